Context: an optimization exercise on an open-source flow, tuned for a short achievable clock period and few clock cycles. The choices shown serve that exercise and are no tape-out recipe.
Only simulation tests tie the RTL to the original design; equivalence was not proved.
Order is by start time. A run may have started before the one above it ended, and the first run may already hold edits.
Some runs may be left out. An edit can pass the tests and still lose a function that they never use.
No driver is modelled on the clock port, so clocking that relies on it looks cheaper here than on a real chip.

==> run.sh <==
#!/bin/bash
# synth_recipe.tcl (not shown) runs the flow's synth.tcl, then flattens the netlist and writes it again
# the make line also repeats each setting of config.mk as NAME=value (left out here)
make -C /OpenROAD-flow-scripts/flow DESIGN_CONFIG=/design/flow/config.mk WORK_HOME=/design/flow/orfs CLKGATE_MAP_FILE= SYNTH_SCRIPT=/design/flow/synth_recipe.tcl finish
==> config.mk <==
export PLATFORM = sky130hd
export DESIGN_NAME = mnpk01
export DESIGN_NICKNAME = mnpk01
export VERILOG_FILES = /design/flow/design.v
export SDC_FILE = /design/flow/constraint.sdc
export NUM_CORES = 4
export LEC_CHECK = 0
export CAP_MARGIN = 20
export CORE_MARGIN = 2
export CORE_UTILIZATION = 40
export SLEW_MARGIN = 20
==> constraint.sdc <==
create_clock -name core_clock -period 9.0 [get_ports {clk}]
set_input_delay 1.8000 -clock core_clock [delete_from_list [all_inputs] [get_ports {clk}]]
set_output_delay 1.8000 -clock core_clock [all_outputs]
set_load 0.01 [all_outputs]
==> design.v <==
module register_file(
    input clk,
    input rst_n,
    input [3:0] addr,
    input high_b,
    input [7:0] d_in,
    input write_en,
    output [7:0] q_out
);
reg [15:0] regfile [15:0];
integer i;
assign q_out = high_b ? regfile[addr][15:8] : regfile[addr][7:0];
always @(posedge clk or negedge rst_n) begin
    if (!rst_n) begin
        for (i = 0; i < 16; i = i + 1)
            regfile[i] <= 16'h0000;
    end else if (write_en) begin
        if (high_b)
            regfile[addr][15:8] <= d_in;
        else
            regfile[addr][7:0] <= d_in;
    end
end
endmodule
module programcounter (
    input clk,
    input rst,
    input pc_inc,
    input pc_load,
    input [15:0] d_in,
    output reg [15:0] pc
);
    always @(posedge clk or posedge rst) begin
        if (rst) begin
            pc <= 16'h0;
        end else begin
        if(pc_inc) begin
            pc <= pc + 16'h1;
        end
        else if(pc_load)begin
            pc <= d_in;
        end
    end
    end
endmodule
module resourcehandler(
    input [7:0] d_in,
    input [7:0] reg_data,
    input reg_passthrough,
    input clk,
    input rst,
    input [3:0] reg_addr_write,
    input [3:0] reg_addr_read,
    output reg [7:0] reg_in
);
always @(posedge clk or posedge rst) begin
    if (rst) begin
        reg_in <= 8'h00;
    end else if (reg_passthrough) begin
        reg_in <= d_in;
    end
end
endmodule
module alu (
    input [7:0] a,
    input [7:0] b,
    input [3:0] op,
    output reg [7:0] out,
    output reg z_flag,
    output reg c_flag,
    output reg n_flag
);
    reg [8:0] tmp_result;
    always @(*) begin
        tmp_result = 9'b0;
        out = a;
        c_flag = 1'b0;
        z_flag = 1'b0;
        n_flag = 1'b0;
        case (op)
        4'b0000: begin   
             tmp_result = a+b;
             out = tmp_result[7:0];
             c_flag =tmp_result[8];
             case(out)
             0: begin
                z_flag=1;
             end
             endcase
        end
        4'b0001: begin   
            out = a-b;
            c_flag = (a<b);
            case(out)
            0: begin
                z_flag = 1;
            end
            endcase
        end
        4'b0010: begin   
            tmp_result = a+1;
            out = tmp_result[7:0];
            c_flag = tmp_result[8];
        end
        4'b0011: begin  
            out = a-1;
            c_flag = (a<1);
            case(out)
            0: begin
                z_flag = 1;
            end
            endcase
        end
        4'b0100: begin  
            out= a&b;
        end
        4'b0101: begin  
            out= a|b;
        end
        4'b0110: begin  
            out = a^b;
        end
        4'b0111: begin  
            out = ~a;
        end
        4'b1000: begin  
            c_flag = a[7];
            out = a<<1;
        end
        4'b1001: begin  
            c_flag = a[0];
            out = a>>1;
        end
        4'b1010: begin  
            out = {a[6:0], a[7]};
            c_flag = a[7];
        end
        4'b1011:begin 
            out = a;
            z_flag = (a==b);
            c_flag = (a>b);
            n_flag = (a<b);
        end
        4'b1100: begin  
            out= a;
        end
        4'b1101: begin  
            out = 0;
        end
        4'b1110: begin  
        end
        endcase
    end
endmodule
module controlunit (
    input             clk,
    input             rst,
    input      [7:0]  rom_data,
    output reg        pc_inc,
    output reg        pc_load,
    output     [15:0] pc_d,
    output reg [3:0]  rf_addr,
    output reg        rf_high,
    output reg        rf_we,
    output reg [7:0]  rf_din,
    input      [7:0]  rf_q,
    output reg        tmp_load,
    input      [7:0]  tmp,
    output     [3:0]  alu_op,
    input      [7:0]  alu_out,
    input             alu_z,
    input             alu_c,
    input             alu_n,
    output     [15:0] ram_addr,
    output     [7:0]  ram_wdata,
    output reg        ram_we,
    input      [7:0]  ram_rdata,
    output            halted
);
    localparam S_FETCH  = 3'd0,
               S_DECODE = 3'd1,
               S_B1     = 3'd2,
               S_B2     = 3'd3,
               S_B3     = 3'd4,
               S_EXEC   = 3'd5,
               S_EXEC2  = 3'd6,
               S_HALT   = 3'd7;
    reg [2:0] state;
    reg [7:0] ir, b1, b2, b3;
    reg       fz, fc, fn;
    wire is_mvi   = (ir == 8'h01);
    wire is_mov   = (ir == 8'h02);
    wire is_mvib  = (ir == 8'h03);
    wire is_load  = (ir == 8'h04);
    wire is_store = (ir == 8'h05);
    wire is_jmp   = (ir >= 8'h06) && (ir <= 8'h0B);
    wire is_alu   = (ir[7:4] == 4'h1) && (ir[3:0] <= 4'hD);
    wire four_byte = is_mvib | is_load | is_store;
    wire rom_multi = ((rom_data >= 8'h01) && (rom_data <= 8'h0B)) ||
                     ((rom_data[7:4] == 4'h1) && (rom_data[3:0] <= 4'hD));
    reg take;
    always @(*) begin
        case (ir[3:0])
            4'h6:    take = 1'b1;
            4'h7:    take = fz;
            4'h8:    take = ~fz;
            4'h9:    take = fc;
            4'hA:    take = ~fc;
            4'hB:    take = fn;
            default: take = 1'b0;
        endcase
    end
    assign alu_op    = ir[3:0];
    assign pc_d      = {b2, b1};
    assign ram_addr  = is_store ? {b2, b1} : {b3, b2};
    assign ram_wdata = rf_q;
    assign halted    = (state == S_HALT);
    always @(*) begin
        pc_inc   = 1'b0;
        pc_load  = 1'b0;
        rf_addr  = b1[3:0];
        rf_high  = b1[4];
        rf_we    = 1'b0;
        rf_din   = b2;
        tmp_load = 1'b0;
        ram_we   = 1'b0;
        case (state)
            S_FETCH, S_B1, S_B2, S_B3: pc_inc = 1'b1;
            S_EXEC: begin
                if (is_mvi) begin
                    rf_we = 1'b1;
                end else if (is_mvib) begin
                    rf_we   = 1'b1;
                    rf_high = 1'b0;
                end else if (is_mov | is_alu) begin
                    rf_addr  = b2[3:0];
                    rf_high  = b2[4];
                    tmp_load = 1'b1;
                end else if (is_load) begin
                    rf_we  = 1'b1;
                    rf_din = ram_rdata;
                end else if (is_store) begin
                    rf_addr = b3[3:0];
                    rf_high = b3[4];
                    ram_we  = 1'b1;
                end else if (is_jmp) begin
                    pc_load = take;
                end
            end
            S_EXEC2: begin
                if (is_mvib) begin
                    rf_we   = 1'b1;
                    rf_high = 1'b1;
                    rf_din  = b3;
                end else if (is_mov) begin
                    rf_we  = 1'b1;
                    rf_din = tmp;
                end else if (is_alu) begin
                    rf_we  = 1'b1;
                    rf_din = alu_out;
                end
            end
            default: ;
        endcase
    end
    always @(posedge clk or posedge rst) begin
        if (rst) begin
            state <= S_FETCH;
            ir <= 8'h00;
            b1 <= 8'h00;
            b2 <= 8'h00;
            b3 <= 8'h00;
            fz <= 1'b0;
            fc <= 1'b0;
            fn <= 1'b0;
        end else begin
            case (state)
                S_FETCH: ir <= rom_data;
                S_B1:    b1 <= rom_data;
                S_B2:    b2 <= rom_data;
                S_B3:    b3 <= rom_data;
                default: ;
            endcase
            case (state)
                S_FETCH: begin
                    if (rom_data == 8'hFF)
                        state <= S_HALT;
                    else if (rom_multi)
                        state <= S_DECODE;
                    else
                        state <= S_FETCH;
                end
                S_DECODE: state <= S_B1;
                S_B1:     state <= S_B2;
                S_B2:     state <= four_byte ? S_B3 : S_EXEC;
                S_B3:     state <= S_EXEC;
                S_EXEC:   state <= (is_mvib | is_mov | is_alu) ? S_EXEC2 : S_FETCH;
                S_EXEC2: begin
                    if (is_alu) begin
                        fz <= alu_z;
                        fc <= alu_c;
                        fn <= alu_n;
                    end
                    state <= S_FETCH;
                end
                default:  state <= S_HALT;
            endcase
        end
    end
endmodule
module mnpk01 (
    input         clk,
    input         rst,
    output [15:0] rom_addr,
    input  [7:0]  rom_data,
    output [15:0] ram_addr,
    output [7:0]  ram_wdata,
    output        ram_we,
    input  [7:0]  ram_rdata,
    output        halted
);
    wire        pc_inc, pc_load;
    wire [15:0] pc_d, pc;
    wire [3:0]  rf_addr;
    wire        rf_high, rf_we;
    wire [7:0]  rf_din, rf_q;
    wire        tmp_load;
    wire [7:0]  tmp;
    wire [3:0]  alu_op;
    wire [7:0]  alu_out;
    wire        alu_z, alu_c, alu_n;
    assign rom_addr = pc;
    programcounter u_pc (
        .clk(clk), .rst(rst), .pc_inc(pc_inc), .pc_load(pc_load),
        .d_in(pc_d), .pc(pc)
    );
    register_file u_rf (
        .clk(clk), .rst_n(~rst), .addr(rf_addr), .high_b(rf_high),
        .d_in(rf_din), .write_en(rf_we), .q_out(rf_q)
    );
    resourcehandler u_rh (
        .d_in(rf_q), .reg_data(8'h00), .reg_passthrough(tmp_load),
        .clk(clk), .rst(rst), .reg_addr_write(4'h0), .reg_addr_read(4'h0),
        .reg_in(tmp)
    );
    alu u_alu (
        .a(rf_q), .b(tmp), .op(alu_op), .out(alu_out),
        .z_flag(alu_z), .c_flag(alu_c), .n_flag(alu_n)
    );
    controlunit u_cu (
        .clk(clk), .rst(rst), .rom_data(rom_data),
        .pc_inc(pc_inc), .pc_load(pc_load), .pc_d(pc_d),
        .rf_addr(rf_addr), .rf_high(rf_high), .rf_we(rf_we), .rf_din(rf_din),
        .rf_q(rf_q), .tmp_load(tmp_load), .tmp(tmp),
        .alu_op(alu_op), .alu_out(alu_out),
        .alu_z(alu_z), .alu_c(alu_c), .alu_n(alu_n),
        .ram_addr(ram_addr), .ram_wdata(ram_wdata), .ram_we(ram_we),
        .ram_rdata(ram_rdata), .halted(halted)
    );
endmodule
==> flow_metrics.tcl, run 1 <==
set metrics [dict create \
    hold_buffers 0 \
    crit_path_end_kind "flip-flop" \
    rsz0062_at_grt "false" \
    synth_edf_count 0 \
    finalSetupViolCount 0 \
    dp_hpwl_um 47500 \
    place_congestion 0.987 \
    clockRootBuffer "clkbuf_16" \
    drt_first_pass_iters 6 \
    num_vias 16600 \
    synth_cell_type_count 87 \
    wl_um 68500 \
    grt_overflow 0 \
    die_w_um 217 \
    layout_commonest_cell "dfrtp_1" \
    fillerInstances 4229 \
    stdcell_area_um2 20800 \
    cts_num_sinks 318 \
    grt_pass1_wl_um 104000 \
    drive_above_1_share_pct 16.1 \
    finalHoldViolations 0 \
    place_area_um2 19500 \
    fp.coreArea_um2 44400 \
    hp-class "flip-flop to flip-flop" \
    drcViolationCount 0 \
    postRouteAntennaNets 0 \
    drt_iter0_drc 2093 \
    syn_inst 1942 \
    finalWorstSetupSlack_ns 1.21 \
    crit_type "flip-flop to flip-flop" \
    synth_async_sr_flop_share_pct 100 \
    startpoint_type "flip-flop" \
    worstMarginPinSlew_ns 1.12 \
    syn_nets 1990 \
    dp_slack_ns 1.50 \
    synth.yosys.seq_area_share_pct 44.0 \
    crit_required_ns 9.41 \
    cts_resized 0 \
    synthTopCellsByArea "dfrtp_1 44%, mux2_2 9.2%, nor2_1 5.2%" \
    r2r_setup_slack_ns 1.21 \
    status "timing/DRC/antenna clean" \
    grt_max_degree 183 \
    cts-htree-levels 2 \
    hold-worst-slack_ns 0.472 \
    post_drt_wl_per_cell_um 26.3 \
    relSlewSlack_pct 25.4 \
    critPathMaxStageDelay_ns 0.66 \
    max_freq_mhz 128 \
    num_io_pins 60 \
    synthFlopType "dfrtp_1" \
    period_needed_ns 7.79 \
    clk_latency_ns 0.57 \
    layout_common_cells "318 x dfrtp_1, 251 x nor2_1, 192 x nand2_1" \
    num_rows 77 \
    fin_nets 2035 \
    cts_setup_buffers 0 \
    regMostFlops "u_rf.regfile" \
    synth_seq_cells 318 \
    finalCritPeriodShare_pct 86.5 \
    crit_fanout 32 \
    reg.largest.list "u_rf.regfile x256, u_pc.pc x16" \
    synth_warnings 6 \
    grt_pass1_vias 16100 \
    areaGrowthSynthToFinish_pct 15.1 \
    start_util_pct 40.8 \
    grtUsageTotal_pct 29.0 \
    numCtsBuffers 37 \
    drv_cap 0 \
    synthesis.area_um2 18100 \
    antenna_found_initial 1 \
    cts_max_path_buffers 3 \
    tritoncts "done" \
    avgSynthCellArea_um2 9.32 \
    yosysTopAreaCell "dfrtp_1" \
    arrival_ns 8.19 \
    diodes 0 \
    skew_ns 0.0308 \
    worstPathCellList "buf_4, nor4bb_1, a2111o_1, a21oi_1, nor2_4, buf_12, mux2i_1, nor3_1, or4_1, o221ai_1, nand2_1, buf_4, ha_1, o21bai_1, a21oi_1, o21bai_1, a21oi_1, xnor2_1, a221oi_1, o221ai_1, a211oi_4, buf_4, o31ai_1" \
    tns_ns 0 \
    die_h_um 217 \
    dieArea_um2 47000 \
    io_buffers 59 \
    slowest_stage "nor2_4" \
    synth_top_area_share_pct 44.0 \
    vias_per_cell 6.38 \
    clkTransAtPathRegs_ns 0.06 \
    report.final.slew_viol_count 0 \
    largest_reg_flops 256 \
]
-- per-stage QoR --
| stage | instances | utilization [%] |
|---|---|---|
| finish | 2606 | 46.9 |
| global route | 2606 | 46.9 |
| CTS | 2605 | 46.8 |
| detailed placement | 2539 | 44.0 |
| global placement | 2539 | 44.0 |
| floorplan | 1942 | - |
-- cells in the mapped netlist (15+ instances only) --
master	instances
a221o_1	15
mux2i_1	26
clkbuf_1	59
o21ai_0	107
ha_1	28
nand4_1	20
a31oi_1	49
mux2_2	148
a21oi_1	140
o31ai_1	47
and3_1	15
nor3_1	24
nand3_1	65
buf_2	50
a221oi_1	20
inv_1	46
nor2_1	253
nand2_1	192
o22ai_1	15
dfrtp_1	318
a22oi_1	26
-- per-layer routing --
metal	vias to the layer above	track usage (%)	wire length (um)
met5	-	0	13
met4	2	16.3	4450
met3	260	5.47	6040
met2	942	44.9	30500
met1	8149	38.3	27500
li1	7275	-	-
-- worst max-delay path, delay by kind of cell, from the launching register on --
family	cells	cell delay (ns)
AO/OA/AOI/OAI	11	3.08
AND/OR/NAND/NOR	5	1.90
flip-flops	1	0.46
buffers and inverters	4	1.19
adder cells (fa/ha/maj)	1	0.39
XOR/XNOR	1	0.13
multiplexers	1	0.44
-- cells by family (layout without fill, tap and decap cells) --
| kind of cell | after synthesis | after routing | share of synthesized area (%) |
|---|---|---|---|
| adder cells (fa/ha/maj) | 30 | 30 | 2.16 |
| XOR/XNOR | 17 | 17 | 0.823 |
| AND/OR/NAND/NOR | 639 | 639 | 15.7 |
| flip-flops | 318 | 318 | 44.0 |
| multiplexers | 174 | 174 | 10.6 |
| AO/OA/AOI/OAI | 590 | 590 | 22.4 |
| buffers and inverters | 174 | 246 | 4.27 |
-- cell type report --
type	instances	area [um2]	area share, %
Multi-Input combinational cell	1450	9480	45.5
Sequential cell	318	7960	38.2
Timing Repair Buffer	134	1220	5.88
Clock buffer	51	1050	5.04
Tap cell	592	741	3.56
Clock inverter	15	201	0.967
Inverter	46	176	0.847
-- final timing paths --
check | from | endpoint | depth (start not counted)
max | u_cu.ir[3] | u_rf.regfile[11][7] | 23
min | u_rf.regfile[4][15] | u_rf.regfile[4][15] | 2
max reg2reg | u_cu.ir[3] | u_rf.regfile[11][7] | 23
min reg2reg | u_rf.regfile[4][15] | u_rf.regfile[4][15] | 2
max in group asynchronous | rst | u_rh.reg_in[7] | 4
min in group asynchronous | rst | u_rf.regfile[7][10] | 3
Testbench counts, summed over its fixed seeds: cycles 83,636.
Power of run 1 is not shown: the default activity estimate is doubtful for this run.
==> run 2: changes to the inputs <==
==> design.v (replaced) <==
module mnpk01 (
    input         clk,
    input         rst,
    output [15:0] rom_addr,
    input  [7:0]  rom_data,
    output [15:0] ram_addr,
    output [7:0]  ram_wdata,
    output        ram_we,
    input  [7:0]  ram_rdata,
    output        halted
);
    localparam OP = 2'd0, B1 = 2'd1, B2 = 2'd2, B3 = 2'd3;
    reg [15:0] pc;
    reg [1:0]  st;
    reg        hlt;
    reg        fz, fc, fn;
    reg [3:0]  jop;
    reg        d_mvi, d_mov, d_mvib, d_load, d_store, d_jmp, d_alu;
    reg [7:0]  b1, b2, q;
    reg [31:0] sela, selb;           
    wire op_multi = ((rom_data >= 8'h01) && (rom_data <= 8'h0B)) ||
                    ((rom_data[7:4] == 4'h1) && (rom_data[3:0] <= 4'hD));
    wire op_halt  = (rom_data == 8'hFF);
    reg jcond;
    always @(*) begin
        case (jop)
            4'h6:    jcond = 1'b1;
            4'h7:    jcond = fz;
            4'h8:    jcond = ~fz;
            4'h9:    jcond = fc;
            4'hA:    jcond = ~fc;
            4'hB:    jcond = fn;
            default: jcond = 1'b0;
        endcase
    end
    wire [31:0] rom_sel = 32'd1 << rom_data[4:0];
    reg        x_valid;
    reg        w_valid, w_alu, w_both;
    reg [31:0] w_we;
    reg [7:0]  w_a, w_b, w_hi;
    reg        w_cin;
    reg        w_sum, w_and, w_or, w_xor, w_not, w_shl, w_shr, w_rol, w_pass;
    reg        w_zf, w_c_co, w_c_nco, w_cmp, w_c7, w_c0;
    reg [31:0] r_we;
    reg [7:0]  r_lo, r_hi;
    reg [15:0] ram_addr_r;
    reg [7:0]  ram_wdata_r;
    reg        ram_we_r;
    reg        halted_r;
    wire flags_busy = w_valid & w_alu;    
    wire skip  = (st == B1) & d_jmp & ~flags_busy & ~jcond;
    wire take  = (st == B2) & d_jmp & jcond;
    wire last3 = (st == B2) & (d_mvi | d_mov | d_alu);
    wire last4 = (st == B3);
    wire disp  = ~hlt & (last3 | last4);
    always @(posedge clk or posedge rst) begin
        if (rst) begin
            pc  <= 16'h0000;
            st  <= OP;
            hlt <= 1'b0;
        end else begin
            if (take)
                pc <= {rom_data, b1};
            else if (skip)
                pc <= pc + 16'd2;
            else
                pc <= pc + 16'd1;
            case (st)
                OP: begin
                    if (op_halt)
                        hlt <= 1'b1;
                    st <= op_multi ? B1 : OP;
                end
                B1:      st <= skip ? OP : B2;
                B2:      st <= (d_mvib | d_load | d_store) ? B3 : OP;
                default: st <= OP;
            endcase
        end
    end
    always @(posedge clk) begin
        q    <= rom_data;
        selb <= rom_sel;
        if (st == OP) begin
            jop     <= rom_data[3:0];
            d_mvi   <= (rom_data == 8'h01);
            d_mov   <= (rom_data == 8'h02);
            d_mvib  <= (rom_data == 8'h03);
            d_load  <= (rom_data == 8'h04);
            d_store <= (rom_data == 8'h05);
            d_jmp   <= (rom_data >= 8'h06) && (rom_data <= 8'h0B);
            d_alu   <= (rom_data[7:4] == 4'h1) && (rom_data[3:0] <= 4'hD);
        end
        if (st == B1) begin
            b1   <= rom_data;
            sela <= rom_sel;
        end
        if (st == B2)
            b2 <= rom_data;
    end
    reg [7:0]  rf [0:31];             
    reg [31:0] rv;                    
    reg [7:0] qa, qb;
    integer i;
    always @(*) begin
        qa = 8'h00;
        qb = 8'h00;
        for (i = 0; i < 32; i = i + 1) begin
            qa = qa | ({8{sela[i] & rv[i]}} & rf[i]);
            qb = qb | ({8{selb[i] & rv[i]}} & rf[i]);
        end
    end
    always @(posedge clk) begin
        for (i = 0; i < 32; i = i + 1)
            if (r_we[i])
                rf[i] <= (i < 16) ? r_lo : r_hi;
    end
    wire [3:0] aop = jop;
    wire x_wr = x_valid & (d_mvi | d_mov | d_mvib | d_load | d_alu);
    wire [31:0] x_we = d_mvib ? {sela[15:0] | sela[31:16], sela[15:0] | sela[31:16]} : sela;
    wire [8:0] sum = {1'b0, w_a} + {1'b0, w_b} + {8'd0, w_cin};
    wire       zero = (sum[7:0] == 8'h00);
    wire [7:0] res = ({8{w_sum}}  & sum[7:0])
                   | ({8{w_and}}  & (w_a & w_b))
                   | ({8{w_or}}   & (w_a | w_b))
                   | ({8{w_xor}}  & (w_a ^ w_b))
                   | ({8{w_not}}  & ~w_a)
                   | ({8{w_shl}}  & {w_a[6:0], 1'b0})
                   | ({8{w_shr}}  & {1'b0, w_a[7:1]})
                   | ({8{w_rol}}  & {w_a[6:0], w_a[7]})
                   | ({8{w_pass}} & w_a);
    always @(posedge clk or posedge rst) begin
        if (rst) begin
            x_valid  <= 1'b0;
            w_valid  <= 1'b0;
            w_alu    <= 1'b0;
            w_we     <= 32'h0;
            r_we     <= 32'h0;
            rv       <= 32'h0;
            ram_we_r <= 1'b0;
            fz <= 1'b0; fc <= 1'b0; fn <= 1'b0;
            halted_r <= 1'b0;
        end else begin
            x_valid  <= disp;
            w_valid  <= x_wr;
            w_alu    <= x_valid & d_alu;
            w_we     <= x_wr ? x_we : 32'h0;
            ram_we_r <= x_valid & d_store;
            r_we     <= w_we;
            if (w_valid & w_alu) begin
                fz <= w_zf & zero;
                fc <= (w_c_co & sum[8]) | (w_c_nco & ~sum[8]) |
                      (w_cmp & sum[8] & ~zero) | (w_c7 & w_a[7]) | (w_c0 & w_a[0]);
                fn <= w_cmp & ~sum[8];
            end
            rv <= rv | r_we;
            if (hlt | ((st == OP) & op_halt & ~(x_valid & d_store)))
                halted_r <= 1'b1;
        end
    end
    always @(posedge clk) begin
        if (last4 & d_load)
            ram_addr_r <= {rom_data, b2};
        if (x_valid & d_store) begin
            ram_addr_r  <= {b2, b1};
            ram_wdata_r <= qb;
        end
        w_both <= d_mvib;
        w_hi   <= q;
        if (d_alu)
            w_a <= qa;
        else if (d_mvi)
            w_a <= q;
        else if (d_mvib)
            w_a <= b2;
        else if (d_load)
            w_a <= ram_rdata;
        else
            w_a <= qb;
        case (aop)
            4'h1, 4'hB: w_b <= ~qb;      
            4'h2:       w_b <= 8'h00;    
            4'h3:       w_b <= 8'hFF;    
            default:    w_b <= qb;
        endcase
        w_cin   <= (aop == 4'h1) | (aop == 4'h2) | (aop == 4'hB);
        w_sum   <= d_alu & (aop <= 4'h3);
        w_and   <= d_alu & (aop == 4'h4);
        w_or    <= d_alu & (aop == 4'h5);
        w_xor   <= d_alu & (aop == 4'h6);
        w_not   <= d_alu & (aop == 4'h7);
        w_shl   <= d_alu & (aop == 4'h8);
        w_shr   <= d_alu & (aop == 4'h9);
        w_rol   <= d_alu & (aop == 4'hA);
        w_pass  <= ~d_alu | (aop == 4'hB) | (aop == 4'hC);
        w_zf    <= (aop == 4'h0) | (aop == 4'h1) | (aop == 4'h3) | (aop == 4'hB);
        w_c_co  <= (aop == 4'h0) | (aop == 4'h2);
        w_c_nco <= (aop == 4'h1) | (aop == 4'h3);
        w_cmp   <= (aop == 4'hB);
        w_c7    <= (aop == 4'h8) | (aop == 4'hA);
        w_c0    <= (aop == 4'h9);
        r_lo <= res;
        r_hi <= w_both ? w_hi : res;
    end
    assign rom_addr  = pc;
    assign ram_addr  = ram_addr_r;
    assign ram_wdata = ram_wdata_r;
    assign ram_we    = ram_we_r;
    assign halted    = halted_r;
endmodule
==> flow/run.sh (new file) <==
#!/bin/bash
# The standard layout (standard.sh: standard synthesis, ORFS
# floorplan to finish), with the timing repair aiming well past the clock
# period: repair_timing's setup margin makes it keep improving the paths
# after the 9 ns constraint is met.
set -euo pipefail
bash standard.sh SETUP_SLACK_MARGIN=6.4 finish > standard.log 2>&1
==> standard.sh (new file) <==
#!/bin/bash
# synth_recipe.tcl (not shown) runs the flow's synth.tcl, then flattens the netlist and writes it again
# the make line also repeats each setting of config.mk as NAME=value (left out here)
make -C /OpenROAD-flow-scripts/flow DESIGN_CONFIG=/design/flow/config.mk WORK_HOME=/design/flow/orfs CLKGATE_MAP_FILE= SYNTH_SCRIPT=/design/flow/synth_recipe.tcl "${@:-finish}"
--- a/config.mk
+++ b/config.mk
@@ -5,7 +5,9 @@
 export SDC_FILE = /design/flow/constraint.sdc
 export NUM_CORES = 4
 export LEC_CHECK = 0
+export ABC_CLOCK_PERIOD_IN_PS = 2500
 export CAP_MARGIN = 20
 export CORE_MARGIN = 2
 export CORE_UTILIZATION = 40
 export SLEW_MARGIN = 20
+export TNS_END_PERCENT = 100
removed: run.sh
==> run 2 against run 1 <==
First-iteration DRC count up 16%. Still clean. Global-route usage is 3.2 points higher. Clock-buffer cell count up 28. Die area up 22%. Hold slack lost 0.13 ns. Highest routed layer unchanged. Flip-flop and latch count up 241. Worst setup slack better by 4.7 ns. Clock skew is 0.010 ns higher.
==> flow_metrics.tcl, run 2 <==
set metrics [dict create \
    vias_per_cell 6.59 \
    hold_buffers 0 \
    finalSetupViolCount 0 \
    relSlewSlack_pct 26.8 \
    yosysMostFrequentCell "edfxtp_1" \
    fillerInstances 4840 \
    crit_required_ns 7.20 \
    drt_first_pass_iters 9 \
    dp_hpwl_um 62600 \
    layout_common_cells "339 x edfxtp_1, 105 x dfrtp_1, 100 x nor2_1" \
    hp-class "flip-flop to flip-flop" \
    layout_commonest_cell "edfxtp_1" \
    die_w_um 240 \
    worstMarginPinSlew_ns 1.10 \
    finalHoldViolations 0 \
    finalCritPeriodShare_pct 33.8 \
    drive_above_1_share_pct 19.1 \
    crit_path_end_kind "primary output" \
    wl_um 92700 \
    grt_overflow 0 \
    arrival_ns 1.25 \
    synthTopCellsByArea "edfxtp_1 46%, dfrtp_1 14%, dfxtp_1 8.7%" \
    place_congestion 1.00 \
    synth.yosys.seq_area_share_pct 68.4 \
    synth_warnings 2 \
    rsz0062_at_grt "true" \
    post_drt_wl_per_cell_um 36.9 \
    drv_cap 0 \
    seqCellArea_um2 15200 \
    fin_nets 1753 \
    crit_fanout 3 \
    num_io_pins 60 \
    grt_max_degree 68 \
    clockRootBuffer "clkbuf_16" \
    fp.coreArea_um2 55000 \
    status "timing/DRC/antenna clean" \
    clk_latency_ns 0.65 \
    cts_max_path_buffers 3 \
    synth_async_sr_flop_share_pct 22.0 \
    startpoint_type "flip-flop" \
    period_needed_ns 3.05 \
    path_delay_family "flip-flops" \
    synthesis.area_um2 22200 \
    multi_input_area_um2 6650 \
    avgSynthCellArea_um2 13.4 \
    syn_nets 1701 \
    synth_seq_cells 559 \
    cts-htree-levels 2 \
    max_freq_mhz 328 \
    grt_pass1_vias 16000 \
    crit_type "flip-flop to primary output" \
    synth_edf_count 339 \
    skew_ns 0.0411 \
    num_vias 16600 \
    numCtsBuffers 57 \
    tritoncts "done" \
    postRouteAntennaNets 0 \
    syn_inst 1663 \
    synth_top_area_share_pct 45.8 \
    regMostFlops "rf" \
    synthFlopType "edfxtp_1" \
    yosysTopAreaCell "edfxtp_1" \
    cts_num_sinks 559 \
    grtUsageTotal_pct 32.2 \
    antenna_found_initial 2 \
    largest_reg_flops 256 \
    worstPathCellList "buf_2" \
    drcViolationCount 0 \
    dieArea_um2 57400 \
    synth_cell_type_count 68 \
    die_h_um 240 \
    synth_common_cells "339 x edfxtp_1, 123 x dfrtp_1, 106 x nor2_1" \
    clkTransAtPathRegs_ns 0.07 \
    io_buffers 59 \
    drt_iter0_drc 2422 \
    cp.buffers_inverters 1 \
    slowest_stage "dfrtp_1" \
    tns_ns 0 \
    num_rows 86 \
    grt_pass1_wl_um 127000 \
    report.final.slew_viol_count 0 \
    critPathMaxStageDelay_ns 0.42 \
    areaGrowthSynthToFinish_pct 15.8 \
    start_util_pct 40.4 \
]
-- run 2: cell count changes after synthesis, moves of 67 or more --
cell	change
edfxtp_1	+339
dfrtp_1	-195
nor2_1	-147
nand2_1	-136
mux2_2	-121
dfxtp_1	+97
o21ai_0	-80
a21oi_1	-74
a32oi_1	+67
-- run 2: stage by stage --
| stage | hold WS [ns] | utilization [%] | std cells | area [um2] | setup WS [ns] |
|---|---|---|---|---|---|
| after floorplan | 0.331 | - | 1663 | 22300 | 5.69 |
| after global placement | 0.331 | 42.7 | 2371 | 23500 | 5.18 |
| after detailed placement | 0.335 | 42.7 | 2371 | 23500 | 5.12 |
| after CTS | 0.341 | 46.4 | 2498 | 25500 | 5.91 |
| after global routing | 0.349 | 46.8 | 2512 | 25700 | 5.93 |
| final | 0.338 | 46.8 | 2513 | 25700 | 5.95 |
-- run 2: routing by layer --
layer,GRT usage [%],vias up,wire length [um]
met5,0,-,12
met2,46.5,1230,39100
met4,19.9,2,6910
li1,-,6551,-
met1,43.1,8421,35800
met3,8.66,364,10900
-- run 2: worst paths after layout --
path	start	endpoint	depth (start not counted)	slack, ns
setup / recovery	pc[13]	rom_addr[13]	1	5.95
hold / removal	w_we[20]	r_we[20]	0	0.34
setup reg to reg	rv[7]	w_a[0]	6	6.39
hold reg to reg	w_we[20]	r_we[20]	0	0.34
max in group asynchronous	rst	rv[4]	4	6.56
min in group asynchronous	rst	pc[10]	3	1.65
-- run 2: cells by family (layout without fill, tap and decap cells) --
logic type | count (synthesis) | count (layout) | synth area share [%]
AOI/OAI and AO/OA | 403 | 403 | 13.6
DFF | 559 | 559 | 68.4
xor gates and xnor gates | 15 | 15 | 0.591
adders and majority gates | 20 | 20 | 1.19
muxes | 45 | 45 | 2.18
and+or+nand+nor | 469 | 471 | 11.3
other | 0 | 2 | 0
buffers and inverters | 152 | 250 | 2.71
-- run 2: layout make-up --
| class | count | area share [%] |
|---|---|---|
| antenna | 2 | 0.0195 |
| clock buffer | 79 | 6.23 |
| clock inverter | 28 | 1.28 |
| inverter | 33 | 0.496 |
| multi-input combinational | 954 | 25.9 |
| sequential | 559 | 59.2 |
| tap | 748 | 3.64 |
| timing repair buffer | 110 | 3.28 |
-- run 2: what timing repair did --
| action | in CTS | in global routing |
|---|---|---|
| gates resized for setup | 239 | 43 |
| setup endpoints to repair | 211 | 139 |
| cloned | 1 | 1 |
| setup buffers | 19 | 11 |
| pin swaps | 2 | 4 |
Testbench counts for the RTL of run 2, summed over its fixed seeds: cycles 47,411.
Power of run 2 is not shown: the default activity estimate is doubtful for this run.
==> run 3: changes to the inputs <==
--- a/design.v
+++ b/design.v
@@ -21,19 +21,6 @@
     wire op_multi = ((rom_data >= 8'h01) && (rom_data <= 8'h0B)) ||
                     ((rom_data[7:4] == 4'h1) && (rom_data[3:0] <= 4'hD));
     wire op_halt  = (rom_data == 8'hFF);
-    reg jcond;
-    always @(*) begin
-        case (jop)
-            4'h6:    jcond = 1'b1;
-            4'h7:    jcond = fz;
-            4'h8:    jcond = ~fz;
-            4'h9:    jcond = fc;
-            4'hA:    jcond = ~fc;
-            4'hB:    jcond = fn;
-            default: jcond = 1'b0;
-        endcase
-    end
-    wire [31:0] rom_sel = 32'd1 << rom_data[4:0];
     reg        x_valid;
     reg        w_valid, w_alu, w_both;
     reg [31:0] w_we;
@@ -47,9 +34,35 @@
     reg [7:0]  ram_wdata_r;
     reg        ram_we_r;
     reg        halted_r;
-    wire flags_busy = w_valid & w_alu;    
-    wire skip  = (st == B1) & d_jmp & ~flags_busy & ~jcond;
-    wire take  = (st == B2) & d_jmp & jcond;
+    wire [8:0] sum = {1'b0, w_a} + {1'b0, w_b} + {8'd0, w_cin};
+    wire       w_fl   = w_valid & w_alu;
+    wire       zero_f = ((w_a ^ w_b) == {w_a[6:0] | w_b[6:0], w_cin});
+    wire       nz = w_fl ? (w_zf & zero_f) : fz;
+    wire       nc = w_fl ? ((w_c_co & sum[8]) | (w_c_nco & ~sum[8]) |
+                            (w_cmp & sum[8] & ~zero_f) | (w_c7 & w_a[7]) | (w_c0 & w_a[0]))
+                         : fc;
+    wire       nn = w_fl ? (w_cmp & ~sum[8]) : fn;
+    function jc;
+        input [3:0] o;
+        input z, c, n;
+        case (o)
+            4'h6:    jc = 1'b1;
+            4'h7:    jc = z;
+            4'h8:    jc = ~z;
+            4'h9:    jc = c;
+            4'hA:    jc = ~c;
+            4'hB:    jc = n;
+            default: jc = 1'b0;
+        endcase
+    endfunction
+    wire jcondf = jc(jop, nz, nc, nn);           
+    wire op_cj  = (rom_data[7:4] == 4'h0) && (rom_data[3:0] >= 4'h7) && (rom_data[3:0] <= 4'hB);
+    wire op_nt  = op_cj & ~jc(rom_data[3:0], fz, fc, fn) & ~(x_valid & d_alu) & ~w_fl;
+    wire [31:0] rom_sel = 32'd1 << rom_data[4:0];
+    wire skip0 = (st == OP) & op_nt;
+    wire skip  = (st == B1) & d_jmp & ~jcondf;
+    reg  take_r;                       
+    wire take  = take_r;
     wire last3 = (st == B2) & (d_mvi | d_mov | d_alu);
     wire last4 = (st == B3);
     wire disp  = ~hlt & (last3 | last4);
@@ -57,10 +70,14 @@
         if (rst) begin
             pc  <= 16'h0000;
             st  <= OP;
+            take_r <= 1'b0;
             hlt <= 1'b0;
         end else begin
+            take_r <= (st == B1) & d_jmp & jcondf;
             if (take)
                 pc <= {rom_data, b1};
+            else if (skip0)
+                pc <= pc + 16'd3;
             else if (skip)
                 pc <= pc + 16'd2;
             else
@@ -69,7 +86,7 @@
                 OP: begin
                     if (op_halt)
                         hlt <= 1'b1;
-                    st <= op_multi ? B1 : OP;
+                    st <= (op_multi & ~op_nt) ? B1 : OP;
                 end
                 B1:      st <= skip ? OP : B2;
                 B2:      st <= (d_mvib | d_load | d_store) ? B3 : OP;
@@ -117,8 +134,6 @@
     wire [3:0] aop = jop;
     wire x_wr = x_valid & (d_mvi | d_mov | d_mvib | d_load | d_alu);
     wire [31:0] x_we = d_mvib ? {sela[15:0] | sela[31:16], sela[15:0] | sela[31:16]} : sela;
-    wire [8:0] sum = {1'b0, w_a} + {1'b0, w_b} + {8'd0, w_cin};
-    wire       zero = (sum[7:0] == 8'h00);
     wire [7:0] res = ({8{w_sum}}  & sum[7:0])
                    | ({8{w_and}}  & (w_a & w_b))
                    | ({8{w_or}}   & (w_a | w_b))
@@ -147,23 +162,17 @@
             ram_we_r <= x_valid & d_store;
             r_we     <= w_we;
             if (w_valid & w_alu) begin
-                fz <= w_zf & zero;
-                fc <= (w_c_co & sum[8]) | (w_c_nco & ~sum[8]) |
-                      (w_cmp & sum[8] & ~zero) | (w_c7 & w_a[7]) | (w_c0 & w_a[0]);
-                fn <= w_cmp & ~sum[8];
+                fz <= w_zf & zero_f;
+                fc <= nc;
+                fn <= nn;
             end
             rv <= rv | r_we;
-            if (hlt | ((st == OP) & op_halt & ~(x_valid & d_store)))
-                halted_r <= 1'b1;
+            halted_r <= hlt | ((st == OP) & op_halt & ~(x_valid & d_store));
         end
     end
     always @(posedge clk) begin
-        if (last4 & d_load)
-            ram_addr_r <= {rom_data, b2};
-        if (x_valid & d_store) begin
-            ram_addr_r  <= {b2, b1};
-            ram_wdata_r <= qb;
-        end
+        ram_addr_r  <= (last4 & d_load) ? {rom_data, b2} : {b2, b1};
+        ram_wdata_r <= qb;
         w_both <= d_mvib;
         w_hi   <= q;
         if (d_alu)
==> run 3 against run 2 <==
Still clean. Flip-flop and latch count grew 1. Maximum frequency shrank 12%. First-iteration DRC count grew 14%. Clock skew grew 0.0079 ns. Non-clock buffer count grew 63. Worst setup slack lost 0.41 ns. Register-to-register slack lost 0.67 ns. Sequential share of layout area shrank 3.9 points. Global-route usage grew 4.2 points. Core utilization grew 2.5 points. Critical path type is now primary input to flip-flop. Critical endpoint is now pc[7]. Highest routed layer is now met4.
==> flow_metrics.tcl, run 3 <==
set metrics [dict create \
    r2r_setup_slack_ns 5.72 \
    relSlewSlack_pct 26.5 \
    synth_edf_count 315 \
    startpoint_type "primary input" \
    layout_common_cells "315 x edfxtp_1, 266 x nand3_1, 97 x dfrtp_1, 97 x dfxtp_1, 93 x buf_4" \
    grt_overflow 0 \
    drv_cap 0 \
    num_rows 86 \
    clockRootBuffer "clkbuf_16" \
    synth_warnings 2 \
    seqCellArea_um2 15100 \
    post_drt_wl_per_cell_um 39.1 \
    multi_input_area_um2 7500 \
    place_congestion 0.993 \
    syn_inst 1815 \
    synth_top_area_share_pct 42.2 \
    synth.yosys.seq_area_share_pct 66.8 \
    arrival_ns 4.04 \
    synthFlopType "edfxtp_1" \
    clk_latency_ns 0.67 \
    tritoncts "done" \
    yosysMostFrequentCell "edfxtp_1" \
    start_util_pct 40.5 \
    fillerInstances 4902 \
    fin_nets 1953 \
    avgSynthCellArea_um2 12.4 \
    status "timing/DRC/antenna clean" \
    cts-htree-levels 2 \
    cts_num_sinks 560 \
    num_io_pins 60 \
    crit_fanout 12 \
    grt_pass1_wl_um 142000 \
    largest_reg_flops 256 \
    period_needed_ns 3.46 \
    die_w_um 241 \
    io_buffers 59 \
    synth_common_cells "315 x edfxtp_1, 271 x nand3_1, 127 x clkbuf_1" \
    areaGrowthSynthToFinish_pct 21.5 \
    cts_max_path_buffers 3 \
    crit_required_ns 9.58 \
    hp-class "flip-flop to flip-flop" \
    regMostFlops "rf" \
    dp_hpwl_um 72500 \
    synthTopCellsByArea "edfxtp_1 42%, dfrtp_1 14%, dfxtp_1 11%" \
    postRouteAntennaNets 0 \
    synth_seq_cells 560 \
    place_area_um2 23900 \
    tns_ns 0 \
    layout_commonest_cell "edfxtp_1" \
    wl_um 106000 \
    finalCritPeriodShare_pct 38.4 \
    synth_async_sr_flop_share_pct 22.1 \
    drt_iter0_drc 2761 \
    finalWorstSetupSlack_ns 5.54 \
    finalHoldViolations 0 \
    grt_pass1_vias 17000 \
    stdcell_area_um2 27300 \
    drive_above_1_share_pct 25.4 \
    synthesis.area_um2 22400 \
    die_h_um 241 \
    skew_ns 0.0491 \
    crit_path_end_kind "flip-flop" \
    grt_max_degree 74 \
    worstMarginPinSlew_ns 1.10 \
    hold_buffers 0 \
    antenna_found_initial 3 \
    num_vias 17800 \
    clkTransAtPathRegs_ns 0.06 \
    yosysTopAreaCell "edfxtp_1" \
    vias_per_cell 6.57 \
    numCtsBuffers 60 \
    finalSetupViolCount 0 \
    max_freq_mhz 289 \
    drcViolationCount 0 \
    grtUsageTotal_pct 36.4 \
    rsz0062_at_grt "true" \
    dp_slack_ns 3.22 \
    fp.coreArea_um2 55300 \
    dieArea_um2 58000 \
    hold-worst-slack_ns 0.338 \
    crit_type "primary input to flip-flop" \
    drt_first_pass_iters 8 \
    syn_nets 1855 \
    report.final.slew_viol_count 0 \
    synth_cell_type_count 70 \
]
-- run 3: final cells by class --
cell class	count	share of cell area [%]
sequential	560	55.3
multi-input combinational	1077	27.5
clock buffer	85	6.28
timing repair buffer	173	5.80
tap	748	3.43
clock inverter	29	1.13
inverter	41	0.578
antenna	1	0.00918
-- run 3: layer usage --
metal | routed length (um) | GRT usage, % | vias up
met5 | 0 | 0 | -
met4 | 7090 | 21.1 | 0
met3 | 11100 | 8.80 | 337
met2 | 45700 | 52.8 | 1286
met1 | 42200 | 50.0 | 9104
li1 | - | - | 7091
-- run 3: path summary, 6_finish.rpt --
kind | from | endpoint | cells past startpoint
setup / recovery | rom_data[2] | pc[7] | 9
max in group asynchronous | rst | rv[9] | 4
hold reg to reg | w_we[10] | r_we[10] | 0
setup reg to reg | w_a[0] | pc[3] | 12
hold / removal | w_we[10] | r_we[10] | 0
min in group asynchronous | rst | r_we[2] | 3
-- run 3: worst max-delay path, stage by stage --
cell and delay (ns):
buf_16 0.11, nand2b_4 0.13, o22ai_2 0.07, a2111o_1 0.48, nor4_4 0.27, a21oi_2 0.14, or3b_4 0.43, or4_1 0.41
a31oi_1 0.19
-- run 3: kinds of logic (layout without fill, tap and decap cells) --
| family | Yosys count | after routing | synth area share (%) |
|---|---|---|---|
| AO/OA/AOI/OAI | 302 | 302 | 9.82 |
| multiplexers | 46 | 46 | 2.24 |
| buffers and inverters | 179 | 328 | 3.09 |
| AND/OR/NAND/NOR | 694 | 695 | 16.3 |
| other | 0 | 1 | 0 |
| XOR/XNOR | 12 | 12 | 0.469 |
| flip-flops | 560 | 560 | 66.8 |
| adder cells (fa/ha/maj) | 22 | 22 | 1.29 |
-- run 3: per-stage QoR --
stage	utilization [%]	std cells
floorplan	-	1815
global placement	43.2	2529
detailed placement	43.2	2529
CTS	48.2	2678
global route	49.3	2713
finish	49.3	2714
-- run 3: repair_timing --
item / CTS / global route
pin swaps: 35 / 37
gates resized for setup: 382 / 87
setup endpoints to repair: 222 / 86
setup buffers: 34 / 33
gates cloned: 1 / 2
Testbench counts for the RTL of run 3, summed over its fixed seeds: cycles 46,571.
Power of run 3 is not shown: the default activity estimate is doubtful for this run.
==> run 4: changes to the inputs <==
--- a/design.v
+++ b/design.v
@@ -17,18 +17,19 @@
     reg [3:0]  jop;
     reg        d_mvi, d_mov, d_mvib, d_load, d_store, d_jmp, d_alu;
     reg [7:0]  b1, b2, q;
-    reg [31:0] sela, selb;           
     wire op_multi = ((rom_data >= 8'h01) && (rom_data <= 8'h0B)) ||
                     ((rom_data[7:4] == 4'h1) && (rom_data[3:0] <= 4'hD));
     wire op_halt  = (rom_data == 8'hFF);
     reg        x_valid;
     reg        w_valid, w_alu, w_both;
-    reg [31:0] w_we;
+    reg        w_wlo, w_whi;
+    reg [3:0]  w_reg;
     reg [7:0]  w_a, w_b, w_hi;
     reg        w_cin;
     reg        w_sum, w_and, w_or, w_xor, w_not, w_shl, w_shr, w_rol, w_pass;
     reg        w_zf, w_c_co, w_c_nco, w_cmp, w_c7, w_c0;
-    reg [31:0] r_we;
+    reg        r_wlo, r_whi;
+    reg [3:0]  r_reg;
     reg [7:0]  r_lo, r_hi;
     reg [15:0] ram_addr_r;
     reg [7:0]  ram_wdata_r;
@@ -37,58 +38,39 @@
     wire [8:0] sum = {1'b0, w_a} + {1'b0, w_b} + {8'd0, w_cin};
     wire       w_fl   = w_valid & w_alu;
     wire       zero_f = ((w_a ^ w_b) == {w_a[6:0] | w_b[6:0], w_cin});
-    wire       nz = w_fl ? (w_zf & zero_f) : fz;
-    wire       nc = w_fl ? ((w_c_co & sum[8]) | (w_c_nco & ~sum[8]) |
-                            (w_cmp & sum[8] & ~zero_f) | (w_c7 & w_a[7]) | (w_c0 & w_a[0]))
-                         : fc;
-    wire       nn = w_fl ? (w_cmp & ~sum[8]) : fn;
-    function jc;
-        input [3:0] o;
-        input z, c, n;
-        case (o)
-            4'h6:    jc = 1'b1;
-            4'h7:    jc = z;
-            4'h8:    jc = ~z;
-            4'h9:    jc = c;
-            4'hA:    jc = ~c;
-            4'hB:    jc = n;
-            default: jc = 1'b0;
-        endcase
-    endfunction
-    wire jcondf = jc(jop, nz, nc, nn);           
-    wire op_cj  = (rom_data[7:4] == 4'h0) && (rom_data[3:0] >= 4'h7) && (rom_data[3:0] <= 4'hB);
-    wire op_nt  = op_cj & ~jc(rom_data[3:0], fz, fc, fn) & ~(x_valid & d_alu) & ~w_fl;
-    wire [31:0] rom_sel = 32'd1 << rom_data[4:0];
-    wire skip0 = (st == OP) & op_nt;
-    wire skip  = (st == B1) & d_jmp & ~jcondf;
-    reg  take_r;                       
-    wire take  = take_r;
+    wire       nz = w_zf & zero_f;
+    wire       nc = (w_c_co & sum[8]) | (w_c_nco & ~sum[8]) |
+                    (w_cmp & sum[8] & ~zero_f) | (w_c7 & w_a[7]) | (w_c0 & w_a[0]);
+    wire       nn = w_cmp & ~sum[8];
+    reg  [4:0] ntm;                    
+    reg  [5:0] jt;                     
+    wire op_nt = (st == OP) && (rom_data[7:4] == 4'h0) &&
+                 (((rom_data[3:0] == 4'h7) & ntm[0]) | ((rom_data[3:0] == 4'h8) & ntm[1]) |
+                  ((rom_data[3:0] == 4'h9) & ntm[2]) | ((rom_data[3:0] == 4'hA) & ntm[3]) |
+                  ((rom_data[3:0] == 4'hB) & ntm[4]));
+    wire take  = jt[0] | (jt[1] & fz) | (jt[2] & ~fz) | (jt[3] & fc) | (jt[4] & ~fc) | (jt[5] & fn);
     wire last3 = (st == B2) & (d_mvi | d_mov | d_alu);
     wire last4 = (st == B3);
     wire disp  = ~hlt & (last3 | last4);
+    wire [15:0] pc_a = take ? {rom_data, b1} : pc + 16'd1;
     always @(posedge clk or posedge rst) begin
         if (rst) begin
             pc  <= 16'h0000;
             st  <= OP;
-            take_r <= 1'b0;
+            ntm <= 5'h00;
+            jt  <= 6'h00;
             hlt <= 1'b0;
         end else begin
-            take_r <= (st == B1) & d_jmp & jcondf;
-            if (take)
-                pc <= {rom_data, b1};
-            else if (skip0)
-                pc <= pc + 16'd3;
-            else if (skip)
-                pc <= pc + 16'd2;
-            else
-                pc <= pc + 16'd1;
+            pc  <= op_nt ? pc + 16'd3 : pc_a;
+            ntm <= {5{~(disp & d_alu) & ~(x_valid & d_alu) & ~w_fl}} & {~fn, fc, ~fc, fz, ~fz};
+            jt  <= {6{(st == B1) & d_jmp}} & (6'd1 << (jop - 4'd6));
             case (st)
                 OP: begin
                     if (op_halt)
                         hlt <= 1'b1;
                     st <= (op_multi & ~op_nt) ? B1 : OP;
                 end
-                B1:      st <= skip ? OP : B2;
+                B1:      st <= B2;
                 B2:      st <= (d_mvib | d_load | d_store) ? B3 : OP;
                 default: st <= OP;
             endcase
@@ -96,7 +78,6 @@
     end
     always @(posedge clk) begin
         q    <= rom_data;
-        selb <= rom_sel;
         if (st == OP) begin
             jop     <= rom_data[3:0];
             d_mvi   <= (rom_data == 8'h01);
@@ -109,23 +90,16 @@
         end
         if (st == B1) begin
             b1   <= rom_data;
-            sela <= rom_sel;
         end
         if (st == B2)
             b2 <= rom_data;
     end
     reg [7:0]  rf [0:31];             
     reg [31:0] rv;                    
-    reg [7:0] qa, qb;
+    wire [7:0] qa = rv[b1[4:0]] ? rf[b1[4:0]] : 8'h00;
+    wire [7:0] qb = rv[q[4:0]]  ? rf[q[4:0]]  : 8'h00;
+    wire [31:0] r_we = {{16{r_whi}} & (16'd1 << r_reg), {16{r_wlo}} & (16'd1 << r_reg)};
     integer i;
-    always @(*) begin
-        qa = 8'h00;
-        qb = 8'h00;
-        for (i = 0; i < 32; i = i + 1) begin
-            qa = qa | ({8{sela[i] & rv[i]}} & rf[i]);
-            qb = qb | ({8{selb[i] & rv[i]}} & rf[i]);
-        end
-    end
     always @(posedge clk) begin
         for (i = 0; i < 32; i = i + 1)
             if (r_we[i])
@@ -133,7 +107,6 @@
     end
     wire [3:0] aop = jop;
     wire x_wr = x_valid & (d_mvi | d_mov | d_mvib | d_load | d_alu);
-    wire [31:0] x_we = d_mvib ? {sela[15:0] | sela[31:16], sela[15:0] | sela[31:16]} : sela;
     wire [7:0] res = ({8{w_sum}}  & sum[7:0])
                    | ({8{w_and}}  & (w_a & w_b))
                    | ({8{w_or}}   & (w_a | w_b))
@@ -148,8 +121,10 @@
             x_valid  <= 1'b0;
             w_valid  <= 1'b0;
             w_alu    <= 1'b0;
-            w_we     <= 32'h0;
-            r_we     <= 32'h0;
+            w_wlo    <= 1'b0;
+            w_whi    <= 1'b0;
+            r_wlo    <= 1'b0;
+            r_whi    <= 1'b0;
             rv       <= 32'h0;
             ram_we_r <= 1'b0;
             fz <= 1'b0; fc <= 1'b0; fn <= 1'b0;
@@ -158,11 +133,13 @@
             x_valid  <= disp;
             w_valid  <= x_wr;
             w_alu    <= x_valid & d_alu;
-            w_we     <= x_wr ? x_we : 32'h0;
+            w_wlo    <= x_wr & (d_mvib | ~b1[4]);
+            w_whi    <= x_wr & (d_mvib | b1[4]);
             ram_we_r <= x_valid & d_store;
-            r_we     <= w_we;
-            if (w_valid & w_alu) begin
-                fz <= w_zf & zero_f;
+            r_wlo    <= w_wlo;
+            r_whi    <= w_whi;
+            if (w_fl) begin
+                fz <= nz;
                 fc <= nc;
                 fn <= nn;
             end
@@ -174,6 +151,8 @@
         ram_addr_r  <= (last4 & d_load) ? {rom_data, b2} : {b2, b1};
         ram_wdata_r <= qb;
         w_both <= d_mvib;
+        w_reg  <= b1[3:0];
+        r_reg  <= w_reg;
         w_hi   <= q;
         if (d_alu)
             w_a <= qa;
==> flow/run.sh (replaced) <==
#!/bin/bash
set -euo pipefail
here=$(pwd)
bash standard.sh SETUP_SLACK_MARGIN=6.4 PRE_CTS_TCL="$here/flow/pre_cts.tcl" finish > standard.log 2>&1
==> flow/pre_cts.tcl (new file) <==
proc my_remove_clock_root {} {
  set block [ord::get_db_block]
  set clk_net [$block findNet clk]
  set roots {}
  foreach it [$clk_net getITerms] {
    lappend roots [$it getInst]
  }
  if { [llength $roots] != 1 } {
    puts "remove_clock_root: clk drives [llength $roots] cells, left as is"
    return
  }
  set root [lindex $roots 0]
  set out_net ""
  foreach it [$root getITerms] {
    if { [$it isOutputSignal] } { set out_net [$it getNet] }
  }
  if { $out_net == "" } { return }
  set loads {}
  foreach it [$out_net getITerms] {
    if { [$it getInst] != $root } { lappend loads $it }
  }
  if { [llength $loads] > 4 || [llength [$out_net getBTerms]] > 0 } {
    puts "remove_clock_root: root drives [llength $loads] pins, left as is"; foreach l $loads { puts "  [[$l getInst] getName] [[[$l getInst] getMaster] getName] [$l getIoType]" }
    return
  }
  puts "remove_clock_root: removing [$root getName], clk now drives [llength $loads] buffers"
  foreach it [$root getITerms] {
    if { [$it getNet] != "NULL" } { $it disconnect }
  }
  foreach it $loads {
    $it disconnect
    $it connect $clk_net
  }
  odb::dbInst_destroy $root
  odb::dbNet_destroy $out_net
}

rename clock_tree_synthesis my_clock_tree_synthesis
proc clock_tree_synthesis { args } {
  my_clock_tree_synthesis {*}$args
  my_remove_clock_root
}
==> run 4 against run 3 <==
Synthesized cell count decreased by 5.8%. Non-clock buffer count rose by 133. Global-route usage grew 1.4 points. Design area grew 0.26%. Worst setup slack gained 0.066 ns. Maximum frequency increased by 1.9%. Routed wire length decreased by 2.8%. Via count grew 4.2%. Sequential share of layout area fell by 10 points. Critical endpoint is now pc[13]. Highest routed layer is now met5.
==> flow_metrics.tcl, run 4 <==
set metrics [dict create \
    clk_latency_ns 0.41 \
    synthesis.area_um2 20600 \
    synth_cell_type_count 95 \
    skew_ns 0.0284 \
    avgSynthCellArea_um2 12.1 \
    critPathMaxStageDelay_ns 0.48 \
    fin_util_pct 53.5 \
    areaGrowthSynthToFinish_pct 32.6 \
    die_h_um 231 \
    post_drt_wl_per_cell_um 38.2 \
    dp_hpwl_um 64600 \
    crit_required_ns 9.33 \
    cts_num_sinks 454 \
    largest_reg_flops 256 \
    numCtsBuffers 50 \
    regMostFlops "rf" \
    crit_path_frequent_cell "or3_4" \
    dp_slack_ns 4.49 \
    synthTopCellsByArea "edfxtp_1 41%, dfxtp_1 9.4%, dfrtp_1 9.0%" \
    yosysTopAreaCell "edfxtp_1" \
    layout_common_cells "283 x edfxtp_1, 167 x buf_4, 76 x nand3_1, 76 x nor2_1, 76 x dfxtp_1" \
    tritoncts "done" \
    synth_top_area_share_pct 41.2 \
    hold_buffers 0 \
    fin_nets 2018 \
    synthFlopType "edfxtp_1" \
    drv_cap 0 \
    num_io_pins 60 \
    status "timing/DRC/antenna clean" \
    grt_overflow 0 \
    drcViolationCount 0 \
    startpoint_type "primary input" \
    synth.yosys.seq_area_share_pct 59.6 \
    finalSetupViolCount 0 \
    clkTransAtPathRegs_ns 0.06 \
    yosysMostFrequentCell "edfxtp_1" \
    finalHoldViolations 0 \
    drt_iter0_drc 3048 \
    crit_type "primary input to flip-flop" \
    start_util_pct 40.3 \
    syn_inst 1709 \
    num_vias 18600 \
    slowest_stage "or4_4" \
    use_met1_pct 51.3 \
    worstMarginPinSlew_ns 1.27 \
    crit_fanout 5 \
    grtUsageMet2_pct 53.8 \
    max_freq_mhz 295 \
    grt_pass1_wl_um 139000 \
    antenna_found_initial 5 \
    fp.coreArea_um2 51100 \
    arrival_ns 3.73 \
    dieArea_um2 53400 \
    worstPathCellList "buf_8, or3_4, or2_4, or4_4, or3_4, o21ai_2, nand4b_1, a21oi_1" \
    postRouteAntennaNets 0 \
    place_congestion 1.07 \
    synth_async_sr_flop_share_pct 16.3 \
    die_w_um 231 \
    reg.largest.list "rf x256, rv x32" \
    synth_common_cells "283 x edfxtp_1, 131 x nor2_1, 97 x dfxtp_1" \
    grt_max_degree 75 \
    grt-busiest-layer "met2" \
    wl_um 103000 \
    vias_per_cell 6.88 \
    num_rows 83 \
    layout_commonest_cell "edfxtp_1" \
    grtUsageTotal_pct 37.8 \
    grt_pass1_vias 17500 \
    synth_warnings 2 \
    rsz0062_at_grt "true" \
    drt_first_pass_iters 7 \
    drive_above_1_share_pct 35.9 \
    report.final.slew_viol_count 0 \
    period_needed_ns 3.39 \
    finalWorstSetupSlack_ns 5.61 \
    path_delay_family "simple AND/OR/NAND/NOR gates" \
    tns_ns 0 \
    cp.buffers_inverters 1 \
    hp-class "flip-flop to flip-flop" \
    synth_seq_cells 454 \
    syn_nets 1748 \
    met3_usage_pct 10.4 \
    crit_path_end_kind "flip-flop" \
    diodes 0 \
    relSlewSlack_pct 15.4 \
    finalCritPeriodShare_pct 37.7 \
    synth_edf_count 283 \
    io_buffers 59 \
]
-- run 4: changes by cell type after synthesis, sizes merged, moves of 20 or more --
cell | before | now
nor2 | 101 | 132
and2 | 42 | 12
nand3 | 271 | 80
dfxtp | 121 | 97
edfxtp | 315 | 283
buf | 9 | 35
o21ai | 27 | 50
clkbuf | 129 | 53
a32oi | 1 | 21
nand4 | 88 | 41
dfrtp | 124 | 74
and3 | 8 | 45
-- run 4: worst paths after layout --
check                       startpoint        to  depth (start not counted)  slack [ns]
max in group asynchronous          rst    pc[14]                          3        6.58
min in group asynchronous          rst    rv[12]                          3        1.94
min reg2reg                   w_reg[1]  r_reg[1]                          0        0.33
max reg2reg                      b1[1]    w_a[2]                          9        6.26
max                        rom_data[7]    pc[13]                          8        5.61
min                           w_reg[1]  r_reg[1]                          0        0.33
-- run 4: layer usage --
layer	vias up	wire [um]
met1	9339	39600
li1	7259	-
met2	1553	43000
met5	-	22
met3	420	12900
met4	4	7620
-- run 4: repair_timing --
action	in CTS	in global routing
resized for setup	476	155
setup buffers	99	64
pin swaps	47	53
endpoints found under the setup margin	174	102
cloned	13	3
-- run 4: final cells by class --
type | count | area [um2]
multi-input combinational | 1115 | 8930
timing repair buffer | 306 | 3240
inverter | 53 | 203
clock buffer | 66 | 1390
sequential | 454 | 12300
clock inverter | 27 | 368
fill | 4423 | 23800
tap | 680 | 851
-- run 4: per-stage QoR --
step           std cells  hold slack (ns)  instance area, um2
5_1_grt             2701            0.334               27300
3_5_place_dp        2428            0.312               22300
2_1_floorplan       1709            0.310               20600
4_1_cts             2633            0.326               26000
6_report            2701            0.327               27300
3_3_place_gp        2427            0.311               22300
-- run 4: cell families after synthesis --
kind of cell | synth area share (%)
xor+xnor | 0.977
compound gates | 14.9
flops | 59.6
mux | 5.15
buf+inv | 3.01
fa+ha+maj | 1.35
simple gates | 15.0
Testbench counts for the RTL of run 4, summed over its fixed seeds: cycles 47,035.
Power of run 4 is not shown: the default activity estimate is doubtful for this run.
==> run 5: changes to the inputs <==
--- a/design.v
+++ b/design.v
@@ -42,54 +42,71 @@
     wire       nc = (w_c_co & sum[8]) | (w_c_nco & ~sum[8]) |
                     (w_cmp & sum[8] & ~zero_f) | (w_c7 & w_a[7]) | (w_c0 & w_a[0]);
     wire       nn = w_cmp & ~sum[8];
-    reg  [4:0] ntm;                    
+    wire       fz_n = w_fl ? nz : fz;
+    wire       fc_n = w_fl ? nc : fc;
+    wire       fn_n = w_fl ? nn : fn;
+    reg        jnt;                    
     reg  [5:0] jt;                     
-    wire op_nt = (st == OP) && (rom_data[7:4] == 4'h0) &&
-                 (((rom_data[3:0] == 4'h7) & ntm[0]) | ((rom_data[3:0] == 4'h8) & ntm[1]) |
-                  ((rom_data[3:0] == 4'h9) & ntm[2]) | ((rom_data[3:0] == 4'hA) & ntm[3]) |
-                  ((rom_data[3:0] == 4'hB) & ntm[4]));
+    wire op_cj = (rom_data[7:4] == 4'h0) && (rom_data[3:0] >= 4'h7) && (rom_data[3:0] <= 4'hB);
+    reg  op_c;
+    always @(*) begin
+        case (rom_data[3:0])
+            4'h7:    op_c = fz_n;
+            4'h8:    op_c = ~fz_n;
+            4'h9:    op_c = fc_n;
+            4'hA:    op_c = ~fc_n;
+            default: op_c = fn_n;
+        endcase
+    end
+    wire skip  = (st == B1) & jnt;
     wire take  = jt[0] | (jt[1] & fz) | (jt[2] & ~fz) | (jt[3] & fc) | (jt[4] & ~fc) | (jt[5] & fn);
     wire last3 = (st == B2) & (d_mvi | d_mov | d_alu);
     wire last4 = (st == B3);
     wire disp  = ~hlt & (last3 | last4);
     wire [15:0] pc_a = take ? {rom_data, b1} : pc + 16'd1;
+    reg dq_mvi, dq_mov, dq_mvib, dq_load, dq_store, dq_jmp, dq_alu;
     always @(posedge clk or posedge rst) begin
         if (rst) begin
             pc  <= 16'h0000;
             st  <= OP;
-            ntm <= 5'h00;
+            jnt <= 1'b0;
             jt  <= 6'h00;
             hlt <= 1'b0;
         end else begin
-            pc  <= op_nt ? pc + 16'd3 : pc_a;
-            ntm <= {5{~(disp & d_alu) & ~(x_valid & d_alu) & ~w_fl}} & {~fn, fc, ~fc, fz, ~fz};
-            jt  <= {6{(st == B1) & d_jmp}} & (6'd1 << (jop - 4'd6));
+            pc  <= skip ? pc + 16'd2 : pc_a;
+            jnt <= (st == OP) & op_cj & ~op_c & ~(x_valid & d_alu);
+            jt  <= {6{(st == B1) & dq_jmp & ~jnt}} & (6'd1 << (q[3:0] - 4'd6));
             case (st)
                 OP: begin
                     if (op_halt)
                         hlt <= 1'b1;
-                    st <= (op_multi & ~op_nt) ? B1 : OP;
+                    st <= op_multi ? B1 : OP;
                 end
-                B1:      st <= B2;
+                B1:      st <= skip ? OP : B2;
                 B2:      st <= (d_mvib | d_load | d_store) ? B3 : OP;
                 default: st <= OP;
             endcase
         end
     end
     always @(posedge clk) begin
-        q    <= rom_data;
-        if (st == OP) begin
-            jop     <= rom_data[3:0];
-            d_mvi   <= (rom_data == 8'h01);
-            d_mov   <= (rom_data == 8'h02);
-            d_mvib  <= (rom_data == 8'h03);
-            d_load  <= (rom_data == 8'h04);
-            d_store <= (rom_data == 8'h05);
-            d_jmp   <= (rom_data >= 8'h06) && (rom_data <= 8'h0B);
-            d_alu   <= (rom_data[7:4] == 4'h1) && (rom_data[3:0] <= 4'hD);
-        end
+        q        <= rom_data;
+        dq_mvi   <= (rom_data == 8'h01);
+        dq_mov   <= (rom_data == 8'h02);
+        dq_mvib  <= (rom_data == 8'h03);
+        dq_load  <= (rom_data == 8'h04);
+        dq_store <= (rom_data == 8'h05);
+        dq_jmp   <= (rom_data >= 8'h06) && (rom_data <= 8'h0B);
+        dq_alu   <= (rom_data[7:4] == 4'h1) && (rom_data[3:0] <= 4'hD);
         if (st == B1) begin
-            b1   <= rom_data;
+            b1      <= rom_data;
+            jop     <= q[3:0];
+            d_mvi   <= dq_mvi;
+            d_mov   <= dq_mov;
+            d_mvib  <= dq_mvib;
+            d_load  <= dq_load;
+            d_store <= dq_store;
+            d_jmp   <= dq_jmp;
+            d_alu   <= dq_alu;
         end
         if (st == B2)
             b2 <= rom_data;
==> run 5 against run 4 <==
Final cell count hardly changed. Die area is 0.42% lower. Via count is 1.3% lower. Critical path type is now flip-flop to flip-flop. Largest cell class unchanged.
==> flow_metrics.tcl, run 5 <==
set metrics [dict create \
    syn_inst 1765 \
    finalHoldViolations 0 \
    finalSetupViolCount 0 \
    yosysMostFrequentCell "edfxtp_1" \
    synth_warnings 2 \
    path_delay_family "simple AND/OR/NAND/NOR gates" \
    io_buffers 59 \
    grtUsageTotal_pct 36.4 \
    yosysTopAreaCell "edfxtp_1" \
    place_area_um2 22100 \
    num_vias 18300 \
    hp-start "w_reg[2]" \
    crit_start "q[1]" \
    crit_fanout 20 \
    hp-class "flip-flop to flip-flop" \
    synth_seq_cells 456 \
    synth_edf_count 282 \
    grt_overflow 0 \
    critPathMaxStageDelay_ns 0.55 \
    start_util_pct 40.3 \
    areaGrowthSynthToFinish_pct 28.7 \
    hold_buffers 0 \
    status "timing/DRC/antenna clean" \
    dp_slack_ns 5.02 \
    r2r-start "q[1]" \
    antenna_found_initial 3 \
    synth.yosys.seq_area_share_pct 59.9 \
    grt_pass1_vias 17200 \
    num_io_pins 60 \
    drive_above_1_share_pct 30.5 \
    stdcell_area_um2 26400 \
    cp.buffers_inverters 2 \
    clk_latency_ns 0.41 \
    report.final.slew_viol_count 0 \
    layout_common_cells "282 x edfxtp_1, 140 x nand3_1, 126 x a22oi_1, 126 x buf_4, 97 x nor2_1" \
    die_h_um 231 \
    max_freq_mhz 355 \
    synth_cell_type_count 81 \
    rsz0062_at_grt "true" \
    num_rows 83 \
    cts_num_sinks 456 \
    worstMarginPinSlew_ns 1.28 \
    drt_iter0_drc 3188 \
    post_drt_wl_per_cell_um 37.2 \
    wl_um 100000 \
    avgSynthCellArea_um2 11.6 \
    clkTransAtPathRegs_ns 0.06 \
    fp.coreArea_um2 51000 \
    arrival_ns 3.12 \
    slowest_stage "or4b_1" \
    dieArea_um2 53100 \
    tns_ns 0 \
    period_needed_ns 2.82 \
    crit_path_end_kind "flip-flop" \
    reg.largest.list "rf x256, rv x32" \
    syn_nets 1804 \
    place_congestion 1.06 \
    crit_required_ns 9.30 \
    synthFlopType "edfxtp_1" \
    layout_commonest_cell "edfxtp_1" \
    synth_async_sr_flop_share_pct 15.4 \
    diodes 0 \
    regMostFlops "rf" \
    numCtsBuffers 50 \
    startpoint_type "flip-flop" \
    synth_common_cells "282 x edfxtp_1, 155 x nor2_1, 154 x nand3_1" \
    dp_hpwl_um 61700 \
    crit_path_frequent_cell "nand4_1" \
    crit_type "flip-flop to flip-flop" \
    synth_top_area_share_pct 41.3 \
    largest_reg_flops 256 \
    drcViolationCount 0 \
    fin_nets 2018 \
    finalWorstSetupSlack_ns 6.18 \
    grt_max_degree 71 \
    vias_per_cell 6.79 \
    drt_first_pass_iters 6 \
    drv_cap 0 \
    tritoncts "done" \
    grt_pass1_wl_um 135000 \
    skew_ns 0.0145 \
    finalCritPeriodShare_pct 31.3 \
    relSlewSlack_pct 14.5 \
    synthTopCellsByArea "edfxtp_1 41%, dfxtp_1 10%, dfrtp_1 8.5%" \
    die_w_um 231 \
    synthesis.area_um2 20500 \
    worstPathCellList "buf_12, nor2b_4, buf_16, nand4_1, and4_1, nand4_1, o32ai_4, or4b_1, a221oi_1" \
    postRouteAntennaNets 0 \
]
run 5: changes by cell type after synthesis, moves of 12 or more:
cell	delta
a22o_1	-29
and3_1	-20
inv_1	-13
nand3_1	+74
a21oi_1	-18
a22oi_1	+62
nor2_1	+24
nand4_1	+13
a221oi_1	-33
mux2i_1	-12
nand2_1	+34
run 5: metal layers:
metal	share of wire, %	global-route usage [%]	up-vias
met1	39	50.9	9178
met3	12	8.00	383
met4	6.9	19.7	4
met5	0.052	0	-
li1	-	-	7246
met2	42	52.8	1514
run 5: area by class of cell:
| cell class | count | area [um2] |
|---|---|---|
| inverters | 39 | 158 |
| clock buffers | 66 | 1350 |
| clock inverters | 26 | 269 |
| multi-input cells | 1176 | 8650 |
| fillers | 4382 | 24600 |
| well taps | 680 | 851 |
| repair buffers | 257 | 2770 |
| flip-flops and latches | 456 | 12400 |
run 5: timing repair:
action | 4_1_cts | 5_1_grt
endpoints found under the setup margin | 161 | 65
hold endpoints to repair | 0 | 0
gates resized for setup | 415 | 128
buffers inserted | 86 | 46
pin swaps | 34 | 61
cloned | 12 | 7
run 5: path summary, 6_finish.rpt:
path	depth (start not counted)	slack, ns	endpoint
hold / removal	0	0.32	r_reg[2]
max in group asynchronous	3	6.57	pc[13]
setup reg to reg	9	6.18	w_b[7]
min in group asynchronous	3	1.95	rv[6]
hold reg to reg	0	0.32	r_reg[2]
setup / recovery	9	6.18	w_b[7]
run 5: kinds of logic after synthesis:
group	count (synthesis)	share of synthesized area [%]
AO/OA/AOI/OAI	372	13.1
XOR/XNOR	21	0.896
AND/OR/NAND/NOR	692	17.4
multiplexers	68	4.35
adder cells (fa/ha/maj)	21	1.35
flip-flops	456	59.9
buffers and inverters	135	2.94
run 5: per-stage QoR:
stage / cells / hold slack, ns / utilization (%)
floorplan: 1765 / 0.310 / -
global placement: 2455 / 0.313 / 43.2
detailed placement: 2457 / 0.312 / 43.3
CTS: 2647 / 0.325 / 49.7
global route: 2700 / 0.331 / 51.8
finish: 2700 / 0.325 / 51.8
Testbench counts for the RTL of run 5, summed over its fixed seeds: cycles 47,411.
Power of run 5 is not shown: the default activity estimate is doubtful for this run.
==> run 6: changes to the inputs <==
--- a/design.v
+++ b/design.v
@@ -25,7 +25,7 @@
     reg        w_wlo, w_whi;
     reg [3:0]  w_reg;
     reg [7:0]  w_a, w_b, w_hi;
-    reg        w_cin;
+    reg        w_cin, w_bz, w_binv;
     reg        w_sum, w_and, w_or, w_xor, w_not, w_shl, w_shr, w_rol, w_pass;
     reg        w_zf, w_c_co, w_c_nco, w_cmp, w_c7, w_c0;
     reg        r_wlo, r_whi;
@@ -35,9 +35,10 @@
     reg [7:0]  ram_wdata_r;
     reg        ram_we_r;
     reg        halted_r;
-    wire [8:0] sum = {1'b0, w_a} + {1'b0, w_b} + {8'd0, w_cin};
+    wire [7:0] bb  = (w_b & {8{~w_bz}}) ^ {8{w_binv}};
+    wire [8:0] sum = {1'b0, w_a} + {1'b0, bb} + {8'd0, w_cin};
     wire       w_fl   = w_valid & w_alu;
-    wire       zero_f = ((w_a ^ w_b) == {w_a[6:0] | w_b[6:0], w_cin});
+    wire       zero_f = ((w_a ^ bb) == {w_a[6:0] | bb[6:0], w_cin});
     wire       nz = w_zf & zero_f;
     wire       nc = (w_c_co & sum[8]) | (w_c_nco & ~sum[8]) |
                     (w_cmp & sum[8] & ~zero_f) | (w_c7 & w_a[7]) | (w_c0 & w_a[0]);
@@ -90,6 +91,7 @@
     end
     always @(posedge clk) begin
         q        <= rom_data;
+        selb     <= 32'd1 << rom_data[4:0];
         dq_mvi   <= (rom_data == 8'h01);
         dq_mov   <= (rom_data == 8'h02);
         dq_mvib  <= (rom_data == 8'h03);
@@ -99,6 +101,7 @@
         dq_alu   <= (rom_data[7:4] == 4'h1) && (rom_data[3:0] <= 4'hD);
         if (st == B1) begin
             b1      <= rom_data;
+            sela    <= 32'd1 << rom_data[4:0];
             jop     <= q[3:0];
             d_mvi   <= dq_mvi;
             d_mov   <= dq_mov;
@@ -113,8 +116,19 @@
     end
     reg [7:0]  rf [0:31];             
     reg [31:0] rv;                    
-    wire [7:0] qa = rv[b1[4:0]] ? rf[b1[4:0]] : 8'h00;
-    wire [7:0] qb = rv[q[4:0]]  ? rf[q[4:0]]  : 8'h00;
+    reg [31:0] sela, selb;
+    wire [31:0] va = sela & rv;
+    wire [31:0] vb = selb & rv;
+    reg [7:0] qa, qb;
+    integer k;
+    always @(*) begin
+        qa = 8'h00;
+        qb = 8'h00;
+        for (k = 0; k < 32; k = k + 1) begin
+            qa = qa | ({8{va[k]}} & rf[k]);
+            qb = qb | ({8{vb[k]}} & rf[k]);
+        end
+    end
     wire [31:0] r_we = {{16{r_whi}} & (16'd1 << r_reg), {16{r_wlo}} & (16'd1 << r_reg)};
     integer i;
     always @(posedge clk) begin
@@ -181,12 +195,9 @@
             w_a <= ram_rdata;
         else
             w_a <= qb;
-        case (aop)
-            4'h1, 4'hB: w_b <= ~qb;      
-            4'h2:       w_b <= 8'h00;    
-            4'h3:       w_b <= 8'hFF;    
-            default:    w_b <= qb;
-        endcase
+        w_b     <= qb;
+        w_bz    <= (aop == 4'h2) | (aop == 4'h3);
+        w_binv  <= (aop == 4'h1) | (aop == 4'h3) | (aop == 4'hB);
         w_cin   <= (aop == 4'h1) | (aop == 4'h2) | (aop == 4'hB);
         w_sum   <= d_alu & (aop <= 4'h3);
         w_and   <= d_alu & (aop == 4'h4);
==> flow/run.sh (replaced) <==
#!/bin/bash
set -euo pipefail
here=$(pwd)
bash standard.sh SETUP_SLACK_MARGIN=6.6 PRE_CTS_TCL="$here/flow/pre_cts.tcl" finish > standard.log 2>&1
==> run 6 against run 5 <==
Final cell count is 10% lower. Critical path depth decreased by 4. Hold slack improved by 0.0077 ns. Sequential share of layout area increased by 8.1 points. Still clean. Flip-flop and latch count grew 58. Global-route usage down 5.1 points. Worst setup slack lost 0.061 ns. Core utilization is 2.7 points lower. First-iteration DRC count shrank 8.8%. Die area rose by 1.5%. Synthesized cell count shrank 8.8%.
==> flow_metrics.tcl, run 6 <==
set metrics [dict create \
    status "timing/DRC/antenna clean" \
    antenna_found_initial 4 \
    grt_overflow 0 \
    tritoncts "done" \
    synth_seq_cells 514 \
    hold_buffers 0 \
    yosysMostFrequentCell "edfxtp_1" \
    synth_edf_count 314 \
    dp_hpwl_um 55000 \
    fp.coreArea_um2 51400 \
    dieArea_um2 53900 \
    synthTopCellsByArea "edfxtp_1 45%, dfxtp_1 12%, dfrtp_1 8.4%" \
    num_rows 83 \
    grt_pass1_vias 15500 \
    syn_nets 1663 \
    drt_first_pass_iters 8 \
    start_util_pct 40.5 \
    die_w_um 232 \
    num_io_pins 60 \
    relSlewSlack_pct 14.4 \
    topRoutingLayerUsed "met5" \
    synth_async_sr_flop_share_pct 13.6 \
    synth_cell_type_count 64 \
    synth_warnings 2 \
    wl_met3_um 11500 \
    hp-class "flip-flop to flip-flop" \
    synth.yosys.seq_area_share_pct 66.2 \
    regMostFlops "rf" \
    crit_fanout 14 \
    drcViolationCount 0 \
    wl_met2_um 36300 \
    grt_pass1_wl_um 118000 \
    finalCritPeriodShare_pct 32.0 \
    arrival_ns 3.19 \
    clkTransAtPathRegs_ns 0.06 \
    clk_latency_ns 0.42 \
    startpoint_type "primary input" \
    yosysTopAreaCell "edfxtp_1" \
    numCtsBuffers 53 \
    largest_reg_flops 256 \
    io_buffers 59 \
    rsz0062_at_grt "true" \
    layout_commonest_cell "edfxtp_1" \
    drive_above_1_share_pct 26.9 \
    drt_iter0_drc 2909 \
    crit_required_ns 9.31 \
    vias_per_cell 6.74 \
    synth_common_cells "314 x edfxtp_1, 148 x a22oi_1, 130 x dfxtp_1" \
    synth_top_area_share_pct 45.3 \
    synthesis.area_um2 20800 \
    finalHoldViolations 0 \
    period_needed_ns 2.88 \
    post_drt_wl_per_cell_um 35.4 \
    synthFlopType "edfxtp_1" \
    fin_util_pct 49.1 \
    place_congestion 0.998 \
    grt_max_degree 71 \
    report.final.slew_viol_count 0 \
    skew_ns 0.0178 \
    crit_path_end_kind "flip-flop" \
    avgSynthCellArea_um2 12.9 \
    die_h_um 232 \
    areaGrowthSynthToFinish_pct 21.2 \
    worstMarginPinSlew_ns 1.28 \
    wirelength_met1_um 32500 \
    grtUsageTotal_pct 31.4 \
    crit_type "primary input to flip-flop" \
    syn_inst 1610 \
    drv_cap 0 \
    num_vias 16400 \
    fin_nets 1755 \
    postRouteAntennaNets 0 \
    wl_um 86000 \
    max_freq_mhz 347 \
    tns_ns 0 \
    layout_common_cells "314 x edfxtp_1, 148 x a22oi_1, 104 x dfxtp_1" \
    finalSetupViolCount 0 \
    cts_num_sinks 514 \
]
[run 6: changes by cell type after synthesis, sizes merged, moves of 17 or more]
cell    previous run  this run
buf               43         7
edfxtp           282       314
clkbuf            53        91
nand3            154        31
a22oi            131       148
and2              14        67
a22o               3        39
a221oi            11        57
o21ai             53        30
nor2             155       101
dfxtp            104       130
nand2             98        67
[run 6: path summary, 6_finish.rpt]
| kind | startpoint | end | slack [ns] | depth (start not counted) |
|---|---|---|---|---|
| setup / recovery | rom_data[4] | jnt | 6.12 | 5 |
| hold / removal | w_reg[2] | r_reg[2] | 0.33 | 0 |
| setup reg to reg | w_binv | jnt | 6.21 | 10 |
| hold reg to reg | w_reg[2] | r_reg[2] | 0.33 | 0 |
| max in group asynchronous | rst | rv[23] | 6.76 | 3 |
| min in group asynchronous | rst | rv[9] | 1.83 | 3 |
[run 6: logic make-up (layout without fill, tap and decap cells)]
family          Yosys count  in the layout  synth area share [%]
compound gates          381            381                  14.0
xor+xnor                 24             24                  1.01
fa+ha+maj                35             35                  2.17
buf+inv                 142            279                  2.65
flops                   514            514                  66.2
mux                      32             32                  1.67
other cells               0              3                     0
simple gates            482            482                  12.3
[run 6: cell type report]
cell class	count	area [um2]
Antenna cell	3	7.51
Clock buffer	73	1480
Clock inverter	26	236
Fill cell	4466	26200
Inverter	44	184
Multi-Input combinational cell	954	7310
Sequential cell	514	13900
Tap cell	680	851
Timing Repair Buffer	136	1320
[run 6: metrics by stage]
step	hold WS, ns	cells	worst slack, ns	area (um2)
2_1_floorplan	0.310	1610	5.99	21100
3_3_place_gp	0.314	2273	4.42	22300
3_5_place_dp	0.312	2274	4.35	22300
4_1_cts	0.332	2410	6.17	24700
5_1_grt	0.339	2427	6.08	25200
6_report	0.332	2430	6.12	25300
[run 6: worst max-delay path: stages]
cell,delay [ns]
buf_8,0.14
nor4_4,0.28
nand3_2,0.15
or4_4,0.52
a2111oi_4,0.28
[run 6: timing repair]
action / CTS / global route
endpoints found under the setup margin: 238 / 109
pin swaps: 22 / 27
resized for setup: 383 / 95
setup buffers: 37 / 16
[run 6: metal layers]
layer | up-vias | track usage (%)
li1 | 6405 | -
met1 | 8184 | 42.0
met2 | 1412 | 45.4
met3 | 364 | 10.3
met4 | 2 | 15.6
met5 | - | 1.38
Testbench counts for the RTL of run 6, summed over its fixed seeds: cycles 47,411.
Power of run 6 is not shown: the default activity estimate is doubtful for this run.
==> run 7: changes to the inputs <==
--- a/design.v
+++ b/design.v
@@ -17,6 +17,7 @@
     reg [3:0]  jop;
     reg        d_mvi, d_mov, d_mvib, d_load, d_store, d_jmp, d_alu;
     reg [7:0]  b1, b2, q;
+    reg [31:0] sela, selb;           
     wire op_multi = ((rom_data >= 8'h01) && (rom_data <= 8'h0B)) ||
                     ((rom_data[7:4] == 4'h1) && (rom_data[3:0] <= 4'hD));
     wire op_halt  = (rom_data == 8'hFF);
@@ -46,25 +47,68 @@
     wire       fz_n = w_fl ? nz : fz;
     wire       fc_n = w_fl ? nc : fc;
     wire       fn_n = w_fl ? nn : fn;
+    localparam NB = 4;
+    reg [NB-1:0] bv;
+    reg [15:0]   btagm1 [0:NB-1];      
+    reg [15:0]   btgt [0:NB-1];
+    reg [5:0]    bkind [0:NB-1];       
+    reg [1:0]    bptr;                 
+    reg [15:0]   pcop;                 
+    reg          seq;                  
+    reg [NB-1:0] hitr;                 
+    reg [15:0]   tgtr;                 
+    reg [5:0]    bkr;                  
+    reg          spec_r;               
+    reg          skz;                  
+    reg  [15:0]  sft;                  
+    reg          mis_r;                
+    reg          rehalt_r;             
+    reg [NB-1:0] bh;
+    reg [15:0]   btarget;
+    reg [5:0]    bk;
+    integer n;
+    always @(*) begin
+        btarget = 16'h0000;
+        bk      = 6'h00;
+        for (n = 0; n < NB; n = n + 1) begin
+            bh[n]   = bv[n] & (btagm1[n] == pc);
+            btarget = btarget | ({16{bh[n]}} & btgt[n]);
+            bk      = bk | ({6{bh[n]}} & bkind[n]);
+        end
+    end
+    function jk;                       
+        input [5:0] k;
+        input z, c, n;
+        jk = k[0] | (k[1] & z) | (k[2] & ~z) | (k[3] & c) | (k[4] & ~c) | (k[5] & n);
+    endfunction
+    wire settled = ~(x_valid & d_alu) & ~w_fl;      
+    wire hit     = seq & (st == OP) & ~spec_r & ~mis_r & (|hitr) &
+                   (settled | bkr[0] | bkr[1] | bkr[2]);
+    wire hit_nt  = hit & settled & ~jk(bkr, fz, fc, fn);
+    wire hit_t   = hit & ~hit_nt;
+    wire hit_sp  = hit & ~settled & ~bkr[0];
+    wire nz_n    = w_fl ? nz : fz;
     reg        jnt;                    
     reg  [5:0] jt;                     
     wire op_cj = (rom_data[7:4] == 4'h0) && (rom_data[3:0] >= 4'h7) && (rom_data[3:0] <= 4'hB);
     reg  op_c;
     always @(*) begin
         case (rom_data[3:0])
-            4'h7:    op_c = fz_n;
-            4'h8:    op_c = ~fz_n;
-            4'h9:    op_c = fc_n;
-            4'hA:    op_c = ~fc_n;
-            default: op_c = fn_n;
+            4'h7:    op_c = fz;
+            4'h8:    op_c = ~fz;
+            4'h9:    op_c = fc;
+            4'hA:    op_c = ~fc;
+            default: op_c = fn;
         endcase
     end
     wire skip  = (st == B1) & jnt;
-    wire take  = jt[0] | (jt[1] & fz) | (jt[2] & ~fz) | (jt[3] & fc) | (jt[4] & ~fc) | (jt[5] & fn);
+    wire take  = jk(jt, fz, fc, fn);
     wire last3 = (st == B2) & (d_mvi | d_mov | d_alu);
     wire last4 = (st == B3);
     wire disp  = ~hlt & (last3 | last4);
-    wire [15:0] pc_a = take ? {rom_data, b1} : pc + 16'd1;
+    wire op_hlt = (st == OP) & op_halt & ~spec_r & ~mis_r;
+    wire [15:0] pc_a = take ? {rom_data, b1} : (skip ? pc + 16'd2 : pc + 16'd1);
+    wire [15:0] pc_b = hit_nt ? pc + 16'd3 : (hit_t ? tgtr : pc_a);
     reg dq_mvi, dq_mov, dq_mvib, dq_load, dq_store, dq_jmp, dq_alu;
     always @(posedge clk or posedge rst) begin
         if (rst) begin
@@ -73,20 +117,49 @@
             jnt <= 1'b0;
             jt  <= 6'h00;
             hlt <= 1'b0;
+            bv  <= {NB{1'b0}};
+            bptr <= 2'd0;
+            spec_r <= 1'b0;
+            seq <= 1'b0;
+            mis_r <= 1'b0;
+            rehalt_r <= 1'b0;
         end else begin
-            pc  <= skip ? pc + 16'd2 : pc_a;
-            jnt <= (st == OP) & op_cj & ~op_c & ~(x_valid & d_alu);
-            jt  <= {6{(st == B1) & dq_jmp & ~jnt}} & (6'd1 << (q[3:0] - 4'd6));
-            case (st)
-                OP: begin
-                    if (op_halt)
-                        hlt <= 1'b1;
-                    st <= op_multi ? B1 : OP;
-                end
+            pc  <= mis_r ? sft : pc_b;
+            jnt <= (st == OP) & op_cj & ~op_c & settled;
+            jt  <= {6{(st == B1) & dq_jmp & ~jnt & ~mis_r}} & (6'd1 << (q[3:0] - 4'd6));
+            spec_r   <= hit_sp;
+            mis_r    <= spec_r & (skz ? ~nz_n : nz_n);
+            seq      <= ~(mis_r | hit_nt | hit_t | take | skip);
+            rehalt_r <= (st == OP) & op_halt & spec_r;
+            if (op_hlt | (rehalt_r & ~mis_r))
+                hlt <= 1'b1;
+            if (mis_r)
+                st <= OP;
+            else case (st)
+                OP:      st <= (op_multi & ~hit) ? B1 : OP;
                 B1:      st <= skip ? OP : B2;
                 B2:      st <= (d_mvib | d_load | d_store) ? B3 : OP;
                 default: st <= OP;
             endcase
+            if ((st == B2) & d_jmp) begin
+                bv[bptr] <= 1'b1;
+                bptr     <= bptr + 2'd1;
+            end
+        end
+    end
+    always @(posedge clk) begin
+        hitr  <= bh;
+        tgtr  <= btarget;
+        bkr   <= bk;
+        skz   <= bkr[1];
+        if (hit_sp)
+            sft <= pc + 16'd3;
+        if (st == OP)
+            pcop <= pc;
+        if ((st == B2) & d_jmp) begin
+            btagm1[bptr] <= pcop - 16'd1;
+            btgt[bptr]  <= {rom_data, b1};
+            bkind[bptr] <= 6'd1 << (jop - 4'd6);
         end
     end
     always @(posedge clk) begin
@@ -116,7 +189,6 @@
     end
     reg [7:0]  rf [0:31];             
     reg [31:0] rv;                    
-    reg [31:0] sela, selb;
     wire [31:0] va = sela & rv;
     wire [31:0] vb = selb & rv;
     reg [7:0] qa, qb;
@@ -175,7 +247,7 @@
                 fn <= nn;
             end
             rv <= rv | r_we;
-            halted_r <= hlt | ((st == OP) & op_halt & ~(x_valid & d_store));
+            halted_r <= hlt | ((op_hlt | (rehalt_r & ~mis_r)) & ~(x_valid & d_store));
         end
     end
     always @(posedge clk) begin
--- a/config.mk
+++ b/config.mk
@@ -9,5 +9,7 @@
 export CAP_MARGIN = 20
 export CORE_MARGIN = 2
 export CORE_UTILIZATION = 40
+export CTS_CLUSTER_DIAMETER = 80
+export CTS_CLUSTER_SIZE = 20
 export SLEW_MARGIN = 20
 export TNS_END_PERCENT = 100
==> run 7 against run 6 <==
Final cell count rose by 36%. Routed wire length rose by 34%. Clock-buffer cell count rose by 4. Maximum frequency fell by 1.3%. First-iteration DRC count rose by 21%. Still clean. Worst setup slack got worse by 0.038 ns. Die area rose by 41%. Flip-flop and latch count rose by 222. Synthesized cell count rose by 35%.
==> flow_metrics.tcl, run 7 <==
set metrics [dict create \
    status "timing/DRC/antenna clean" \
    synth_common_cells "499 x edfxtp_1, 201 x a22oi_1, 157 x dfxtp_1" \
    postRouteAntennaNets 0 \
    fp.coreArea_um2 73100 \
    tns_ns 0 \
    crit_required_ns 7.20 \
    die_w_um 276 \
    clkTransAtPathRegs_ns 0.09 \
    synth_edf_count 499 \
    tritoncts "done" \
    num_io_pins 60 \
    r2r-start "ram_wdata_r[0]" \
    grt_max_degree 45 \
    drt_first_pass_iters 27 \
    critPathMaxStageDelay_ns 0.42 \
    hold_buffers 0 \
    stdcell_area_um2 35400 \
    wl_um 115000 \
    clk_latency_ns 0.44 \
    avgSynthCellArea_um2 13.6 \
    crit_path_end_kind "primary output" \
    vias_per_cell 6.45 \
    period_needed_ns 2.92 \
    grt_pass1_wl_um 157000 \
    synthFlopType "edfxtp_1" \
    synthTopCellsByArea "edfxtp_1 51%, dfxtp_1 11%, dfrtp_1 6.8%" \
    dieArea_um2 76100 \
    drt_iter0_drc 3519 \
    worstPathCellList "buf_12, buf_6" \
    drcViolationCount 0 \
    num_rows 99 \
    synthesis.area_um2 29600 \
    post_drt_wl_per_cell_um 34.9 \
    finalHoldViolations 0 \
    fin_nets 2364 \
    synth_top_family_by_area "compound AO/OA/AOI/OAI gates" \
    relSlewSlack_pct 14.6 \
    synth_seq_cells 736 \
    hold_depth 0 \
    worstMarginPinSlew_ns 1.28 \
    grt_pass1_vias 20300 \
    finalSetupViolCount 0 \
    yosysTopAreaCell "edfxtp_1" \
    yosysMostFrequentCell "edfxtp_1" \
    skew_ns 0.0464 \
    layout_commonest_cell "edfxtp_1" \
    drive_above_1_share_pct 26.7 \
    reg.largest.list "rf x256, btagm1 x64, btgt x64" \
    crit_type "flip-flop to primary output" \
    syn_nets 2231 \
    syn_inst 2168 \
    cts_num_sinks 736 \
    die_h_um 276 \
    synth_top_area_share_pct 50.7 \
    crit_fanout 2 \
    place_area_um2 31400 \
    hp-start "w_reg[0]" \
    regMostFlops "rf" \
    areaGrowthSynthToFinish_pct 19.8 \
    rsz0062_at_grt "true" \
    synth.yosys.seq_area_share_pct 68.1 \
    max_freq_mhz 343 \
    place_congestion 0.987 \
    io_buffers 59 \
    synth_async_sr_flop_share_pct 10.9 \
    dp_hpwl_um 70800 \
    whs_endpoint "r_reg[0]" \
    muxShareOfSynthArea_pct 1.50 \
    grt_overflow 0 \
    synth-xor-area-share_pct 3.88 \
    grtUsageTotal_pct 29.7 \
    layout_common_cells "499 x edfxtp_1, 179 x a22oi_1, 129 x dfxtp_1" \
    antenna_found_initial 5 \
    finalCritPeriodShare_pct 32.4 \
    slowest_stage "dfrtp_1" \
    synth_simple_gate_area_share_pct 10.5 \
    synthAdderAreaFrac_pct 1.95 \
    report.final.slew_viol_count 0 \
    largest_reg_flops 256 \
    r2r_setup_slack_ns 6.27 \
    drv_cap 0 \
    synth_warnings 2 \
    start_util_pct 40.5 \
    synth_cell_type_count 77 \
    rr_worst_depth 12 \
    synth_compound_area_share_pct 11.5 \
    num_vias 21300 \
    hp-class "flip-flop to flip-flop" \
    arrival_ns 1.12 \
    numCtsBuffers 44 \
    regToRegEndpoint "r_hi[6]" \
    startpoint_type "flip-flop" \
]
## run 7: cell count changes after synthesis, moves of 15 or more
cell      change
xnor2_1      +67
xor2_1       +40
nor2_1       +29
a221oi_1     -16
edfxtp_1    +185
dfxtp_1      +27
nand2_1      +30
a22oi_1      +53
clkbuf_1     +15
a22o_1       -23
## run 7: worst max-delay path by stage
stage	from	to	cells past startpoint
2_1_floorplan	rom_data[3]	st[0]	8
3_3_place_gp	rom_data[0]	st[0]	7
3_5_place_dp	rom_data[0]	st[0]	7
4_1_cts	pc[5]	rom_addr[5]	2
5_1_grt	pc[5]	rom_addr[5]	2
6_report	pc[5]	rom_addr[5]	2
## run 7: final cells by class
cell class	instances	area (um2)
antenna	1	2.50
tap	959	1200
multi-input combinational	1245	9940
sequential	736	20200
inverter	54	213
clock buffer	77	1310
timing repair buffer	221	2480
fill	6266	37600
clock inverter	4	57.6
## run 7: critical path: cells and delay by family (launching register included)
family,cells,cell delay [ns]
buffers and inverters,2,0.26
flip-flops,1,0.42
## run 7: logic make-up after synthesis
kind of cell	after synthesis
multiplexers	41
buffers and inverters	187
flip-flops	736
adder cells (fa/ha/maj)	45
XOR/XNOR	131
AO/OA/AOI/OAI	440
AND/OR/NAND/NOR	588
## run 7: per-stage QoR
stage               util, %  worst slack, ns  hold slack (ns)  instances
floorplan                 -             6.01            0.310       2168
global placement       43.0             4.86            0.317       3093
detailed placement     43.0             4.83            0.313       3095
CTS                    47.2             6.09            0.332       3268
global route           48.5             6.06            0.344       3296
finish                 48.5             6.08            0.330       3297
## run 7: per-layer routing
layer  vias to the layer above  wire, um  part of all wire [%]  global-route usage, %
met5                         -        13                 0.011                      0
met4                         2      5660                   4.9                   11.7
met3                       363     14800                    13                   9.06
met2                      1567     48100                    42                   42.3
met1                     10800     46400                    40                   42.2
li1                       8512         -                     -                      -
## run 7: timing repair
action                     in CTS  in global routing
buffers inserted               84                 25
setup endpoints to repair     350                256
pin swaps                      53                 74
gates resized for setup       487                162
cloned                          8                  1
Testbench counts for the RTL of run 7, summed over its fixed seeds: cycles 45,992.
Power of run 7 is not shown: the default activity estimate is doubtful for this run.
==> run 8: changes to the inputs <==
--- a/design.v
+++ b/design.v
@@ -26,7 +26,7 @@
     reg        w_wlo, w_whi;
     reg [3:0]  w_reg;
     reg [7:0]  w_a, w_b, w_hi;
-    reg        w_cin, w_bz, w_binv;
+    reg        w_cin;
     reg        w_sum, w_and, w_or, w_xor, w_not, w_shl, w_shr, w_rol, w_pass;
     reg        w_zf, w_c_co, w_c_nco, w_cmp, w_c7, w_c0;
     reg        r_wlo, r_whi;
@@ -36,7 +36,7 @@
     reg [7:0]  ram_wdata_r;
     reg        ram_we_r;
     reg        halted_r;
-    wire [7:0] bb  = (w_b & {8{~w_bz}}) ^ {8{w_binv}};
+    wire [7:0] bb  = w_b;              
     wire [8:0] sum = {1'b0, w_a} + {1'b0, bb} + {8'd0, w_cin};
     wire       w_fl   = w_valid & w_alu;
     wire       zero_f = ((w_a ^ bb) == {w_a[6:0] | bb[6:0], w_cin});
@@ -61,8 +61,6 @@
     reg          spec_r;               
     reg          skz;                  
     reg  [15:0]  sft;                  
-    reg          mis_r;                
-    reg          rehalt_r;             
     reg [NB-1:0] bh;
     reg [15:0]   btarget;
     reg [5:0]    bk;
@@ -82,12 +80,13 @@
         jk = k[0] | (k[1] & z) | (k[2] & ~z) | (k[3] & c) | (k[4] & ~c) | (k[5] & n);
     endfunction
     wire settled = ~(x_valid & d_alu) & ~w_fl;      
-    wire hit     = seq & (st == OP) & ~spec_r & ~mis_r & (|hitr) &
+    wire hit     = seq & (st == OP) & ~spec_r & (|hitr) &
                    (settled | bkr[0] | bkr[1] | bkr[2]);
     wire hit_nt  = hit & settled & ~jk(bkr, fz, fc, fn);
     wire hit_t   = hit & ~hit_nt;
     wire hit_sp  = hit & ~settled & ~bkr[0];
     wire nz_n    = w_fl ? nz : fz;
+    wire mis     = spec_r & (skz ? ~nz_n : nz_n);
     reg        jnt;                    
     reg  [5:0] jt;                     
     wire op_cj = (rom_data[7:4] == 4'h0) && (rom_data[3:0] >= 4'h7) && (rom_data[3:0] <= 4'hB);
@@ -106,7 +105,7 @@
     wire last3 = (st == B2) & (d_mvi | d_mov | d_alu);
     wire last4 = (st == B3);
     wire disp  = ~hlt & (last3 | last4);
-    wire op_hlt = (st == OP) & op_halt & ~spec_r & ~mis_r;
+    wire op_hlt = (st == OP) & op_halt & ~mis;
     wire [15:0] pc_a = take ? {rom_data, b1} : (skip ? pc + 16'd2 : pc + 16'd1);
     wire [15:0] pc_b = hit_nt ? pc + 16'd3 : (hit_t ? tgtr : pc_a);
     reg dq_mvi, dq_mov, dq_mvib, dq_load, dq_store, dq_jmp, dq_alu;
@@ -121,19 +120,15 @@
             bptr <= 2'd0;
             spec_r <= 1'b0;
             seq <= 1'b0;
-            mis_r <= 1'b0;
-            rehalt_r <= 1'b0;
         end else begin
-            pc  <= mis_r ? sft : pc_b;
+            pc  <= mis ? sft : pc_b;
             jnt <= (st == OP) & op_cj & ~op_c & settled;
-            jt  <= {6{(st == B1) & dq_jmp & ~jnt & ~mis_r}} & (6'd1 << (q[3:0] - 4'd6));
+            jt  <= {6{(st == B1) & dq_jmp & ~jnt}} & (6'd1 << (q[3:0] - 4'd6));
             spec_r   <= hit_sp;
-            mis_r    <= spec_r & (skz ? ~nz_n : nz_n);
-            seq      <= ~(mis_r | hit_nt | hit_t | take | skip);
-            rehalt_r <= (st == OP) & op_halt & spec_r;
-            if (op_hlt | (rehalt_r & ~mis_r))
+            seq      <= ~(mis | hit_nt | hit_t | take | skip);
+            if (op_hlt)
                 hlt <= 1'b1;
-            if (mis_r)
+            if (mis)
                 st <= OP;
             else case (st)
                 OP:      st <= (op_multi & ~hit) ? B1 : OP;
@@ -247,7 +242,7 @@
                 fn <= nn;
             end
             rv <= rv | r_we;
-            halted_r <= hlt | ((op_hlt | (rehalt_r & ~mis_r)) & ~(x_valid & d_store));
+            halted_r <= hlt | (op_hlt & ~(x_valid & d_store));
         end
     end
     always @(posedge clk) begin
@@ -267,9 +262,12 @@
             w_a <= ram_rdata;
         else
             w_a <= qb;
-        w_b     <= qb;
-        w_bz    <= (aop == 4'h2) | (aop == 4'h3);
-        w_binv  <= (aop == 4'h1) | (aop == 4'h3) | (aop == 4'hB);
+        case (aop)
+            4'h1, 4'hB: w_b <= ~qb;      
+            4'h2:       w_b <= 8'h00;    
+            4'h3:       w_b <= 8'hFF;    
+            default:    w_b <= qb;       
+        endcase
         w_cin   <= (aop == 4'h1) | (aop == 4'h2) | (aop == 4'hB);
         w_sum   <= d_alu & (aop <= 4'h3);
         w_and   <= d_alu & (aop == 4'h4);
==> run 8 against run 7 <==
Design area decreased by 3.3%. Register-to-register slack improved by 0.27 ns. Routed wire length increased by 2.1%. Synthesized cell count increased by 1.5%. Sequential share of layout area increased by 2.2 points. Area after synthesis about the same. Clock skew increased by 0.014 ns. Die area about the same. Largest cell class unchanged.
==> flow_metrics.tcl, run 8 <==
set metrics [dict create \
    vias_per_cell 6.54 \
    drt_iter0_drc 3381 \
    seqCellArea_um2 20300 \
    crit_type "flip-flop to primary output" \
    layout_common_cells "499 x edfxtp_1, 145 x a22oi_1, 138 x dfxtp_1" \
    report.final.slew_viol_count 0 \
    worstPathCellList "buf_8, buf_6" \
    place_congestion 0.982 \
    avgSynthCellArea_um2 13.4 \
    relSlewSlack_pct 16.3 \
    arrival_ns 1.13 \
    crit_fanout 2 \
    numCtsBuffers 45 \
    use_met1_pct 41.2 \
    hp-class "flip-flop to flip-flop" \
    drv_cap 0 \
    num_rows 99 \
    dp_slack_ns 5.07 \
    grt_pass1_vias 20400 \
    finalSetupViolCount 0 \
    die_h_um 276 \
    path_delay_family "flip-flops" \
    clk_latency_ns 0.46 \
    largest_reg_flops 256 \
    drt_first_pass_iters 19 \
    critPathMaxStageDelay_ns 0.41 \
    synth_common_cells "499 x edfxtp_1, 163 x dfxtp_1, 162 x nor2_1" \
    met3_usage_pct 9.00 \
    yosysTopAreaCell "edfxtp_1" \
    clkTransAtPathRegs_ns 0.09 \
    synth.yosys.seq_area_share_pct 68.3 \
    fp.coreArea_um2 73100 \
    multi_input_area_um2 9470 \
    grt_max_degree 48 \
    synth_top_area_share_pct 50.7 \
    fin_util_pct 46.9 \
    startpoint_type "flip-flop" \
    worstMarginPinSlew_ns 1.25 \
    grt-busiest-layer "met2" \
    tns_ns 0 \
    synth_warnings 2 \
    antenna_found_initial 5 \
    regMostFlops "rf" \
    syn_nets 2249 \
    reg.largest.list "rf x256, btagm1 x64, btgt x64" \
    post_drt_wl_per_cell_um 36.0 \
    drive_above_1_share_pct 22.6 \
    tritoncts "done" \
    grtUsageMet2_pct 43.8 \
    synth_edf_count 499 \
    layout_commonest_cell "edfxtp_1" \
    drcViolationCount 0 \
    dp_hpwl_um 73200 \
    grt_overflow 0 \
    cp.buffers_inverters 2 \
    synth_seq_cells 740 \
    io_buffers 59 \
    areaGrowthSynthToFinish_pct 15.9 \
    status "timing/DRC/antenna clean" \
    synthTopCellsByArea "edfxtp_1 51%, dfxtp_1 11%, dfrtp_1 6.6%" \
    num_io_pins 60 \
    wl_um 117000 \
    synthesis.area_um2 29600 \
    fin_nets 2316 \
    die_w_um 276 \
    skew_ns 0.0600 \
    fillerInstances 6409 \
    finalWorstSetupSlack_ns 6.07 \
    dieArea_um2 76100 \
    max_freq_mhz 342 \
    grtUsageTotal_pct 30.2 \
    postRouteAntennaNets 0 \
    diodes 0 \
    synth_cell_type_count 76 \
    crit_path_end_kind "primary output" \
    synthFlopType "edfxtp_1" \
    start_util_pct 40.5 \
    synth_async_sr_flop_share_pct 10.5 \
    grt_pass1_wl_um 159000 \
    syn_inst 2200 \
    crit_required_ns 7.20 \
    hold_buffers 0 \
    finalCritPeriodShare_pct 32.5 \
    cts_num_sinks 740 \
    slowest_stage "dfrtp_1" \
    yosysMostFrequentCell "edfxtp_1" \
    num_vias 21300 \
    rsz0062_at_grt "true" \
    period_needed_ns 2.93 \
    finalHoldViolations 0 \
]
run 8: cell count changes in the layout (fill, tap and decap cells not counted), moves of 14 or more:
cell | previous run | this run
ha_1 | 38 | 23
a32oi_1 | 24 | 105
a221oi_1 | 38 | 22
o21ai_0 | 16 | 40
buf_4 | 95 | 73
a22oi_1 | 179 | 145
and2_2 | 33 | 17
a22oi_2 | 22 | 3
a31oi_1 | 4 | 29
nor2_1 | 72 | 121
buf_6 | 72 | 44
a22o_1 | 16 | 2
nand4_1 | 55 | 74
run 8: path summary, 6_finish.rpt:
check / start / endpoint / depth (start not counted) / slack, ns
max reg2reg: rv[13] / w_a[4] / 6 / 6.54
max in group asynchronous: rst / pc[2] / 4 / 6.71
min in group asynchronous: rst / rv[1] / 3 / 1.75
min: w_reg[0] / r_reg[0] / 0 / 0.33
max: pc[7] / rom_addr[7] / 2 / 6.07
min reg2reg: w_reg[0] / r_reg[0] / 0 / 0.33
run 8: repair_timing:
| item | CTS | global route |
|---|---|---|
| endpoints found under the setup margin | 419 | 216 |
| pin swaps | 36 | 21 |
| buffers inserted | 51 | 18 |
| gates cloned | 6 | 4 |
| gates resized for setup | 425 | 86 |
run 8: cell families after synthesis:
family | count (synthesis) | share of synthesized area (%)
and+or+nand+nor | 594 | 10.4
muxes | 49 | 1.77
buffers and inverters | 199 | 2.66
adders and majority gates | 31 | 1.36
DFF | 740 | 68.3
AOI/OAI and AO/OA | 468 | 12.0
xor gates and xnor gates | 119 | 3.53
run 8: layout make-up:
class                      count  area share, %
clock buffer                  72           3.64
clock inverter                11          0.380
inverter                      46          0.541
multi-input combinational   1266           27.6
sequential                   740           59.3
tap                          959           3.50
timing repair buffer         169           5.04
run 8: per-stage QoR:
step                      cells  cell area [um2]  hold WS, ns
final                      3263            34300        0.332
after global routing       3263            34300        0.345
after floorplan            2200            29800        0.310
after detailed placement   3100            31300        0.316
after CTS                  3240            33700        0.336
after global placement     3099            31300        0.317
run 8: worst register-to-register path, cell delays in order, from the launching register on:
cell	delay, ns
dfrtp_4	0.55
buf_4	0.21
a31oi_1	0.38
nand4_1	0.15
or4_4	0.62
o211ai_1	0.26
o211ai_1	0.14
run 8: metal layers:
metal | share of wire, % | routed length, um
met1 | 39 | 45800
met2 | 42 | 49400
met3 | 13 | 15000
met4 | 6.1 | 7130
met5 | 0.047 | 55
Testbench counts for the RTL of run 8, summed over its fixed seeds: cycles 45,731.
Power of run 8 is not shown: the default activity estimate is doubtful for this run.
==> run 9: changes to the inputs <==
--- a/design.v
+++ b/design.v
@@ -11,6 +11,7 @@
 );
     localparam OP = 2'd0, B1 = 2'd1, B2 = 2'd2, B3 = 2'd3;
     reg [15:0] pc;
+    reg [15:0] pco;                  
     reg [1:0]  st;
     reg        hlt;
     reg        fz, fc, fn;
@@ -108,10 +109,13 @@
     wire op_hlt = (st == OP) & op_halt & ~mis;
     wire [15:0] pc_a = take ? {rom_data, b1} : (skip ? pc + 16'd2 : pc + 16'd1);
     wire [15:0] pc_b = hit_nt ? pc + 16'd3 : (hit_t ? tgtr : pc_a);
+    wire [15:0] pco_a = take ? {rom_data, b1} : (skip ? pco + 16'd2 : pco + 16'd1);
+    wire [15:0] pco_b = hit_nt ? pco + 16'd3 : (hit_t ? tgtr : pco_a);
     reg dq_mvi, dq_mov, dq_mvib, dq_load, dq_store, dq_jmp, dq_alu;
     always @(posedge clk or posedge rst) begin
         if (rst) begin
             pc  <= 16'h0000;
+            pco <= 16'h0000;
             st  <= OP;
             jnt <= 1'b0;
             jt  <= 6'h00;
@@ -122,6 +126,7 @@
             seq <= 1'b0;
         end else begin
             pc  <= mis ? sft : pc_b;
+            pco <= mis ? sft : pco_b;
             jnt <= (st == OP) & op_cj & ~op_c & settled;
             jt  <= {6{(st == B1) & dq_jmp & ~jnt}} & (6'd1 << (q[3:0] - 4'd6));
             spec_r   <= hit_sp;
@@ -287,7 +292,7 @@
         r_lo <= res;
         r_hi <= w_both ? w_hi : res;
     end
-    assign rom_addr  = pc;
+    assign rom_addr  = pco;
     assign ram_addr  = ram_addr_r;
     assign ram_wdata = ram_wdata_r;
     assign ram_we    = ram_we_r;
==> run 9 against run 8 <==
Clock skew decreased by 0.018 ns. Worst setup slack improved by 0.067 ns. Final cell count increased by 8.6%. First-iteration DRC count increased by 15%. Critical endpoint is now rom_addr[11]. Highest routed layer unchanged.
==> flow_metrics.tcl, run 9 <==
set metrics [dict create \
    fp.coreArea_um2 77100 \
    rr_worst_depth 6 \
    worstMarginPinSlew_ns 1.26 \
    reg.largest.list "rf x256, btagm1 x64, btgt x64" \
    synthTopCellsByArea "edfxtp_1 48%, dfxtp_1 11%, dfrtp_1 7.6%" \
    cp.buffers_inverters 1 \
    finalWorstSetupSlack_ns 6.14 \
    syn_inst 2356 \
    crit_required_ns 7.20 \
    r2r-start "rv[16]" \
    grtUsageTotal_pct 32.1 \
    layout_commonest_cell "edfxtp_1" \
    synth_compound_area_share_pct 12.4 \
    drt_first_pass_iters 7 \
    slowest_stage "dfrtp_2" \
    synth_edf_count 499 \
    num_vias 23000 \
    drive_above_1_share_pct 25.0 \
    numCtsBuffers 48 \
    grt_max_degree 56 \
    synth_seq_cells 756 \
    max_freq_mhz 350 \
    synthesis.area_um2 31000 \
    synth.yosys.seq_area_share_pct 66.5 \
    layout_common_cells "499 x edfxtp_1, 135 x dfxtp_1, 133 x a22oi_1" \
    tritoncts "done" \
    whs_endpoint "r_reg[1]" \
    antenna_found_initial 4 \
    postRouteAntennaNets 0 \
    hp-start "w_reg[1]" \
    worstPathCellList "buf_6" \
    drcViolationCount 0 \
    path_delay_family "flip-flops" \
    startpoint_type "flip-flop" \
    drv_cap 0 \
    finalSetupViolCount 0 \
    fillerInstances 6883 \
    start_util_pct 40.2 \
    report.final.slew_viol_count 0 \
    regMostFlops "rf" \
    clkTransAtPathRegs_ns 0.09 \
    regToRegEndpoint "w_a[0]" \
    skew_ns 0.0420 \
    dp_slack_ns 5.11 \
    largest_reg_flops 256 \
    dp_hpwl_um 81300 \
    syn_nets 2409 \
    yosysMostFrequentCell "edfxtp_1" \
    die_h_um 282 \
    muxShareOfSynthArea_pct 1.27 \
    yosysTopAreaCell "edfxtp_1" \
    place_congestion 0.998 \
    r2r_setup_slack_ns 6.55 \
    grt_pass1_vias 22200 \
    synth_cell_type_count 75 \
    worst-path-stages 1 \
    wl_um 130000 \
    avgSynthCellArea_um2 13.2 \
    synth-xor-area-share_pct 4.04 \
    synthFlopType "edfxtp_1" \
    synth_warnings 2 \
    fin_nets 2516 \
    synth_top_area_share_pct 48.3 \
    cts_num_sinks 756 \
    rsz0062_at_grt "true" \
    fin_util_pct 47.3 \
    tns_ns 0 \
    multi_input_area_um2 10800 \
    num_io_pins 60 \
    synth_top_family_by_area "compound AO/OA/AOI/OAI gates" \
    grt_pass1_wl_um 176000 \
    finalCritPeriodShare_pct 31.8 \
    period_needed_ns 2.86 \
    arrival_ns 1.06 \
    areaGrowthSynthToFinish_pct 17.7 \
    crit_fanout 2 \
    clk_latency_ns 0.46 \
    hold_depth 0 \
    crit_type "flip-flop to primary output" \
    relSlewSlack_pct 15.9 \
    hold-worst-slack_ns 0.333 \
    dieArea_um2 79700 \
    hp-class "flip-flop to flip-flop" \
    synth_async_sr_flop_share_pct 12.4 \
    status "timing/DRC/antenna clean" \
    critPathMaxStageDelay_ns 0.47 \
    crit_path_end_kind "primary output" \
    vias_per_cell 6.50 \
    grt_overflow 0 \
    drt_iter0_drc 3889 \
    synth_common_cells "499 x edfxtp_1, 170 x nor2_1, 163 x dfxtp_1" \
    num_rows 102 \
    finalHoldViolations 0 \
    seqCellArea_um2 20700 \
    synthAdderAreaFrac_pct 1.46 \
    io_buffers 59 \
    die_w_um 282 \
    post_drt_wl_per_cell_um 36.7 \
    synth_simple_gate_area_share_pct 11.7 \
]
## run 9: worst max-delay path by stage
| stage | start | endpoint | slack (ns) |
|---|---|---|---|
| 2_1_floorplan | rst | bptr[0] | 6.09 |
| 3_3_place_gp | rst | fn | 5.16 |
| 3_5_place_dp | rst | fc | 5.11 |
| 4_1_cts | pco[11] | rom_addr[11] | 6.15 |
| 5_1_grt | pco[11] | rom_addr[11] | 6.14 |
| 6_report | pco[11] | rom_addr[11] | 6.14 |
## run 9: per-stage QoR
| step | instance area (um2) | std cells |
|---|---|---|
| 6_report | 36500 | 3544 |
| 5_1_grt | 36500 | 3543 |
| 4_1_cts | 35800 | 3516 |
| 3_5_place_dp | 33100 | 3357 |
| 3_3_place_gp | 33100 | 3357 |
| 2_1_floorplan | 31500 | 2356 |
## run 9: final cells by class
cell class | instances | area share, %
inverter | 47 | 0.562
timing repair inverter | 2 | 0.0343
timing repair buffer | 208 | 5.40
antenna | 1 | 0.00686
tap | 1040 | 3.57
clock buffer | 72 | 3.51
multi-input combinational | 1401 | 29.6
clock inverter | 17 | 0.535
sequential | 756 | 56.8
## run 9: logic make-up (layout without fill, tap and decap cells)
logic type,Yosys count,count (layout)
AND/OR/NAND/NOR,678,680
multiplexers,36,36
AO/OA/AOI/OAI,506,507
flip-flops,756,756
other,0,1
adder cells (fa/ha/maj),35,35
XOR/XNOR,143,143
buffers and inverters,202,346
## run 9: repair_timing
item,CTS,global route
hold buffers,0,0
gates cloned,7,4
endpoints found under the setup margin,322,221
buffers inserted,63,23
pin swaps,39,46
hold endpoints to repair,0,0
resized for setup,429,109
## run 9: per-layer routing
layer  share of wire, %  global-route usage [%]  routed length (um)  vias up
li1                   -                       -                   -     9227
met1                 38                    42.4               49200    11700
met2                 43                    48.0               56300     1717
met3                 12                    8.79               15400      433
met4                7.0                    17.5                9110        4
met5              0.025                       0                  32        -
Testbench counts for the RTL of run 9, summed over its fixed seeds: cycles 45,731.
Power of run 9 is not shown: the default activity estimate is doubtful for this run.
==> run 10: changes to the inputs <==
--- a/config.mk
+++ b/config.mk
@@ -8,8 +8,9 @@
 export ABC_CLOCK_PERIOD_IN_PS = 2500
 export CAP_MARGIN = 20
 export CORE_MARGIN = 2
-export CORE_UTILIZATION = 40
+export CORE_UTILIZATION = 60
 export CTS_CLUSTER_DIAMETER = 80
 export CTS_CLUSTER_SIZE = 20
+export PLACE_DENSITY = 0.7
 export SLEW_MARGIN = 20
 export TNS_END_PERCENT = 100
==> run 10 against run 9 <==
Still clean on timing, DRC and antenna. Area after synthesis unchanged. Routed wire length down 8.0%. Synthesized cell count unchanged. Worst setup slack better by 0.039 ns. Flip-flop and latch count unchanged. Die area down 33%. Maximum frequency up 1.4%. Critical path type unchanged. Highest routed layer unchanged.
==> flow_metrics.tcl, run 10 <==
set metrics [dict create \
    yosysTopAreaCell "edfxtp_1" \
    num_io_pins 60 \
    reg.largest.list "rf x256, btagm1 x64, btgt x64" \
    synth_edf_count 499 \
    place_area_um2 32600 \
    regMostFlops "rf" \
    tns_ns 0 \
    met3_usage_pct 18.0 \
    synth.yosys.seq_area_share_pct 66.5 \
    hp-class "flip-flop to flip-flop" \
    crit_fanout 2 \
    finalCritPeriodShare_pct 31.3 \
    cts_num_sinks 756 \
    worstPathCellList "buf_6" \
    synth_cell_type_count 75 \
    synthTopCellsByArea "edfxtp_1 48%, dfxtp_1 11%, dfrtp_1 7.6%" \
    path_delay_family "flip-flops" \
    num_vias 23600 \
    postRouteAntennaNets 0 \
    synthFlopType "edfxtp_1" \
    arrival_ns 1.02 \
    grt_pass1_vias 22400 \
    syn_inst 2356 \
    io_buffers 59 \
    use_met1_pct 56.0 \
    areaGrowthSynthToFinish_pct 16.0 \
    layout_common_cells "499 x edfxtp_1, 134 x dfxtp_1, 133 x a22oi_1" \
    dp_hpwl_um 73600 \
    worstMarginPinSlew_ns 1.33 \
    synth_async_sr_flop_share_pct 12.4 \
    grt_max_degree 53 \
    period_needed_ns 2.82 \
    status "timing/DRC/antenna clean" \
    drcViolationCount 0 \
    finalSetupViolCount 0 \
    crit_type "flip-flop to primary output" \
    drt_iter0_drc 4611 \
    synth_warnings 2 \
    grt-busiest-layer "met2" \
    grt_pass1_wl_um 164000 \
    numCtsBuffers 44 \
    fin_nets 2520 \
    clkTransAtPathRegs_ns 0.09 \
    num_rows 83 \
    crit_path_end_kind "primary output" \
    synthesis.area_um2 31000 \
    wl_um 120000 \
    largest_reg_flops 256 \
    die_h_um 231 \
    synth_seq_cells 756 \
    skew_ns 0.0327 \
    syn_nets 2409 \
    vias_per_cell 7.40 \
    critPathMaxStageDelay_ns 0.47 \
    slowest_stage "dfrtp_2" \
    report.final.slew_viol_count 0 \
    synth_top_area_share_pct 48.3 \
    dieArea_um2 53500 \
    fp.coreArea_um2 51200 \
    relSlewSlack_pct 11.2 \
    grt_overflow 0 \
    max_freq_mhz 355 \
    die_w_um 231 \
    tritoncts "done" \
    grtUsageMet2_pct 63.3 \
    grtUsageTotal_pct 44.0 \
    cp.buffers_inverters 1 \
    clk_latency_ns 0.43 \
    yosysMostFrequentCell "edfxtp_1" \
    layout_commonest_cell "edfxtp_1" \
    finalHoldViolations 0 \
    stdcell_area_um2 36000 \
    start_util_pct 60.5 \
    drt_first_pass_iters 10 \
    antenna_found_initial 1 \
    avgSynthCellArea_um2 13.2 \
    post_drt_wl_per_cell_um 37.6 \
    startpoint_type "flip-flop" \
    rsz0062_at_grt "true" \
    crit_required_ns 7.20 \
    synth_common_cells "499 x edfxtp_1, 170 x nor2_1, 163 x dfxtp_1" \
    drive_above_1_share_pct 24.7 \
    place_congestion 1.11 \
    drv_cap 0 \
]
run 10: cell counts after synthesis:
No cell type changed its count.
run 10: path summary, 6_finish.rpt:
check | startpoint | to | slack (ns) | cells after the start
min in group asynchronous | rst | pc[10] | 1.77 | 2
worst max register to register | w_a[7] | pc[15] | 6.48 | 11
worst min register to register | w_reg[2] | r_reg[2] | 0.33 | 0
worst max-delay path | pco[0] | rom_addr[0] | 6.18 | 1
max in group asynchronous | rst | rv[4] | 6.76 | 4
worst min-delay path | w_reg[2] | r_reg[2] | 0.33 | 0
run 10: cell type report:
cell class	instances	area [um2]
Antenna cell	3	7.51
Clock buffer	75	1220
Clock inverter	4	47.5
Fill cell	3431	15200
Inverter	47	205
Multi-Input combinational cell	1400	10700
Sequential cell	756	20700
Tap cell	680	851
Timing Repair Buffer	218	2160
Timing Repair inverter	1	7.51
run 10: per-stage QoR:
| step | util [%] | instances | setup WS, ns | hold WS [ns] |
|---|---|---|---|---|
| finish | 70.2 | 3184 | 6.18 | 0.330 |
| global route | 70.2 | 3181 | 6.17 | 0.341 |
| CTS | 68.4 | 3140 | 6.16 | 0.334 |
| detailed placement | 63.7 | 2998 | 5.08 | 0.312 |
| global placement | 63.7 | 2997 | 5.12 | 0.313 |
| floorplan | - | 2356 | 6.09 | 0.310 |
run 10: logic make-up after synthesis:
family / count (synthesis) / synth area share [%]
XOR/XNOR: 143 / 4.04
AO/OA/AOI/OAI: 506 / 12.4
multiplexers: 36 / 1.27
adder cells (fa/ha/maj): 35 / 1.46
AND/OR/NAND/NOR: 678 / 11.7
buffers and inverters: 202 / 2.75
flip-flops: 756 / 66.5
run 10: routing by layer:
| metal | vias to the layer above | wire length, um |
|---|---|---|
| li1 | 9234 | - |
| met4 | 6 | 9910 |
| met1 | 11500 | 40800 |
| met3 | 635 | 18200 |
| met2 | 2194 | 50700 |
| met5 | - | 110 |
run 10: what timing repair did:
item | CTS | global route
setup buffers | 56 | 38
hold buffers | 0 | 0
endpoints found under the setup margin | 464 | 311
resized for setup | 393 | 169
cloned | 7 | 2
pin swaps | 22 | 43
Power of run 10 is not shown: the default activity estimate is doubtful for this run.
==> run 11: changes to the inputs <==
--- a/design.v
+++ b/design.v
@@ -19,6 +19,7 @@
     reg        d_mvi, d_mov, d_mvib, d_load, d_store, d_jmp, d_alu;
     reg [7:0]  b1, b2, q;
     reg [31:0] sela, selb;           
+    reg dq_mvi, dq_mov, dq_mvib, dq_load, dq_store, dq_jmp, dq_alu;
     wire op_multi = ((rom_data >= 8'h01) && (rom_data <= 8'h0B)) ||
                     ((rom_data[7:4] == 4'h1) && (rom_data[3:0] <= 4'hD));
     wire op_halt  = (rom_data == 8'hFF);
@@ -101,7 +102,8 @@
             default: op_c = fn;
         endcase
     end
-    wire skip  = (st == B1) & jnt;
+    wire skipz = dq_jmp & w_fl & (((q[3:0] == 4'h7) & ~nz) | ((q[3:0] == 4'h8) & nz));
+    wire skip  = (st == B1) & (jnt | skipz);
     wire take  = jk(jt, fz, fc, fn);
     wire last3 = (st == B2) & (d_mvi | d_mov | d_alu);
     wire last4 = (st == B3);
@@ -111,7 +113,6 @@
     wire [15:0] pc_b = hit_nt ? pc + 16'd3 : (hit_t ? tgtr : pc_a);
     wire [15:0] pco_a = take ? {rom_data, b1} : (skip ? pco + 16'd2 : pco + 16'd1);
     wire [15:0] pco_b = hit_nt ? pco + 16'd3 : (hit_t ? tgtr : pco_a);
-    reg dq_mvi, dq_mov, dq_mvib, dq_load, dq_store, dq_jmp, dq_alu;
     always @(posedge clk or posedge rst) begin
         if (rst) begin
             pc  <= 16'h0000;
@@ -128,7 +129,7 @@
             pc  <= mis ? sft : pc_b;
             pco <= mis ? sft : pco_b;
             jnt <= (st == OP) & op_cj & ~op_c & settled;
-            jt  <= {6{(st == B1) & dq_jmp & ~jnt}} & (6'd1 << (q[3:0] - 4'd6));
+            jt  <= {6{(st == B1) & dq_jmp & ~skip}} & (6'd1 << (q[3:0] - 4'd6));
             spec_r   <= hit_sp;
             seq      <= ~(mis | hit_nt | hit_t | take | skip);
             if (op_hlt)
==> run 11 against run 10 <==
Non-clock buffer count rose by 41. Design area rose by 1.5%. Maximum frequency fell by 4.8%. Routed wire length fell by 0.21%. First-iteration DRC count fell by 10%. Sequential share of layout area fell by 0.94 points. Critical path depth rose by 9. Synthesized cell count fell by 2.5%. Register-to-register slack got worse by 0.44 ns. Core utilization rose by 2.5 points. Clock-buffer cell count fell by 1. Critical endpoint is now pc[4]. Hold slack improved by 0.0077 ns.
==> flow_metrics.tcl, run 11 <==
set metrics [dict create \
    post_drt_wl_per_cell_um 37.5 \
    wl_um 119000 \
    synth_cell_type_count 70 \
    critPathMaxStageDelay_ns 0.57 \
    drive_above_1_share_pct 27.5 \
    synth-xor-area-share_pct 3.84 \
    synth.yosys.seq_area_share_pct 67.4 \
    drv_cap 0 \
    die_w_um 230 \
    dieArea_um2 52700 \
    num_rows 82 \
    drt_iter0_drc 4151 \
    worstPathCellList "fa_2, nand2b_4, and4bb_4, a21o_4, a31oi_4, buf_12, mux2i_2, o21ai_0, a31oi_1, a211o_1" \
    drt_first_pass_iters 10 \
    synth_warnings 2 \
    relSlewSlack_pct 12.5 \
    dp_cells 2928 \
    die_h_um 230 \
    syn_nets 2351 \
    grt_pass1_vias 22300 \
    start_util_pct 60.9 \
    fin_util_pct 72.7 \
    report.final.slew_viol_count 0 \
    crit_required_ns 9.35 \
    layout_commonest_cell "edfxtp_1" \
    hold_buffers 0 \
    synth_edf_count 499 \
    synth_simple_gate_area_share_pct 10.4 \
    synth_compound_area_share_pct 12.9 \
    io_buffers 59 \
    hp-class "flip-flop to flip-flop" \
    clkTransAtPathRegs_ns 0.08 \
    grt_max_degree 55 \
    numCtsBuffers 45 \
    antenna_found_initial 4 \
    muxShareOfSynthArea_pct 1.68 \
    arrival_ns 3.32 \
    yosysMostFrequentCell "edfxtp_1" \
    yosysTopAreaCell "edfxtp_1" \
    largest_reg_flops 256 \
    final_cells 3183 \
    synthTopCellsByArea "edfxtp_1 49%, dfxtp_1 11%, dfrtp_1 7.7%" \
    areaGrowthSynthToFinish_pct 19.4 \
    finalCritPeriodShare_pct 32.9 \
    skew_ns 0.0226 \
    synthAdderAreaFrac_pct 1.48 \
    synth_top_area_share_pct 49.1 \
    fp.coreArea_um2 50200 \
    layout_common_cells "499 x edfxtp_1, 210 x a22oi_1, 140 x dfxtp_1" \
    worstMarginPinSlew_ns 1.31 \
    num_io_pins 60 \
    syn_inst 2298 \
    finalHoldViolations 0 \
    synth_common_cells "499 x edfxtp_1, 217 x a22oi_1, 163 x dfxtp_1" \
    fin_nets 2526 \
    postRouteAntennaNets 0 \
    max_freq_mhz 338 \
    synthesis.area_um2 30500 \
    dp_hpwl_um 73500 \
    slowest_stage "fa_2" \
    clk_latency_ns 0.43 \
    synth_top_family_by_area "compound AO/OA/AOI/OAI gates" \
    regMostFlops "rf" \
    reg.largest.list "rf x256, btagm1 x64, btgt x64" \
    tns_ns 0 \
    grt_overflow 0 \
    synth_async_sr_flop_share_pct 12.4 \
    grt_pass1_wl_um 166000 \
    finalSetupViolCount 0 \
    status "timing/DRC/antenna clean" \
    drcViolationCount 0 \
    synth_seq_cells 756 \
    place_congestion 1.05 \
    startpoint_type "flip-flop" \
    rsz0062_at_grt "true" \
    crit_fanout 6 \
    avgSynthCellArea_um2 13.3 \
    crit_path_end_kind "flip-flop" \
    cts_num_sinks 756 \
    tritoncts "done" \
    vias_per_cell 7.26 \
    hold-worst-slack_ns 0.337 \
    synthFlopType "edfxtp_1" \
    period_needed_ns 2.96 \
    grtUsageTotal_pct 45.2 \
    num_vias 23100 \
    crit_type "flip-flop to flip-flop" \
]
==> run 11: cell count changes after synthesis, sizes merged, moves of 12 or more <==
cell / before / now
a221oi: 40 / 53
a22o: 22 / 50
a22oi: 135 / 217
a31oi: 30 / 9
a32oi: 75 / 0
and2: 55 / 73
and3: 51 / 18
buf: 45 / 13
nand4: 71 / 59
nor2: 170 / 122
nor3: 27 / 39
==> run 11: cell families after synthesis <==
group,after synthesis
adders and majority gates,35
buffers and inverters,188
muxes,48
xor gates and xnor gates,134
AOI/OAI and AO/OA,532
DFF,756
and+or+nand+nor,605
==> run 11: worst max-delay path: cells and delay by family (launching register included) <==
kind / cells / cell delay (ns)
multiplexers: 1 / 0.54
flip-flops: 1 / 0.34
AND/OR/NAND/NOR: 2 / 0.38
AO/OA/AOI/OAI: 5 / 0.92
buffers and inverters: 1 / 0.15
adder cells (fa/ha/maj): 1 / 0.57
==> run 11: per-layer routing <==
layer | part of all wire, % | vias to the layer above | wire (um) | global-route usage [%]
li1 | - | 9105 | - | -
met1 | 33 | 11300 | 39700 | 55.6
met2 | 43 | 2121 | 51700 | 66.9
met3 | 14 | 610 | 16200 | 14.9
met4 | 9.9 | 0 | 11800 | 33.5
met5 | 0 | - | 0 | 0
==> run 11: metrics by stage <==
step | setup WS [ns] | area [um2]
2_1_floorplan | 6.09 | 31200
3_3_place_gp | 5.09 | 32200
3_5_place_dp | 5.07 | 32300
4_1_cts | 6.12 | 35600
5_1_grt | 5.99 | 36500
6_report | 6.04 | 36500
==> run 11: worst paths after layout <==
| path | startpoint | to | slack (ns) | cells after the start |
|---|---|---|---|---|
| max in group asynchronous | rst | rv[26] | 6.72 | 3 |
| setup reg to reg | w_b[0] | pc[4] | 6.04 | 10 |
| hold reg to reg | w_reg[0] | r_reg[0] | 0.34 | 0 |
| setup / recovery | w_b[0] | pc[4] | 6.04 | 10 |
| min in group asynchronous | rst | pc[1] | 1.89 | 2 |
| hold / removal | w_reg[0] | r_reg[0] | 0.34 | 0 |
==> run 11: layout make-up <==
cell class	instances	area, um2
Antenna cell	2	5.00
Clock buffer	74	1210
Clock inverter	8	72.6
Fill cell	3182	13700
Inverter	54	214
Multi-Input combinational cell	1356	10800
Sequential cell	756	20700
Tap cell	672	841
Timing Repair Buffer	259	2670
Timing Repair inverter	2	12.5
==> run 11: what timing repair did <==
action | in CTS | in global routing
gates resized for setup | 539 | 115
endpoints found under the setup margin | 510 | 180
pin swaps | 113 | 74
cloned | 9 | 0
setup buffers | 125 | 36
Testbench counts for the RTL of run 11, summed over its fixed seeds: cycles 45,643.
Power of run 11 is not shown: the default activity estimate is doubtful for this run.

## port drivers added, routing unchanged
In the flow no input, the clock included, has a driving cell. The finished layouts below were timed again as built, in two steps.
Step 1 (the two cells are an assumption about what drives the block):
set clk [get_ports {clk}]
set_driving_cell -lib_cell sky130_fd_sc_hd__clkbuf_16 $clk
set_driving_cell -lib_cell sky130_fd_sc_hd__buf_2 [delete_from_list [all_inputs] $clk]
Step 2 moves the port delays by t, midway between the first and last clock arrival at a register: inputs arrive t later, outputs are due t later. That takes back most of the time a late clock gives input paths.
Three values: no drivers, after step 1, after step 2; two values: the first two.
run | shift t [ns] | setup WS [ns] | hold slack, ns | worst setup path after step 2 | worst slew at a driven data input, ns
run 1 | 0.613 | 1.214 / 1.214 / 1.214 | 0.472 / 0.472 / 0.472 | register to register | 0.05
run 2 | 0.692 | 5.954 / 5.898 / 5.860 | 0.338 / 0.338 / 0.338 | input to register | 0.05
run 3 | 0.701 | 5.540 / 5.509 / 4.808 | 0.338 / 0.338 / 0.338 | input to register | 0.08
run 4 | 0.532 | 5.606 / 5.582 / 5.159 | 0.327 / 0.327 / 0.327 | input to register | 0.07
run 5 | 0.538 | 6.180 / 6.089 / 5.982 | 0.325 / 0.325 / 0.325 | input to register | 0.06
run 6 | 0.542 | 6.120 / 6.087 / 5.647 | 0.332 / 0.333 / 0.333 | input to register | 0.07
run 7 | 0.543 | 6.081 / 5.955 / 5.859 | 0.330 / 0.330 / 0.330 | input to register | 0.06
run 8 | 0.556 | 6.075 / 5.950 / 6.056 | 0.332 / 0.332 / 0.332 | input to register | 0.08
run 9 | 0.561 | 6.142 / 6.017 / 5.987 | 0.333 / 0.333 / 0.333 | input to register | 0.07
run 10 | 0.540 | 6.180 / 6.053 / 6.006 | 0.330 / 0.330 / 0.330 | input to register | 0.06
run 11 | 0.544 | 6.037 / 6.011 / 5.753 | 0.337 / 0.337 / 0.337 | input to register | 0.07
After both steps every run listed still meets setup and hold. The setup slack of run 3, which loses most, moves by -0.031 ns with the drivers and by -0.732 ns with both steps.
